Context: an optimization exercise on an open-source flow, tuned for a short achievable clock period and few clock cycles per item. The choices shown serve that exercise and are no tape-out recipe.
Where RTL was checked, it was by simulation tests only, not by an equivalence proof against the original.
The runs stand in the order in which they began. Some may have run side by side, so a run need not build on the results above it, and the first need not be the original design.
The series may have gaps, and a smaller design here may also do less where the tests do not look.
For run 2, only the layout was checked, not whether the RTL still works.

File: design/flow/run.sh
#!/bin/bash
# synth_recipe.tcl (not shown) runs the flow's synth.tcl, then flattens the netlist and writes it again
# the make line also repeats each setting of config.mk as NAME=value (left out here)
make -C /OpenROAD-flow-scripts/flow DESIGN_CONFIG=/design/flow/config.mk WORK_HOME=/design/flow/orfs CLKGATE_MAP_FILE= SYNTH_SCRIPT=/design/flow/synth_recipe.tcl finish
File: design/flow/config.mk
export PLATFORM = sky130hd
export DESIGN_NAME = pd5
export DESIGN_NICKNAME = pd5
export VERILOG_FILES = /design/flow/design.v
export SDC_FILE = /design/flow/constraint.sdc
export NUM_CORES = 4
export LEC_CHECK = 0
export CAP_MARGIN = 20
export CORE_MARGIN = 2
export CORE_UTILIZATION = 40
export SLEW_MARGIN = 20
File: design/flow/constraint.sdc
create_clock -name core_clock -period 10.0 [get_ports {clk}]
set_input_delay 2.0000 -clock core_clock [delete_from_list [all_inputs] [get_ports {clk}]]
set_output_delay 2.0000 -clock core_clock [all_outputs]
set_load 0.01 [all_outputs]
File: design/flow/design.v
parameter logic [31:0] ZERO = 32'd0;
parameter logic [6:0] OPCODE_RTYPE  = 7'b0110011;
parameter logic [6:0] OPCODE_ITYPE  = 7'b0010011;
parameter logic [6:0] OPCODE_LOAD   = 7'b0000011;
parameter logic [6:0] OPCODE_STORE  = 7'b0100011;
parameter logic [6:0] OPCODE_BRANCH = 7'b1100011;
parameter logic [6:0] OPCODE_JALR   = 7'b1100111;
parameter logic [6:0] OPCODE_JAL    = 7'b1101111;
parameter logic [6:0] OPCODE_LUI    = 7'b0110111;
parameter logic [6:0] OPCODE_AUIPC  = 7'b0010111;
parameter logic [2:0] FUNCT3_ADD_SUB = 3'b000;
parameter logic [2:0] FUNCT3_SLL     = 3'b001;
parameter logic [2:0] FUNCT3_SLT     = 3'b010;
parameter logic [2:0] FUNCT3_SLTU    = 3'b011;
parameter logic [2:0] FUNCT3_XOR     = 3'b100;
parameter logic [2:0] FUNCT3_OR      = 3'b110;
parameter logic [2:0] FUNCT3_AND     = 3'b111;
parameter logic [2:0] FUNCT3_SRL_SRA = 3'b101;
parameter logic [2:0] FUNCT3_BEQ    = 3'b000;   
parameter logic [2:0] FUNCT3_BNE    = 3'b001;  
parameter logic [2:0] FUNCT3_BLT    = 3'b100;  
parameter logic [2:0] FUNCT3_BGE    = 3'b101;  
parameter logic [2:0] FUNCT3_BLTU   = 3'b110;  
parameter logic [2:0] FUNCT3_BGEU   = 3'b111;  
parameter logic [2:0] FUNCT3_LB    = 3'b000;
parameter logic [2:0] FUNCT3_LH    = 3'b001;
parameter logic [2:0] FUNCT3_LW    = 3'b010;
parameter logic [2:0] FUNCT3_LBU   = 3'b100;
parameter logic [2:0] FUNCT3_LHU   = 3'b101;
parameter logic [2:0] FUNCT3_SB    = 3'b000;
parameter logic [2:0] FUNCT3_SH    = 3'b001;
parameter logic [2:0] FUNCT3_SW    = 3'b010;
parameter logic [6:0] FUNCT7_ADD  = 7'b0000000;
parameter logic [6:0] FUNCT7_SUB  = 7'b0100000;
parameter logic [6:0] FUNCT7_SRL  = 7'b0000000;
parameter logic [6:0] FUNCT7_SRA  = 7'b0100000;
parameter logic [6:0] FUNCT7_SLL  = 7'b0000000;
parameter logic [6:0] FUNCT7_SLT  = 7'b0000000;
parameter logic [6:0] FUNCT7_SLTU = 7'b0000000;
parameter logic [6:0] FUNCT7_XOR  = 7'b0000000;
parameter logic [6:0] FUNCT7_OR   = 7'b0000000;
parameter logic [6:0] FUNCT7_AND  = 7'b0000000;
parameter logic [3:0] ALU_ADD  = 4'b0000;
parameter logic [3:0] ALU_SUB  = 4'b0001;
parameter logic [3:0] ALU_AND  = 4'b0010;
parameter logic [3:0] ALU_OR   = 4'b0011;
parameter logic [3:0] ALU_XOR  = 4'b0100;
parameter logic [3:0] ALU_SLL  = 4'b0101;
parameter logic [3:0] ALU_SRL  = 4'b0110;
parameter logic [3:0] ALU_SRA  = 4'b0111;
parameter logic [3:0] ALU_SLT  = 4'b1000;
parameter logic [3:0] ALU_SLTU = 4'b1001;
parameter logic [3:0] ALU_LUI  = 4'b1010;
parameter logic [3:0] ALU_AUIPC= 4'b1011;
 module branch_control #(
    parameter int DWIDTH=32
)(
    input logic [6:0] opcode_i,
    input logic [2:0] funct3_i,
    input logic [DWIDTH-1:0] rs1_i,
    input logic [DWIDTH-1:0] rs2_i,
    output logic breq_o,
    output logic brlt_o
);
    always_comb begin
        breq_o = 1'b0;
        brlt_o = 1'b0;
        if (opcode_i == OPCODE_BRANCH) begin
            breq_o = (rs1_i == rs2_i) ? 1'b1 : 1'b0;
            case (funct3_i)
                FUNCT3_BLT, FUNCT3_BGE: begin
                    brlt_o = ($signed(rs1_i) < $signed(rs2_i)) ? 1'b1 : 1'b0;
                end
                FUNCT3_BLTU, FUNCT3_BGEU: begin
                    brlt_o = (rs1_i < rs2_i) ? 1'b1 : 1'b0;
                end
                default: begin
                    brlt_o = 1'b0;
                end
            endcase
        end
    end
endmodule
module control #(
	parameter int DWIDTH=32
)(
    input logic [DWIDTH-1:0] insn_i,
    input logic [6:0] opcode_i,
    input logic [6:0] funct7_i,
    input logic [2:0] funct3_i,
    output logic pcsel_o,
    output logic immsel_o,
    output logic regwren_o,
    output logic rs1sel_o,
    output logic rs2sel_o,
    output logic memren_o,
    output logic memwren_o,
    output logic [1:0] wbsel_o,
    output logic [3:0] alusel_o
);
    always_comb begin
        pcsel_o = 1'b0;       
        immsel_o = 1'b0;      
        regwren_o = 1'b0;     
        rs1sel_o = 1'b0;      
        rs2sel_o = 1'b0;      
        memren_o = 1'b0;      
        memwren_o = 1'b0;     
        wbsel_o = 2'b00;      
        alusel_o = ALU_ADD;   
        case (opcode_i)
            OPCODE_RTYPE: begin
                regwren_o = 1'b1;     
                rs1sel_o = 1'b0;      
                rs2sel_o = 1'b0;      
                immsel_o = 1'b0;      
                wbsel_o = 2'b00;      
                case (funct3_i)
                    FUNCT3_ADD_SUB: begin
                        if (funct7_i == FUNCT7_SUB) begin
                            alusel_o = ALU_SUB;   
                        end else begin
                            alusel_o = ALU_ADD;   
                        end
                    end
                    FUNCT3_AND: alusel_o = ALU_AND;     
                    FUNCT3_OR: alusel_o = ALU_OR;       
                    FUNCT3_XOR: alusel_o = ALU_XOR;     
                    FUNCT3_SLL: alusel_o = ALU_SLL;     
                    FUNCT3_SRL_SRA: begin
                        if (funct7_i == FUNCT7_SRA) begin
                            alusel_o = ALU_SRA;   
                        end else begin
                            alusel_o = ALU_SRL;   
                        end
                    end
                    FUNCT3_SLT: alusel_o = ALU_SLT;     
                    FUNCT3_SLTU: alusel_o = ALU_SLTU;   
                    default: alusel_o = ALU_ADD;        
                endcase
            end
            OPCODE_ITYPE: begin
                regwren_o = 1'b1;     
                rs1sel_o = 1'b0;      
                rs2sel_o = 1'b1;      
                immsel_o = 1'b1;      
                wbsel_o = 2'b00;      
                case (funct3_i)
                    FUNCT3_ADD_SUB: alusel_o = ALU_ADD;   
                    FUNCT3_AND: alusel_o = ALU_AND;       
                    FUNCT3_OR: alusel_o = ALU_OR;         
                    FUNCT3_XOR: alusel_o = ALU_XOR;       
                    FUNCT3_SLL: alusel_o = ALU_SLL;       
                    FUNCT3_SRL_SRA: begin
                        if (funct7_i == FUNCT7_SRA) begin
                            alusel_o = ALU_SRA;   
                        end else begin
                            alusel_o = ALU_SRL;   
                        end
                    end
                    FUNCT3_SLT: alusel_o = ALU_SLT;       
                    FUNCT3_SLTU: alusel_o = ALU_SLTU;     
                    default: alusel_o = ALU_ADD;          
                endcase
            end
            OPCODE_LOAD: begin
                regwren_o = 1'b1;     
                rs1sel_o = 1'b0;      
                rs2sel_o = 1'b1;      
                immsel_o = 1'b1;      
                memren_o = 1'b1;      
                wbsel_o = 2'b01;      
                alusel_o = ALU_ADD;   
            end
            OPCODE_STORE: begin
                regwren_o = 1'b0;     
                rs1sel_o = 1'b0;      
                rs2sel_o = 1'b1;      
                immsel_o = 1'b1;      
                memwren_o = 1'b1;     
                wbsel_o = 2'b00;      
                alusel_o = ALU_ADD;   
            end
            OPCODE_BRANCH: begin
                regwren_o = 1'b0;     
                rs1sel_o = 1'b0;      
                rs2sel_o = 1'b0;      
                immsel_o = 1'b1;      
                pcsel_o = 1'b0;       
                wbsel_o = 2'b00;      
                alusel_o = ALU_SUB;   
            end
            OPCODE_JAL: begin
                regwren_o = 1'b1;     
                rs1sel_o = 1'b1;      
                rs2sel_o = 1'b1;      
                immsel_o = 1'b1;      
                pcsel_o = 1'b1;       
                wbsel_o = 2'b10;      
                alusel_o = ALU_ADD;   
            end
            OPCODE_JALR: begin
                regwren_o = 1'b1;     
                rs1sel_o = 1'b0;      
                rs2sel_o = 1'b1;      
                immsel_o = 1'b1;      
                pcsel_o = 1'b1;       
                wbsel_o = 2'b10;      
                alusel_o = ALU_ADD;   
            end
            OPCODE_LUI: begin
                regwren_o = 1'b1;     
                rs1sel_o = 1'b1;      
                rs2sel_o = 1'b1;      
                immsel_o = 1'b1;      
                wbsel_o = 2'b00;      
                alusel_o = ALU_LUI;   
            end
            OPCODE_AUIPC: begin
                regwren_o = 1'b1;     
                rs1sel_o = 1'b1;      
                rs2sel_o = 1'b1;      
                immsel_o = 1'b1;      
                wbsel_o = 2'b00;      
                alusel_o = ALU_AUIPC;  
            end
            default: begin
                pcsel_o = 1'b0;       
                immsel_o = 1'b0;      
                regwren_o = 1'b0;     
                rs1sel_o = 1'b0;      
                rs2sel_o = 1'b0;     
                memren_o = 1'b0;      
                memwren_o = 1'b0;    
                wbsel_o = 2'b00;      
                alusel_o = ALU_ADD;   
            end
        endcase
    end
endmodule
module decode #(
    parameter int DWIDTH=32,
    parameter int AWIDTH=32
)(
    input logic clk,
    input logic rst,
    input logic [DWIDTH - 1:0] insn_i,
    input logic [AWIDTH - 1:0] pc_i,
    output logic [AWIDTH-1:0] pc_o,
    output logic [DWIDTH-1:0] insn_o,
    output logic [6:0] opcode_o,
    output logic [4:0] rd_o,
    output logic [4:0] rs1_o,
    output logic [4:0] rs2_o,
    output logic [6:0] funct7_o,
    output logic [2:0] funct3_o,
    output logic [4:0] shamt_o,   
    output logic [DWIDTH-1:0] imm_o
);	
    logic [DWIDTH-1:0] imm_internal;
    logic [6:0] opcode_internal;
    igen #( .DWIDTH(DWIDTH) ) imm_gen (
        .opcode_i(insn_i[6:0]),
        .insn_i(insn_i),
        .imm_o(imm_internal)
    );
    assign opcode_internal = insn_i[6:0];
    always_comb begin
        pc_o = pc_i;
        insn_o = insn_i;
        opcode_o = opcode_internal;
        rd_o = insn_i[11:7];
        rs1_o = insn_i[19:15];
        rs2_o = insn_i[24:20];
        funct7_o = insn_i[31:25];
        funct3_o = insn_i[14:12];
        shamt_o = insn_i[24:20];  
        imm_o = imm_internal;
        case (opcode_internal)
            OPCODE_RTYPE: begin
                rd_o = insn_i[11:7];      
                funct3_o = insn_i[14:12];  
                rs1_o = insn_i[19:15];     
                rs2_o = insn_i[24:20];     
                funct7_o = insn_i[31:25];  
            end
            OPCODE_ITYPE, OPCODE_LOAD, OPCODE_JALR: begin
                rd_o = insn_i[11:7];      
                funct3_o = insn_i[14:12];  
                rs1_o = insn_i[19:15];     
                if (opcode_internal == OPCODE_ITYPE && 
                   (funct3_o == FUNCT3_SLL || funct3_o == FUNCT3_SRL_SRA)) begin
                    funct7_o = insn_i[31:25];  
                    shamt_o = insn_i[24:20];   
                end
            end
            OPCODE_STORE: begin
                funct3_o = insn_i[14:12];  
                rs1_o = insn_i[19:15];     
                rs2_o = insn_i[24:20];     
            end
            OPCODE_BRANCH: begin
                funct3_o = insn_i[14:12];  
                rs1_o = insn_i[19:15];     
                rs2_o = insn_i[24:20];     
            end
            OPCODE_LUI, OPCODE_AUIPC: begin
                rd_o = insn_i[11:7];       
            end
            OPCODE_JAL: begin
                rd_o = insn_i[11:7];       
            end
            default: begin
                rd_o = insn_i[11:7];       
                funct3_o = insn_i[14:12];  
                rs1_o = insn_i[19:15];     
                rs2_o = insn_i[24:20];     
                funct7_o = insn_i[31:25];  
                shamt_o = insn_i[24:20];   
            end
        endcase
    end
endmodule
module alu #(
    parameter int DWIDTH=32,
    parameter int AWIDTH=32
)(
    input logic [AWIDTH-1:0] pc_i,
    input logic [DWIDTH-1:0] rs1_i,
    input logic [DWIDTH-1:0] rs2_i,
    input logic [DWIDTH-1:0] imm_i,
    input logic [6:0] opcode_i,
    input logic [2:0] funct3_i,
    input logic [6:0] funct7_i,
    output logic [DWIDTH-1:0] res_o,
    output logic brtaken_o
);
    logic breq_o;
    logic brlt_o;
    branch_control br_ctrl (
        .opcode_i (opcode_i),
        .funct3_i (funct3_i),
        .rs1_i   (rs1_i),
        .rs2_i   (rs2_i),
        .breq_o   (breq_o),
        .brlt_o   (brlt_o)
    );
    always_comb begin
        res_o = ZERO;
        brtaken_o = 1'b0;
        case (opcode_i)
            OPCODE_RTYPE: begin  
                case (funct3_i)
                    FUNCT3_ADD_SUB: begin  
                        if (funct7_i == FUNCT7_SUB)
                            res_o = rs1_i - rs2_i;  
                        else
                            res_o = rs1_i + rs2_i;  
                    end
                    FUNCT3_SLL: res_o = rs1_i << rs2_i[4:0];  
                    FUNCT3_SLT: res_o = ($signed(rs1_i) < $signed(rs2_i)) ? 32'd1 : ZERO;  
                    FUNCT3_SLTU: res_o = (rs1_i < rs2_i) ? 32'd1 : ZERO;  
                    FUNCT3_XOR: res_o = rs1_i ^ rs2_i;  
                    FUNCT3_SRL_SRA: begin  
                        if (funct7_i == FUNCT7_SRA)
                            res_o = $signed(rs1_i) >>> rs2_i[4:0];  
                        else
                            res_o = rs1_i >> rs2_i[4:0];  
                    end
                    FUNCT3_OR: res_o = rs1_i | rs2_i;  
                    FUNCT3_AND: res_o = rs1_i & rs2_i;  
                    default: res_o = ZERO;
                endcase
            end
            OPCODE_ITYPE: begin  
                case (funct3_i)
                    FUNCT3_ADD_SUB: res_o = rs1_i + imm_i;  
                    FUNCT3_SLL: res_o = rs1_i << imm_i[4:0];  
                    FUNCT3_SLT: res_o = ($signed(rs1_i) < $signed(imm_i)) ? 32'd1 : ZERO;  
                    FUNCT3_SLTU: res_o = (rs1_i < imm_i) ? 32'd1 : ZERO;  
                    FUNCT3_XOR: res_o = rs1_i ^ imm_i;  
                    FUNCT3_SRL_SRA: begin  
                        if (imm_i[10] == 1'b1)  
                            res_o = $signed(rs1_i) >>> imm_i[4:0];  
                        else
                            res_o = rs1_i >> imm_i[4:0];  
                    end
                    FUNCT3_OR: res_o = rs1_i | imm_i;  
                    FUNCT3_AND: res_o = rs1_i & imm_i;  
                    default: res_o = ZERO;
                endcase
            end
            OPCODE_LOAD: begin  
                case (funct3_i)
                    FUNCT3_LB, FUNCT3_LBU, FUNCT3_LH, FUNCT3_LHU, FUNCT3_LW: begin
                        res_o = rs1_i + imm_i;  
                    end
                    default: res_o = ZERO;
                endcase
            end
            OPCODE_STORE: begin  
                case (funct3_i)
                    FUNCT3_SB, FUNCT3_SH, FUNCT3_SW: begin
                        res_o = rs1_i + imm_i;  
                    end
                    default: res_o = ZERO;
                endcase
            end
            OPCODE_BRANCH: begin  
                res_o = pc_i + imm_i;  
                case (funct3_i)
                    FUNCT3_BEQ: brtaken_o = breq_o;  
                    FUNCT3_BNE: brtaken_o = ~breq_o;  
                    FUNCT3_BLT: brtaken_o = brlt_o;  
                    FUNCT3_BGE: brtaken_o = ~brlt_o | breq_o;  
                    FUNCT3_BLTU: brtaken_o = brlt_o;  
                    FUNCT3_BGEU: brtaken_o = ~brlt_o | breq_o;  
                    default: brtaken_o = 1'b0;
                endcase
            end
            OPCODE_JAL: begin  
                res_o = pc_i + imm_i;  
            end
            OPCODE_JALR: begin  
                res_o = rs1_i + imm_i;  
            end
            OPCODE_LUI: begin  
                res_o = imm_i;  
            end
            OPCODE_AUIPC: begin  
                res_o = pc_i + imm_i;  
            end
            default: begin  
                res_o = ZERO;
                brtaken_o = 1'b0;
            end
        endcase
    end
endmodule
module fetch #(
    parameter int DWIDTH=32,
    parameter int AWIDTH=32,
    parameter int BASEADDR=32'h01000000
)(
    input logic clk,
    input logic rst,
    input logic pcsel_i,                     
    input logic [AWIDTH-1:0] pctarget_i,    
    output logic [AWIDTH-1:0] pc_o,
    output logic [DWIDTH-1:0] insn_o
);
    logic [AWIDTH - 1:0] pc;
    always_ff @(posedge clk) begin 
        if (rst) begin
            pc <= BASEADDR;
        end else begin
            if (pcsel_i)
                pc <= pctarget_i;   
            else
                pc <= pc + 32'd4;   
        end
    end
    assign pc_o = pc;
endmodule
module hazard_unit (
    input  logic [4:0] d_rs1,
    input  logic [4:0] d_rs2,
    input  logic [4:0] e_rs1,
    input  logic [4:0] e_rs2,
    input  logic [4:0] e_rd,
    input  logic       e_memren,
    input  logic [4:0] m_rd,
    input  logic       m_regwren,
    input  logic [4:0] w_rd,
    input  logic       w_regwren,
    input  logic       e_br_taken,
    input  logic [6:0] e_opcode,
    output logic       stall_if,
    output logic       ifid_wren,
    output logic       ifid_flush,
    output logic       idex_flush,
    output logic [1:0] rs1_sel,
    output logic [1:0] rs2_sel,
    output logic       wm_fwd_sel
);
    logic load_use_hazard;
    assign load_use_hazard =
        e_memren &&
        (e_rd != 5'd0) &&
        ((e_rd == d_rs1) || (e_rd == d_rs2));
    logic wd_hazard;
    assign wd_hazard =
        w_regwren &&
        (w_rd != 5'd0) &&
        ((w_rd == d_rs1) || (w_rd == d_rs2));
    logic stall_hazard;
    assign stall_hazard = load_use_hazard | wd_hazard;
    logic is_jump;
    assign is_jump =
        (e_opcode == 7'b1101111) ||    
        (e_opcode == 7'b1100111);      
    logic control_flow_change;
    assign control_flow_change = e_br_taken | is_jump;
    assign stall_if   = stall_hazard & ~control_flow_change;
    assign ifid_wren  = ~stall_if;
    assign ifid_flush = control_flow_change;
    assign idex_flush = control_flow_change | stall_hazard;
    always_comb begin
        rs1_sel = 2'b00;
        rs2_sel = 2'b00;
        if (m_regwren && (m_rd != 0) && (m_rd == e_rs1))
            rs1_sel = 2'b01;
        else if (w_regwren && (w_rd != 0) && (w_rd == e_rs1))
            rs1_sel = 2'b10;
        if (m_regwren && (m_rd != 0) && (m_rd == e_rs2))
            rs2_sel = 2'b01;
        else if (w_regwren && (w_rd != 0) && (w_rd == e_rs2))
            rs2_sel = 2'b10;
    end
    assign wm_fwd_sel = 1'b0;
endmodule
module igen #(
    parameter int DWIDTH=32
)(
    input logic [6:0] opcode_i,
    input logic [DWIDTH-1:0] insn_i,
    output logic [31:0] imm_o
);
    always_comb begin
        case (opcode_i)
            OPCODE_ITYPE, OPCODE_LOAD, OPCODE_JALR: begin
                imm_o = {{20{insn_i[31]}}, insn_i[31:20]};
            end
            OPCODE_STORE: begin
                imm_o = {{20{insn_i[31]}}, insn_i[31:25], insn_i[11:7]};
            end
            OPCODE_BRANCH: begin
                imm_o = {{19{insn_i[31]}}, insn_i[31], insn_i[7], insn_i[30:25], insn_i[11:8], 1'b0};
            end
            OPCODE_LUI, OPCODE_AUIPC: begin
                imm_o = {insn_i[31:12], 12'b0};
            end
            OPCODE_JAL: begin
                imm_o = {{11{insn_i[31]}}, insn_i[31], insn_i[19:12], insn_i[20], insn_i[30:21], 1'b0};
            end
            default: begin
                imm_o = 32'd0;  
            end
        endcase
    end
endmodule
module pipeline_registers #(
    parameter int AWIDTH = 32,
    parameter int DWIDTH = 32
)(
    input  logic clk,
    input  logic reset,
    input  logic               ifid_wren,           
    input  logic               ifid_flush,          
    input  logic [AWIDTH-1:0]  f_pc,                
    input  logic [DWIDTH-1:0]  f_insn,              
    output logic [AWIDTH-1:0]  d_pc,                
    output logic [DWIDTH-1:0]  d_insn,              
    input  logic               idex_wren,           
    input  logic               idex_flush,          
    input  logic [AWIDTH-1:0]  d_pc_i,              
    input  logic [DWIDTH-1:0]  d_rs1data,           
    input  logic [DWIDTH-1:0]  d_rs2data,           
    input  logic [DWIDTH-1:0]  d_imm,               
    input  logic [4:0]         d_rs1,               
    input  logic [4:0]         d_rs2,               
    input  logic [4:0]         d_rd,                
    input  logic [2:0]         d_funct3,            
    input  logic [6:0]         d_funct7,            
    input  logic [6:0]         d_opcode,            
    input  logic               d_regwren,           
    input  logic               d_memren,            
    input  logic               d_memwren,           
    input  logic [1:0]         d_wbsel,             
    input  logic [3:0]         d_alusel,            
    input  logic               d_pcsel,             
    output logic [AWIDTH-1:0]  e_pc,                
    output logic [DWIDTH-1:0]  e_rs1data,           
    output logic [DWIDTH-1:0]  e_rs2data,           
    output logic [DWIDTH-1:0]  e_imm,               
    output logic [4:0]         e_rs1,               
    output logic [4:0]         e_rs2,               
    output logic [4:0]         e_rd,                
    output logic [2:0]         e_funct3,            
    output logic [6:0]         e_funct7,            
    output logic [6:0]         e_opcode,            
    output logic               e_regwren,           
    output logic               e_memren,            
    output logic               e_memwren,           
    output logic [1:0]         e_wbsel,             
    output logic [3:0]         e_alusel,            
    output logic               e_pcsel,             
    input  logic               exmem_wren,          
    input  logic [AWIDTH-1:0]  e_pc_i,              
    input  logic [DWIDTH-1:0]  e_alu_res,           
    input  logic [DWIDTH-1:0]  e_rs2data_i,         
    input  logic [4:0]         e_rs2_i,             
    input  logic [4:0]         e_rd_i,              
    input  logic [2:0]         e_funct3_i,          
    input  logic               e_regwren_i,         
    input  logic               e_memren_i,          
    input  logic               e_memwren_i,         
    input  logic [1:0]         e_wbsel_i,           
    input  logic               e_br_taken,          
    output logic [AWIDTH-1:0]  m_pc,                
    output logic [DWIDTH-1:0]  m_alu_res,           
    output logic [DWIDTH-1:0]  m_rs2data,           
    output logic [4:0]         m_rs2,               
    output logic [4:0]         m_rd,                
    output logic [2:0]         m_funct3,            
    output logic               m_regwren,           
    output logic               m_memren,            
    output logic               m_memwren,           
    output logic [1:0]         m_wbsel,             
    output logic               m_br_taken,          
    input  logic               memwb_wren,          
    input  logic [AWIDTH-1:0]  m_pc_i,              
    input  logic [DWIDTH-1:0]  m_alu_res_i,         
    input  logic [DWIDTH-1:0]  m_mem_data,          
    input  logic [4:0]         m_rd_i,              
    input  logic               m_regwren_i,         
    input  logic [1:0]         m_wbsel_i,           
    input  logic               m_br_taken_i,        
    output logic [AWIDTH-1:0]  w_pc,                
    output logic [DWIDTH-1:0]  w_alu_res,           
    output logic [DWIDTH-1:0]  w_mem_data,          
    output logic [4:0]         w_rd,                
    output logic               w_regwren,           
    output logic [1:0]         w_wbsel,             
    output logic               w_br_taken           
);
    logic [AWIDTH-1:0] ifid_pc_reg;                 
    logic [DWIDTH-1:0] ifid_insn_reg;               
    always_ff @(posedge clk) begin
        if (reset) begin
            ifid_pc_reg   <= '0;
            ifid_insn_reg <= 32'h00000000;
        end else if (ifid_flush) begin
            ifid_pc_reg   <= d_pc_i;
            ifid_insn_reg <= 32'h00000013;   
        end else if (ifid_wren) begin
            ifid_pc_reg   <= f_pc;
            ifid_insn_reg <= f_insn;
        end
    end
    assign d_pc   = ifid_pc_reg;
    assign d_insn = ifid_insn_reg;
    logic [AWIDTH-1:0] idex_pc_reg;                 
    logic [DWIDTH-1:0] idex_rs1data_reg;            
    logic [DWIDTH-1:0] idex_rs2data_reg;            
    logic [DWIDTH-1:0] idex_imm_reg;                
    logic [4:0]        idex_rs1_reg;                
    logic [4:0]        idex_rs2_reg;                
    logic [4:0]        idex_rd_reg;                 
    logic [2:0]        idex_funct3_reg;             
    logic [6:0]        idex_funct7_reg;             
    logic [6:0]        idex_opcode_reg;             
    logic              idex_regwren_reg;            
    logic              idex_memren_reg;             
    logic              idex_memwren_reg;            
    logic [1:0]        idex_wbsel_reg;              
    logic [3:0]        idex_alusel_reg;             
    logic              idex_pcsel_reg;              
    always_ff @(posedge clk) begin
        if (reset) begin
            idex_pc_reg       <= '0;
            idex_rs1data_reg  <= '0;
            idex_rs2data_reg  <= '0;
            idex_imm_reg      <= '0;
            idex_rs1_reg      <= '0;
            idex_rs2_reg      <= '0;
            idex_rd_reg       <= '0;
            idex_funct3_reg   <= '0;
            idex_funct7_reg   <= '0;
            idex_opcode_reg   <= '0;
            idex_regwren_reg  <= 1'b0;
            idex_memren_reg   <= 1'b0;
            idex_memwren_reg  <= 1'b0;
            idex_wbsel_reg    <= 2'b00;
            idex_alusel_reg   <= 4'b0000;
            idex_pcsel_reg    <= 1'b0;
        end else if (idex_flush) begin
            idex_pc_reg       <= d_pc_i;
            idex_rs1data_reg  <= '0;
            idex_rs2data_reg  <= '0;
            idex_imm_reg      <= '0;
            idex_rs1_reg      <= '0;
            idex_rs2_reg      <= '0;
            idex_rd_reg       <= '0;
            idex_funct3_reg   <= '0;
            idex_funct7_reg   <= '0;
            idex_opcode_reg   <= '0;
            idex_regwren_reg  <= d_regwren;
            idex_memren_reg   <= 1'b0;
            idex_memwren_reg  <= 1'b0;
            idex_wbsel_reg    <= 2'b00;
            idex_alusel_reg   <= 4'b0000;
            idex_pcsel_reg    <= 1'b0;
        end else if (idex_wren) begin
            idex_pc_reg       <= d_pc_i;
            idex_rs1data_reg  <= d_rs1data;
            idex_rs2data_reg  <= d_rs2data;
            idex_imm_reg      <= d_imm;
            idex_rs1_reg      <= d_rs1;
            idex_rs2_reg      <= d_rs2;
            idex_rd_reg       <= d_rd;
            idex_funct3_reg   <= d_funct3;
            idex_funct7_reg   <= d_funct7;
            idex_opcode_reg   <= d_opcode;
            idex_regwren_reg  <= d_regwren;
            idex_memren_reg   <= d_memren;
            idex_memwren_reg  <= d_memwren;
            idex_wbsel_reg    <= d_wbsel;
            idex_alusel_reg   <= d_alusel;
            idex_pcsel_reg    <= d_pcsel;
        end
    end
    assign e_pc       = idex_pc_reg;
    assign e_rs1data  = idex_rs1data_reg;
    assign e_rs2data  = idex_rs2data_reg;
    assign e_imm      = idex_imm_reg;
    assign e_rs1      = idex_rs1_reg;
    assign e_rs2      = idex_rs2_reg;
    assign e_rd       = idex_rd_reg;
    assign e_funct3   = idex_funct3_reg;
    assign e_funct7   = idex_funct7_reg;
    assign e_opcode   = idex_opcode_reg;
    assign e_regwren  = idex_regwren_reg;
    assign e_memren   = idex_memren_reg;
    assign e_memwren  = idex_memwren_reg;
    assign e_wbsel    = idex_wbsel_reg;
    assign e_alusel   = idex_alusel_reg;
    assign e_pcsel    = idex_pcsel_reg;
    logic [AWIDTH-1:0] exmem_pc_reg;                
    logic [DWIDTH-1:0] exmem_alu_res_reg;           
    logic [DWIDTH-1:0] exmem_rs2data_reg;           
    logic [4:0]        exmem_rs2_reg;               
    logic [4:0]        exmem_rd_reg;                
    logic [2:0]        exmem_funct3_reg;            
    logic              exmem_regwren_reg;           
    logic              exmem_memren_reg;            
    logic              exmem_memwren_reg;           
    logic [1:0]        exmem_wbsel_reg;             
    logic              exmem_br_taken_reg;          
    always_ff @(posedge clk) begin
        if (reset) begin
            exmem_pc_reg       <= '0;
            exmem_alu_res_reg  <= '0;
            exmem_rs2data_reg  <= '0;
            exmem_rs2_reg      <= '0;
            exmem_rd_reg       <= '0;
            exmem_funct3_reg   <= '0;
            exmem_regwren_reg  <= 1'b0;
            exmem_memren_reg   <= 1'b0;
            exmem_memwren_reg  <= 1'b0;
            exmem_wbsel_reg    <= 2'b00;
            exmem_br_taken_reg <= 1'b0;
        end else if (exmem_wren) begin
            exmem_pc_reg       <= e_pc_i;
            exmem_alu_res_reg  <= e_alu_res;
            exmem_rs2data_reg  <= e_rs2data_i;
            exmem_rs2_reg      <= e_rs2_i;
            exmem_rd_reg       <= e_rd_i;
            exmem_funct3_reg   <= e_funct3_i;
            exmem_regwren_reg  <= e_regwren_i;
            exmem_memren_reg   <= e_memren_i;
            exmem_memwren_reg  <= e_memwren_i;
            exmem_wbsel_reg    <= e_wbsel_i;
            exmem_br_taken_reg <= e_br_taken;
        end
    end
    assign m_pc       = exmem_pc_reg;
    assign m_alu_res  = exmem_alu_res_reg;
    assign m_rs2data  = exmem_rs2data_reg;
    assign m_rs2      = exmem_rs2_reg;
    assign m_rd       = exmem_rd_reg;
    assign m_funct3   = exmem_funct3_reg;
    assign m_regwren  = exmem_regwren_reg;
    assign m_memren   = exmem_memren_reg;
    assign m_memwren  = exmem_memwren_reg;
    assign m_wbsel    = exmem_wbsel_reg;
    assign m_br_taken = exmem_br_taken_reg;
    logic [AWIDTH-1:0] memwb_pc_reg;                
    logic [DWIDTH-1:0] memwb_alu_res_reg;           
    logic [DWIDTH-1:0] memwb_mem_data_reg;          
    logic [4:0]        memwb_rd_reg;                
    logic              memwb_regwren_reg;           
    logic [1:0]        memwb_wbsel_reg;             
    logic              memwb_br_taken_reg;          
    always_ff @(posedge clk) begin
        if (reset) begin
            memwb_pc_reg       <= '0;
            memwb_alu_res_reg  <= '0;
            memwb_mem_data_reg <= '0;
            memwb_rd_reg       <= '0;
            memwb_regwren_reg  <= 1'b0;
            memwb_wbsel_reg    <= 2'b00;
            memwb_br_taken_reg <= 1'b0;
        end else if (memwb_wren) begin
            memwb_pc_reg       <= m_pc_i;
            memwb_alu_res_reg  <= m_alu_res_i;
            memwb_mem_data_reg <= m_mem_data;
            memwb_rd_reg       <= m_rd_i;
            memwb_regwren_reg  <= m_regwren_i;
            memwb_wbsel_reg    <= m_wbsel_i;
            memwb_br_taken_reg <= m_br_taken_i;
        end
    end
    assign w_pc       = memwb_pc_reg;
    assign w_alu_res  = memwb_alu_res_reg;
    assign w_mem_data = memwb_mem_data_reg;
    assign w_rd       = memwb_rd_reg;
    assign w_regwren  = memwb_regwren_reg;
    assign w_wbsel    = memwb_wbsel_reg;
    assign w_br_taken = memwb_br_taken_reg;
endmodule
 module register_file #(
     parameter int DWIDTH=32
 )(
     input logic clk,
     input logic rst,
     input logic [4:0] rs1_i,
     input logic [4:0] rs2_i,
     input logic [4:0] rd_i,
     input logic [DWIDTH-1:0] datawb_i,   
     input logic regwren_i,  
     output logic [DWIDTH-1:0] rs1data_o,
     output logic [DWIDTH-1:0] rs2data_o
 );
    localparam logic [DWIDTH-1:0] stack_pointer = 32'h0110_0000;
    logic [DWIDTH-1:0] registers [31:0];
    assign rs1data_o = (rs1_i != 0) ? registers[rs1_i] : '0;
    assign rs2data_o = (rs2_i != 0) ? registers[rs2_i] : '0;
    always_ff @(posedge clk) begin
        if (rst) begin
            for (int i = 0; i < 32; i++) begin
                registers[i] <= '0;
            end
            registers[2] <= stack_pointer;  
        end else begin
            if (regwren_i && rd_i != 5'd0) begin
                registers[rd_i] <= datawb_i;
            end
            registers[0] <= '0;
        end
    end
endmodule
 module writeback #(
     parameter int DWIDTH=32,
     parameter int AWIDTH=32
 )(
     input logic [AWIDTH-1:0] pc_i,
     input logic [DWIDTH-1:0] alu_res_i,
     input logic [DWIDTH-1:0] memory_data_i,
     input logic [1:0] wbsel_i,
     input logic brtaken_i,
     output logic [DWIDTH-1:0] writeback_data_o,
     output logic [AWIDTH-1:0] next_pc_o
 );
    always_comb begin
        case (wbsel_i)
            2'b00: begin
                writeback_data_o = alu_res_i;           
            end
            2'b01: begin
                writeback_data_o = memory_data_i;      
            end
            2'b10: begin
                writeback_data_o = pc_i + 4;           
            end
            default: begin
                writeback_data_o = '0;                
            end
        endcase
    end
    always_comb begin
        if (brtaken_i || wbsel_i == 2'b10) begin
            next_pc_o = alu_res_i;   
        end else begin
            next_pc_o = pc_i + 4;    
        end
    end
endmodule
module pd5 #(
    parameter int AWIDTH = 32,
    parameter int DWIDTH = 32)(
    input  logic              clk,
    input  logic              reset,
    output logic [AWIDTH-1:0] imem_addr,
    input  logic [DWIDTH-1:0] imem_rdata,
    output logic [AWIDTH-1:0] dmem_addr,
    output logic [DWIDTH-1:0] dmem_wdata,
    output logic [2:0]        dmem_funct3,
    output logic              dmem_re,
    output logic              dmem_we,
    input  logic [DWIDTH-1:0] dmem_rdata
);
  logic [AWIDTH-1:0] probe_f_pc;
  logic [DWIDTH-1:0] probe_f_insn;
  logic [AWIDTH-1:0] probe_d_pc;
  logic [6:0]        probe_d_opcode;
  logic [4:0]        probe_d_rd;
  logic [2:0]        probe_d_funct3;
  logic [4:0]        probe_d_rs1;
  logic [4:0]        probe_d_rs2;
  logic [6:0]        probe_d_funct7;
  logic [DWIDTH-1:0] probe_d_imm;
  logic [4:0]        probe_d_shamt;
  logic              probe_r_write_enable;
  logic [4:0]        probe_r_write_destination;
  logic [DWIDTH-1:0] probe_r_write_data;
  logic [4:0]        probe_r_read_rs1;
  logic [4:0]        probe_r_read_rs2;
  logic [DWIDTH-1:0] probe_r_read_rs1_data;
  logic [DWIDTH-1:0] probe_r_read_rs2_data;
  logic [AWIDTH-1:0] probe_e_pc;
  logic [DWIDTH-1:0] probe_e_alu_res;
  logic              probe_e_br_taken;
  logic [AWIDTH-1:0] probe_m_pc;
  logic [DWIDTH-1:0] probe_m_address;
  logic [1:0]        probe_m_size_encoded;
  logic [DWIDTH-1:0] probe_m_data;
  logic [AWIDTH-1:0] probe_w_pc;
  logic              probe_w_enable;
  logic [4:0]        probe_w_destination;
  logic [DWIDTH-1:0] probe_w_data;
  logic [DWIDTH-1:0] d_insn;
  logic [AWIDTH-1:0] next_pc;
  logic [DWIDTH-1:0] data_out;
  logic pcsel, immsel, regwren, rs1sel, rs2sel, memren, memwren;
  logic [1:0] wbsel;
  logic [3:0] alusel;
  logic [DWIDTH-1:0] dmem_data_o;
  logic [DWIDTH-1:0] rf_rs1data_raw;
  logic [DWIDTH-1:0] rf_rs2data_raw;
  logic [AWIDTH-1:0] ifid_pc;
  logic [DWIDTH-1:0] ifid_insn;
  logic [AWIDTH-1:0] e_pc;
  logic [DWIDTH-1:0] e_rs1data;
  logic [DWIDTH-1:0] e_rs2data;
  logic [DWIDTH-1:0] e_imm;
  logic [4:0]        e_rs1;
  logic [4:0]        e_rs2;
  logic [4:0]        e_rd;
  logic [2:0]        e_funct3;
  logic [6:0]        e_funct7;
  logic [6:0]        e_opcode;
  logic              e_regwren;
  logic              e_memren;
  logic              e_memwren;
  logic [1:0]        e_wbsel;
  logic [3:0]        e_alusel;
  logic              e_pcsel;
  logic [AWIDTH-1:0] m_pc;
  logic [DWIDTH-1:0] m_alu_res;
  logic [DWIDTH-1:0] m_rs2data;
  logic [4:0]        m_rd;
  logic [2:0]        m_funct3;
  logic              m_regwren;
  logic              m_memren;
  logic              m_memwren;
  logic [1:0]        m_wbsel;
  logic              m_br_taken;
  logic [4:0]        m_rs2;       
  logic [AWIDTH-1:0] w_pc;
  logic [DWIDTH-1:0] w_alu_res;
  logic [DWIDTH-1:0] w_mem_data;
  logic [4:0]        w_rd;
  logic              w_regwren;
  logic [1:0]        w_wbsel;
  logic              w_br_taken;
  logic       stall_if;     
  logic       ifid_wren;    
  logic       ifid_flush;   
  logic       idex_flush;   
  logic [1:0] rs1_sel;      
  logic [1:0] rs2_sel;      
  logic [DWIDTH-1:0] e_rs1_val;
  logic [DWIDTH-1:0] e_rs2_val;
  logic [DWIDTH-1:0] e_alu_res;
  logic              e_br_taken;
  logic              fetch_pcsel;
  logic [AWIDTH-1:0] fetch_pctarget;
  assign fetch_pcsel   = stall_if ? 1'b1 : (e_pcsel || e_br_taken);
  assign fetch_pctarget = stall_if ? probe_f_pc : next_pc;
  fetch #(
      .AWIDTH(AWIDTH),
      .DWIDTH(DWIDTH),
      .BASEADDR(32'h01000000)
  ) fetch_stage (
      .clk(clk),
      .rst(reset),
      .pcsel_i(fetch_pcsel),
      .pctarget_i(fetch_pctarget),
      .pc_o(probe_f_pc),
      .insn_o()   
  );
  assign imem_addr    = probe_f_pc;
  assign probe_f_insn = imem_rdata;
  pipeline_registers #(
      .AWIDTH(AWIDTH),
      .DWIDTH(DWIDTH)
  ) pipe_regs (
      .clk(clk),
      .reset(reset),
      .ifid_wren (ifid_wren),
      .ifid_flush(ifid_flush),
      .f_pc      (probe_f_pc),
      .f_insn    (probe_f_insn),
      .d_pc      (ifid_pc),
      .d_insn    (ifid_insn),
      .idex_wren (1'b1),         
      .idex_flush(idex_flush),
      .d_pc_i    (probe_d_pc),
      .d_rs1data (rf_rs1data_raw),
      .d_rs2data (rf_rs2data_raw),
      .d_imm     (probe_d_imm),
      .d_rs1     (probe_d_rs1),
      .d_rs2     (probe_d_rs2),
      .d_rd      (probe_d_rd),
      .d_funct3  (probe_d_funct3),
      .d_funct7  (probe_d_funct7),
      .d_opcode  (probe_d_opcode),
      .d_regwren (regwren),
      .d_memren  (memren),
      .d_memwren (memwren),
      .d_wbsel   (wbsel),
      .d_alusel  (alusel),
      .d_pcsel   (pcsel),
      .e_pc      (e_pc),
      .e_rs1data (e_rs1data),
      .e_rs2data (e_rs2data),
      .e_imm     (e_imm),
      .e_rs1     (e_rs1),
      .e_rs2     (e_rs2),
      .e_rd      (e_rd),
      .e_funct3  (e_funct3),
      .e_funct7  (e_funct7),
      .e_opcode  (e_opcode),
      .e_regwren (e_regwren),
      .e_memren  (e_memren),
      .e_memwren (e_memwren),
      .e_wbsel   (e_wbsel),
      .e_alusel  (e_alusel),
      .e_pcsel   (e_pcsel),
      .exmem_wren (1'b1),
      .e_pc_i     (e_pc),
      .e_alu_res  (e_alu_res),
      .e_rs2data_i(e_rs2_val),
      .e_rs2_i    (e_rs2),       
      .e_rd_i     (e_rd),
      .e_funct3_i (e_funct3),
      .e_regwren_i(e_regwren),
      .e_memren_i (e_memren),
      .e_memwren_i(e_memwren),
      .e_wbsel_i  (e_wbsel),
      .e_br_taken (e_br_taken),
      .m_pc       (m_pc),
      .m_alu_res  (m_alu_res),
      .m_rs2data  (m_rs2data),
      .m_rs2      (m_rs2),
      .m_rd       (m_rd),
      .m_funct3   (m_funct3),
      .m_regwren  (m_regwren),
      .m_memren   (m_memren),
      .m_memwren  (m_memwren),
      .m_wbsel    (m_wbsel),
      .m_br_taken (m_br_taken),
      .memwb_wren (1'b1),
      .m_pc_i      (m_pc),
      .m_alu_res_i (m_alu_res),
      .m_mem_data  (dmem_data_o),
      .m_rd_i      (m_rd),
      .m_regwren_i (m_regwren),
      .m_wbsel_i   (m_wbsel),
      .m_br_taken_i(m_br_taken),
      .w_pc       (w_pc),
      .w_alu_res  (w_alu_res),
      .w_mem_data (w_mem_data),
      .w_rd       (w_rd),
      .w_regwren  (w_regwren),
      .w_wbsel    (w_wbsel),
      .w_br_taken (w_br_taken)
  );
  decode #(
      .AWIDTH(AWIDTH),
      .DWIDTH(DWIDTH)
  ) decode_stage (
      .clk   (clk),
      .rst   (reset),
      .insn_i(ifid_insn),
      .pc_i  (ifid_pc),
      .pc_o     (probe_d_pc),
      .insn_o   (d_insn),
      .opcode_o (probe_d_opcode),
      .rd_o     (probe_d_rd),
      .rs1_o    (probe_d_rs1),
      .rs2_o    (probe_d_rs2),
      .funct7_o (probe_d_funct7),
      .funct3_o (probe_d_funct3),
      .shamt_o  (probe_d_shamt),
      .imm_o    (probe_d_imm)
  );
  control #(
      .DWIDTH(DWIDTH)
  ) control_unit (
      .insn_i   (d_insn),
      .opcode_i (probe_d_opcode),
      .funct7_i (probe_d_funct7),
      .funct3_i (probe_d_funct3),
      .pcsel_o  (pcsel),
      .immsel_o (immsel),
      .regwren_o(regwren),
      .rs1sel_o (rs1sel),
      .rs2sel_o (rs2sel),
      .memren_o (memren),
      .memwren_o(memwren),
      .wbsel_o  (wbsel),
      .alusel_o (alusel)
  );
  assign probe_r_read_rs1 = probe_d_rs1;
  assign probe_r_read_rs2 = probe_d_rs2;
  assign probe_r_write_enable      = w_regwren;
  assign probe_r_write_destination = w_rd;
  register_file #(
      .DWIDTH(DWIDTH)
  ) reg_file (
      .clk       (clk),
      .rst       (reset),
      .rs1_i     (probe_r_read_rs1),
      .rs2_i     (probe_r_read_rs2),
      .rd_i      (probe_r_write_destination),
      .datawb_i  (probe_w_data),
      .regwren_i (probe_r_write_enable),
      .rs1data_o (rf_rs1data_raw),
      .rs2data_o (rf_rs2data_raw)
  );
  assign probe_r_read_rs1_data = rf_rs1data_raw;
  assign probe_r_read_rs2_data = rf_rs2data_raw;
  hazard_unit hazards (
      .d_rs1     (probe_d_rs1),
      .d_rs2     (probe_d_rs2),
      .e_rs1     (e_rs1),
      .e_rs2     (e_rs2),
      .e_rd      (e_rd),
      .e_memren  (e_memren),
      .e_opcode  (e_opcode),
      .m_rd      (m_rd),
      .m_regwren (m_regwren),
      .w_rd      (w_rd),
      .w_regwren (w_regwren),
      .e_br_taken(e_br_taken),
      .stall_if  (stall_if),
      .ifid_wren (ifid_wren),
      .ifid_flush(ifid_flush),
      .idex_flush(idex_flush),
      .rs1_sel   (rs1_sel),
      .rs2_sel   (rs2_sel),
      .wm_fwd_sel()
  );
  assign probe_e_pc = e_pc;
  always_comb begin
      e_rs1_val = e_rs1data;
      e_rs2_val = e_rs2data;
      case (rs1_sel)
          2'b01: e_rs1_val = m_alu_res;     
          2'b10: e_rs1_val = probe_w_data;  
          default: e_rs1_val = e_rs1data;   
      endcase
      case (rs2_sel)
          2'b01: e_rs2_val = m_alu_res;     
          2'b10: e_rs2_val = probe_w_data;  
          default: e_rs2_val = e_rs2data;   
      endcase
  end
  alu #(
      .DWIDTH(DWIDTH),
      .AWIDTH(AWIDTH)
  ) alu_stage (
      .pc_i    (e_pc),
      .rs1_i   (e_rs1_val),
      .rs2_i   (e_rs2_val),
      .imm_i   (e_imm),
      .opcode_i(e_opcode),
      .funct3_i(e_funct3),
      .funct7_i(e_funct7),
      .res_o   (e_alu_res),
      .brtaken_o(e_br_taken)
  );
  assign probe_e_alu_res  = e_alu_res;
  assign probe_e_br_taken = e_br_taken;
  writeback #(
      .DWIDTH(DWIDTH),
      .AWIDTH(AWIDTH)
  ) writeback_pc (
      .pc_i          (probe_e_pc),
      .alu_res_i     (e_alu_res),
      .memory_data_i (dmem_data_o),   
      .wbsel_i       (e_wbsel),
      .brtaken_i     (e_br_taken),
      .writeback_data_o(),            
      .next_pc_o     (next_pc)
  );
  logic              wm_fwd_sel;
  logic [DWIDTH-1:0] m_store_data;
  assign wm_fwd_sel = m_memwren && w_regwren &&
                      (w_rd != 5'd0) &&
                      (w_rd == m_rs2);
  assign m_store_data = wm_fwd_sel ? probe_w_data : m_rs2data;
  assign dmem_addr   = m_alu_res;
  assign dmem_wdata  = m_store_data;   
  assign dmem_funct3 = m_funct3;
  assign dmem_re     = m_memren;
  assign dmem_we     = m_memwren;
  assign dmem_data_o = dmem_rdata;
  assign probe_m_pc           = m_pc;
  assign probe_m_address      = m_alu_res;
  assign probe_m_size_encoded = m_funct3[1:0];
  assign probe_m_data         = m_store_data;
  writeback #(
      .DWIDTH(DWIDTH),
      .AWIDTH(AWIDTH)
  ) writeback_stage (
      .pc_i          (w_pc),
      .alu_res_i     (w_alu_res),
      .memory_data_i (w_mem_data),
      .wbsel_i       (w_wbsel),
      .brtaken_i     (w_br_taken),
      .writeback_data_o(probe_w_data),
      .next_pc_o     ()   
  );
  assign probe_w_pc          = w_pc;
  assign probe_w_enable      = w_regwren;
  assign probe_w_destination = w_rd;
endmodule
==> flow_summary.ini, run 1 <==
[global_route]
grt-ovfl-total = 0
grt_max_degree = 119
grt_antenna_before_repair = 42
grt_usage = 0.399
grt_first_pass_wirelength_um = 629000
grt_pass1_vias = 73001

[flow_run]
drv_cap = 0

[setup_path]
r2r-end = pipe_regs.exmem_alu_res_reg[27]
critPathArrivalTime_ns = 9.26
end_kind = flip-flop
required_ns = 10.65
r2r_slack_ns = 1.39
reg2reg_depth = 19
path_class = reg -> reg
worstSetupStartpointType = flip-flop
rr_startpoint = pipe_regs.memwb_rd_reg[2]
path_max_fanout = 33

[clocking]
postCtsResizedCells = 0
clk_root_buffer_cell = clkbuf_16
cts_tree = built
clock_latency_ns = 0.85
cts-buffers-inserted = 167
cts_num_sinks = 1503
cts_hold_buf = 0
htree_num_levels = 4
clockBufferDepth = 3
cts_setup_buffers = 0
clk_pin_slew_ns = 0.06

[hold_path]
min_to = pipe_regs.exmem_regwren_reg
min_from = pipe_regs.idex_regwren_reg
hold_depth = 1
hold_path.class = reg -> reg

[floorplanning]
start_util = 0.401
io_pins = 167
die_y_um = 478
rows = 174
die_area_um2 = 229000
core-area_um2 = 224000
die_x_um = 478

[yosys]
avgSynthCellArea_um2 = 10.9
synth_cells = 8257
async_flop_share = 0
yosys.area.top_type = edfxtp_1
yosysSeqAreaShare = 0.445
synth_ff_type = edfxtp_1
ys_seq_elements = 1503
post_synth_main_area_contributors = edfxtp_1, mux4_2, dfxtp_1
netlist.area_leader.share = 0.331
synth-edff-count = 992
synthesis.area_um2 = 89900
synth_warnings = 11
ys_types = 124

[cells_and_area]
syn_to_final_growth_pct = 13.0
finalNetCount = 8516
final_cell_mix = nor2_1, edfxtp_1, mux4_2
postLayoutCoreUtil = 0.453
final_common_cell = nor2_1
fillers = 20862
drive_above_1_share = 0.184
regMostFlops = reg_file.registers
largest_register_ffs = 1024

[placement]
port_buffers = 166
place.gp.congestion = 1.10
dp_hpwl_um = 323000

[detailed_routing]
wl_per_cell_um = 41.0
drc_errors = 0
ant_nets = 0
drtPass1Iterations = 8
drtIter0Drc = 12383
vias_per_cell = 6.79
wirelength_um = 467000
vias = 77247

[sta]
period_share = 0.861
slew_headroom = 0.0969
hold_viol_final = 0
setup_violations = 0
worst_slew_pin_slew_ns = 1.34
period_minus_slack_ns = 8.61
max_freq_ghz = 0.116
rsz0062_at_grt = no
maxSlewViolCount = 0
skew_ns = 0.0612
fin_tns_setup_ns = 0

[outcome]
status = finished clean
## per-layer routing
metal | share of wire | GRT usage
met1 | 0.36 | 0.501
met5 | 0.00021 | 0
met4 | 0.096 | 0.309
met2 | 0.44 | 0.597
met3 | 0.11 | 0.0899
## worst max-delay path, cell delays in order (launching register included)
cell	delay, ns
dfxtp_1	0.76
nor3_2	0.27
a211oi_2	0.52
and2_2	0.82
buf_4	0.40
a211oi_1	0.12
a21oi_1	0.86
ha_1	0.44
nand3_1	0.22
a2111oi_0	0.46
buf_4	0.23
o21ai_0	0.31
a31oi_1	0.51
o221ai_1	0.41
o311ai_0	0.67
xnor2_1	0.36
a21oi_1	0.22
buf_4	0.26
nor2_1	0.40
nor2_1	0.10
## cell type report
cell class | count | area [µm²] | share of cell area
Clock buffer | 226 | 4640 | 0.0456
Inverter | 188 | 709 | 0.00698
Antenna cell | 32 | 80.1 | 0.000788
Clock inverter | 87 | 1070 | 0.0106
Timing Repair Buffer | 479 | 4120 | 0.0406
Sequential cell | 1503 | 40100 | 0.394
Multi-Input combinational cell | 5863 | 47200 | 0.464
Tap cell | 2992 | 3740 | 0.0368
## logic make-up (layout without fill, tap and decap cells)
group	Yosys count	count (layout)	share of synthesized area
xor+xnor	183	183	0.0178
fa+ha+maj	248	248	0.0348
buf+inv	922	980	0.0405
mux	874	874	0.191
compound gates	1737	1737	0.132
simple gates	2789	2789	0.139
flops	1503	1503	0.445
other cells	1	64	0.0000417
## worst max-delay path by stage
stage	start	to	depth (start not counted)	slack, ns
after detailed placement	pipe_regs.memwb_rd_reg[2]	fetch_stage.pc[22]	18	1.51
after global placement	pipe_regs.memwb_wbsel_reg[0]	pipe_regs.idex_imm_reg[13]	19	1.64
after floorplan	pipe_regs.memwb_wbsel_reg[0]	pipe_regs.idex_imm_reg[17]	25	3.94
after CTS	pipe_regs.memwb_rd_reg[2]	fetch_stage.pc[22]	18	1.52
final	pipe_regs.memwb_rd_reg[2]	pipe_regs.exmem_alu_res_reg[27]	19	1.39
after global routing	pipe_regs.memwb_rd_reg[2]	fetch_stage.pc[22]	19	1.08
## Yosys cell counts (all sizes together), types with 17 or more instances
master      n
o22a       38
a221o      17
a311oi     20
xor2       63
mux2i     176
a31oi      85
and3       54
xnor2     120
a221oi     47
nand2     377
and4       19
clkbuf    568
o211ai     61
nor3      130
mux2       25
o21a       26
a21oi     436
nor4       25
a2111oi    19
nor2b     198
mux4      673
o21bai     28
a32oi      19
dfxtp     511
ha        244
o22ai      48
a31o       17
nand3     120
o21ai     355
and2       58
nor2     1585
a22oi      39
or2        25
nand2b     68
a211oi    132
a21o       96
inv       181
o31ai      38
o311ai     18
buf       166
edfxtp    992
nand4      52
o221ai     36
## stage by stage
step                      std cells  instance area, µm²  hold slack, ns  setup slack [ns]
after floorplan                8288               90000           0.414              3.94
after global placement        11018               95700           0.433              1.64
after detailed placement      11021               95700           0.423              1.51
after CTS                     11334              101000           0.420              1.52
after global routing          11351              102000           0.436              1.08
final                         11370              102000           0.427              1.39
Testbench counts, summed over its fixed seeds: cycles 36,005, instrs 26,936.
Power of run 1 is not shown: the default activity estimate is doubtful for this run.
==> run 2, diff against run 1 <==
==> design/flow/design.v (replaced) <==
parameter logic [31:0] ZERO = 32'd0;
parameter logic [6:0] OPCODE_RTYPE  = 7'b0110011;
parameter logic [6:0] OPCODE_ITYPE  = 7'b0010011;
parameter logic [6:0] OPCODE_LOAD   = 7'b0000011;
parameter logic [6:0] OPCODE_STORE  = 7'b0100011;
parameter logic [6:0] OPCODE_BRANCH = 7'b1100011;
parameter logic [6:0] OPCODE_JALR   = 7'b1100111;
parameter logic [6:0] OPCODE_JAL    = 7'b1101111;
parameter logic [6:0] OPCODE_LUI    = 7'b0110111;
parameter logic [6:0] OPCODE_AUIPC  = 7'b0010111;
parameter logic [2:0] FUNCT3_ADD_SUB = 3'b000;
parameter logic [2:0] FUNCT3_SLL     = 3'b001;
parameter logic [2:0] FUNCT3_SLT     = 3'b010;
parameter logic [2:0] FUNCT3_SLTU    = 3'b011;
parameter logic [2:0] FUNCT3_XOR     = 3'b100;
parameter logic [2:0] FUNCT3_OR      = 3'b110;
parameter logic [2:0] FUNCT3_AND     = 3'b111;
parameter logic [2:0] FUNCT3_SRL_SRA = 3'b101;
parameter logic [2:0] FUNCT3_BEQ    = 3'b000;   
parameter logic [2:0] FUNCT3_BNE    = 3'b001;  
parameter logic [2:0] FUNCT3_BLT    = 3'b100;  
parameter logic [2:0] FUNCT3_BGE    = 3'b101;  
parameter logic [2:0] FUNCT3_BLTU   = 3'b110;  
parameter logic [2:0] FUNCT3_BGEU   = 3'b111;  
parameter logic [2:0] FUNCT3_LB    = 3'b000;
parameter logic [2:0] FUNCT3_LH    = 3'b001;
parameter logic [2:0] FUNCT3_LW    = 3'b010;
parameter logic [2:0] FUNCT3_LBU   = 3'b100;
parameter logic [2:0] FUNCT3_LHU   = 3'b101;
parameter logic [2:0] FUNCT3_SB    = 3'b000;
parameter logic [2:0] FUNCT3_SH    = 3'b001;
parameter logic [2:0] FUNCT3_SW    = 3'b010;
parameter logic [6:0] FUNCT7_ADD  = 7'b0000000;
parameter logic [6:0] FUNCT7_SUB  = 7'b0100000;
parameter logic [6:0] FUNCT7_SRL  = 7'b0000000;
parameter logic [6:0] FUNCT7_SRA  = 7'b0100000;
parameter logic [6:0] FUNCT7_SLL  = 7'b0000000;
parameter logic [6:0] FUNCT7_SLT  = 7'b0000000;
parameter logic [6:0] FUNCT7_SLTU = 7'b0000000;
parameter logic [6:0] FUNCT7_XOR  = 7'b0000000;
parameter logic [6:0] FUNCT7_OR   = 7'b0000000;
parameter logic [6:0] FUNCT7_AND  = 7'b0000000;
parameter logic [3:0] ALU_ADD  = 4'b0000;
parameter logic [3:0] ALU_SUB  = 4'b0001;
parameter logic [3:0] ALU_AND  = 4'b0010;
parameter logic [3:0] ALU_OR   = 4'b0011;
parameter logic [3:0] ALU_XOR  = 4'b0100;
parameter logic [3:0] ALU_SLL  = 4'b0101;
parameter logic [3:0] ALU_SRL  = 4'b0110;
parameter logic [3:0] ALU_SRA  = 4'b0111;
parameter logic [3:0] ALU_SLT  = 4'b1000;
parameter logic [3:0] ALU_SLTU = 4'b1001;
parameter logic [3:0] ALU_LUI  = 4'b1010;
parameter logic [3:0] ALU_AUIPC= 4'b1011;
module pd5 #(
    parameter int AWIDTH = 32,
    parameter int DWIDTH = 32)(
    input  logic              clk,
    input  logic              reset,
    output logic [AWIDTH-1:0] imem_addr,
    input  logic [DWIDTH-1:0] imem_rdata,
    output logic [AWIDTH-1:0] dmem_addr,
    output logic [DWIDTH-1:0] dmem_wdata,
    output logic [2:0]        dmem_funct3,
    output logic              dmem_re,
    output logic              dmem_we,
    input  logic [DWIDTH-1:0] dmem_rdata
);
  localparam logic [31:0] BASEADDR = 32'h0100_0000;
  localparam logic [31:0] SP_RESET = 32'h0110_0000;
  localparam logic [6:0] OP_R      = 7'b0110011;
  localparam logic [6:0] OP_I      = 7'b0010011;
  localparam logic [6:0] OP_LOAD   = 7'b0000011;
  localparam logic [6:0] OP_STORE  = 7'b0100011;
  localparam logic [6:0] OP_BRANCH = 7'b1100011;
  localparam logic [6:0] OP_JAL    = 7'b1101111;
  localparam logic [6:0] OP_JALR   = 7'b1100111;
  localparam logic [6:0] OP_LUI    = 7'b0110111;
  localparam logic [6:0] OP_AUIPC  = 7'b0010111;
  logic [31:0] pc;
  logic        d_valid;
  logic [31:0] d_pc;
  logic [31:0] d_insn;
  logic        e_we, e_load, e_store, e_branch, e_jalr, e_pred, e_sfwd;
  logic [4:0]  e_rd;
  logic [2:0]  e_f3;
  logic [31:0] e_a, e_b, e_s, e_alt, e_pc4;
  logic        e_sub, e_sra;
  logic        e_r_add, e_r_sll, e_r_sr, e_r_slt, e_r_sltu;
  logic        e_r_xor, e_r_or, e_r_and, e_r_link;
  logic        m_we, m_load, m_store, m_sfwd;
  logic [4:0]  m_rd;
  logic [2:0]  m_f3;
  logic [31:0] m_res, m_sdata;
  logic        w_we;
  logic [4:0]  w_rd;
  logic [31:0] w_res;
  logic [31:0] rf [1:31];
  logic [31:0] e_bx, e_sum, e_res, e_sll, e_sr;
  logic        e_eq, e_ltu, e_lt, e_taken, e_redirect;
  logic [31:0] e_target;
  assign e_bx  = e_sub ? ~e_b : e_b;
  assign e_sum = e_a + e_bx + {31'b0, e_sub};
  assign e_eq  = (e_a == e_b);
  assign e_ltu = (e_a < e_b);
  assign e_lt  = (e_a[31] ^ e_b[31]) ? e_a[31] : e_ltu;
  assign e_sll = e_a << e_b[4:0];
  assign e_sr  = $signed({e_sra & e_a[31], e_a}) >>> e_b[4:0];
  assign e_res = ({32{e_r_add}}  & e_sum)
               | ({32{e_r_sll}}  & e_sll)
               | ({32{e_r_sr}}   & e_sr)
               | ({32{e_r_slt}}  & {31'b0, e_lt})
               | ({32{e_r_sltu}} & {31'b0, e_ltu})
               | ({32{e_r_xor}}  & (e_a ^ e_b))
               | ({32{e_r_or}}   & (e_a | e_b))
               | ({32{e_r_and}}  & (e_a & e_b))
               | ({32{e_r_link}} & e_pc4);
  always_comb begin
    case (e_f3[2:1])
      2'b00:   e_taken = e_eq;
      2'b10:   e_taken = e_lt;
      2'b11:   e_taken = e_ltu;
      default: e_taken = 1'b0;
    endcase
    e_taken = e_taken ^ e_f3[0];
  end
  assign e_redirect = e_jalr | (e_branch & (e_taken ^ e_pred));
  assign e_target   = e_jalr ? {e_sum[31:1], 1'b0} : e_alt;
  logic [31:0] m_fwd;
  assign m_fwd = m_load ? dmem_rdata : m_res;
  assign dmem_addr   = m_res;
  assign dmem_wdata  = m_sfwd ? w_res : m_sdata;
  assign dmem_funct3 = m_f3;
  assign dmem_re     = m_load;
  assign dmem_we     = m_store;
  logic [6:0]  op;
  logic [4:0]  rs1, rs2, rd;
  logic [2:0]  f3;
  logic        is_r, is_i, is_load, is_store, is_branch, is_jal, is_jalr;
  logic        is_lui, is_auipc;
  logic        uses_rs1, uses_rs2, use_imm, writes;
  logic [31:0] imm_i, imm_s, imm_b, imm_u, imm_j, imm;
  assign op  = d_insn[6:0];
  assign rd  = d_insn[11:7];
  assign f3  = d_insn[14:12];
  assign rs1 = d_insn[19:15];
  assign rs2 = d_insn[24:20];
  assign is_r      = (op == OP_R);
  assign is_i      = (op == OP_I);
  assign is_load   = (op == OP_LOAD);
  assign is_store  = (op == OP_STORE);
  assign is_branch = (op == OP_BRANCH);
  assign is_jal    = (op == OP_JAL);
  assign is_jalr   = (op == OP_JALR);
  assign is_lui    = (op == OP_LUI);
  assign is_auipc  = (op == OP_AUIPC);
  assign uses_rs1 = is_r | is_i | is_load | is_store | is_branch | is_jalr;
  assign uses_rs2 = is_r | is_store | is_branch;
  assign use_imm  = is_i | is_load | is_store | is_jalr | is_lui | is_auipc;
  assign writes   = (is_r | is_i | is_load | is_jal | is_jalr | is_lui | is_auipc)
                    && (rd != 5'd0);
  assign imm_i = {{20{d_insn[31]}}, d_insn[31:20]};
  assign imm_s = {{20{d_insn[31]}}, d_insn[31:25], d_insn[11:7]};
  assign imm_b = {{20{d_insn[31]}}, d_insn[7], d_insn[30:25], d_insn[11:8], 1'b0};
  assign imm_u = {d_insn[31:12], 12'b0};
  assign imm_j = {{12{d_insn[31]}}, d_insn[19:12], d_insn[20], d_insn[30:21], 1'b0};
  always_comb begin
    if (is_store)               imm = imm_s;
    else if (is_lui | is_auipc) imm = imm_u;
    else                        imm = imm_i;
  end
  logic [31:0] d_pc4, d_target;
  logic        d_pred, d_redirect;
  assign d_pc4      = d_pc + 32'd4;
  assign d_target   = d_pc + (is_jal ? imm_j : imm_b);
  assign d_pred     = is_branch & d_insn[31];           
  assign d_redirect = d_valid & (is_jal | d_pred);
  logic e_ld_wr, stall, issue, sfwd;
  assign e_ld_wr = e_load & e_we;
  assign stall   = d_valid & e_ld_wr &
                   ((uses_rs1 & (e_rd == rs1)) |
                    (uses_rs2 & ~is_store & (e_rd == rs2)));
  assign sfwd    = is_store & e_ld_wr & (e_rd == rs2);
  assign issue   = d_valid & ~stall & ~e_redirect;
  logic [31:0] rf1, rf2;
  assign rf1 = (rs1 == 5'd0) ? 32'b0 : rf[rs1];
  assign rf2 = (rs2 == 5'd0) ? 32'b0 : rf[rs2];
  logic hit_e1, hit_m1, hit_w1, hit_e2, hit_m2, hit_w2;
  assign hit_e1 = e_we & (e_rd == rs1);
  assign hit_m1 = m_we & (m_rd == rs1);
  assign hit_w1 = w_we & (w_rd == rs1);
  assign hit_e2 = e_we & (e_rd == rs2);
  assign hit_m2 = m_we & (m_rd == rs2);
  assign hit_w2 = w_we & (w_rd == rs2);
  logic [31:0] rs1_val, rs2_val, a_val, b_val;
  always_comb begin
    if (hit_e1)      rs1_val = e_res;
    else if (hit_m1) rs1_val = m_fwd;
    else if (hit_w1) rs1_val = w_res;
    else             rs1_val = rf1;
    if (hit_e2)      rs2_val = e_res;
    else if (hit_m2) rs2_val = m_fwd;
    else if (hit_w2) rs2_val = w_res;
    else             rs2_val = rf2;
    if (is_auipc)    a_val = d_pc;
    else if (is_lui) a_val = 32'b0;
    else             a_val = rs1_val;
    b_val = use_imm ? imm : rs2_val;
  end
  always_ff @(posedge clk) begin
    if (reset)           pc <= BASEADDR;
    else if (e_redirect) pc <= e_target;
    else if (stall)      pc <= pc;
    else if (d_redirect) pc <= d_target;
    else                 pc <= pc + 32'd4;
    if (reset)
      d_valid <= 1'b0;
    else if (e_redirect | d_redirect)
      d_valid <= stall & ~e_redirect;
    else if (!stall)
      d_valid <= 1'b1;
    if (!stall) begin
      d_pc   <= pc;
      d_insn <= imem_rdata;
    end
    if (reset) begin
      e_we     <= 1'b0;
      e_load   <= 1'b0;
      e_store  <= 1'b0;
      e_branch <= 1'b0;
      e_jalr   <= 1'b0;
    end else begin
      e_we     <= issue & writes;
      e_load   <= issue & is_load;
      e_store  <= issue & is_store;
      e_branch <= issue & is_branch;
      e_jalr   <= issue & is_jalr;
    end
    e_pred   <= d_pred;
    e_sfwd   <= sfwd;
    e_rd     <= rd;
    e_f3     <= f3;
    e_a      <= a_val;
    e_b      <= b_val;
    e_s      <= rs2_val;
    e_alt    <= d_pred ? d_pc4 : d_target;
    e_pc4    <= d_pc4;
    e_sub    <= is_r & (f3 == 3'b000) & d_insn[30];
    e_sra    <= d_insn[30];
    e_r_add  <= ((is_r | is_i) & (f3 == 3'b000)) | is_load | is_store | is_lui | is_auipc;
    e_r_sll  <= (is_r | is_i) & (f3 == 3'b001);
    e_r_slt  <= (is_r | is_i) & (f3 == 3'b010);
    e_r_sltu <= (is_r | is_i) & (f3 == 3'b011);
    e_r_xor  <= (is_r | is_i) & (f3 == 3'b100);
    e_r_sr   <= (is_r | is_i) & (f3 == 3'b101);
    e_r_or   <= (is_r | is_i) & (f3 == 3'b110);
    e_r_and  <= (is_r | is_i) & (f3 == 3'b111);
    e_r_link <= is_jal | is_jalr;
    if (reset) begin
      m_we    <= 1'b0;
      m_load  <= 1'b0;
      m_store <= 1'b0;
    end else begin
      m_we    <= e_we;
      m_load  <= e_load;
      m_store <= e_store;
    end
    m_sfwd  <= e_sfwd;
    m_rd    <= e_rd;
    m_f3    <= e_f3;
    m_res   <= e_res;
    m_sdata <= e_s;
    if (reset) w_we <= 1'b0;
    else       w_we <= m_we;
    w_rd  <= m_rd;
    w_res <= m_fwd;
  end
  always_ff @(posedge clk) begin
    for (int i = 1; i < 32; i++) begin
      if (reset)
        rf[i] <= (i == 2) ? SP_RESET : 32'b0;
      else if (w_we && w_rd == 5'(i))
        rf[i] <= w_res;
    end
  end
  assign imem_addr = pc;
endmodule
--- a/design/flow/config.mk
+++ b/design/flow/config.mk
@@ -6,6 +6,8 @@
 export NUM_CORES = 4
 export LEC_CHECK = 0
+export ABC_CLOCK_PERIOD_IN_PS = 2500
 export CAP_MARGIN = 20
 export CORE_MARGIN = 2
 export CORE_UTILIZATION = 40
+export SETUP_SLACK_MARGIN = 5
 export SLEW_MARGIN = 20
==> run 2 against run 1 <==
Against the previous run:
- still clean on timing, DRC and antenna
- first-iteration DRC count up 51%
- synthesized cell count is 11% higher
- clock skew is 0.016 ns higher
==> flow_summary.ini, run 2 <==
[clocking]
cts_num_sinks = 1388
clk_pin_slew_ns = 0.06
clockBufferDepth = 3
cts-buffers-inserted = 155
clk_root_buffer_cell = clkbuf_16
cts_tree = built
clock_latency_ns = 0.89
htree_num_levels = 4

[global_route]
grt_max_degree = 219
grt_first_pass_wirelength_um = 596000
grt_usage = 0.469
grt_pass1_vias = 73054
grt_antenna_before_repair = 26
grt-ovfl-total = 0

[yosys]
ys_top_cells_by_count = nand2_1, dfxtp_1, a21oi_1
yosysSeqAreaShare = 0.400
post_synth_main_area_contributors = dfxtp_1, nand2_1, a21oi_1
yosys.area.top_type = dfxtp_1
synth_warnings = 34
yosysMostFrequentCell = nand2_1
avgSynthCellArea_um2 = 7.74
async_flop_share = 0
synthesis.area_um2 = 71100
synth-edff-count = 64
netlist.area_leader.share = 0.373
ys_seq_elements = 1388
synth_ff_type = dfxtp_1
ys_types = 92
synth_cells = 9185

[floorplanning]
rows = 154
die_area_um2 = 181000
die_x_um = 426
start_util = 0.403
die_y_um = 426
core-area_um2 = 176000
io_pins = 167

[detailed_routing]
drc_errors = 0
wl_per_cell_um = 38.9
ant_nets = 0
drtIter0Drc = 18658
vias_per_cell = 7.13
drtPass1Iterations = 12
vias = 81349
wirelength_um = 444000

[placement]
dp_hpwl_um = 266000
place.gp.congestion = 1.05
port_buffers = 166

[cells_and_area]
seqCellArea_um2 = 28400
syn_to_final_growth_pct = 13.2
final_cell_mix = nand2_1, dfxtp_1, a21oi_1
multi_input_area_um2 = 39700
largest_register_ffs = 992
finalNetCount = 9130
drive_above_1_share = 0.0916
final_common_cell = nand2_1
regMostFlops = rf
fillers = 17508

[sta]
period_minus_slack_ns = 5.34
period_share = 0.534
max_freq_ghz = 0.187
fin_tns_setup_ns = 0
setup_violations = 0
skew_ns = 0.0776
slew_headroom = 0.0460
maxSlewViolCount = 0
rsz0062_at_grt = no
whs_ns = 0.279
worst_slew_pin_slew_ns = 1.43
hold_viol_final = 0

[setup_path]
rr_startpoint = d_insn[20]
startpoint = d_insn[20]
end_kind = flip-flop
required_ns = 10.70
path_max_fanout = 22
slowest_stage = a2111oi_0
cpPeakStageDelay_ns = 0.98
critPathBufInv = 1
crit_chain = buf_4, and3b_1, and2_2, a2111oi_0, nand3_1, nor4_1, nor3_1, a21oi_1, nand2_1, a22o_1, a221o_1
worstSetupStartpointType = flip-flop
critPathTopFamily = simple AND/OR/NAND/NOR gates
critPathArrivalTime_ns = 6.05
path_class = reg -> reg

[hold_path]
hold_path.class = reg -> reg
min_from = e_s[19]

[flow_run]
drv_cap = 0

[outcome]
status = finished clean
[run 2: kinds of logic (layout without fill, tap and decap cells)]
family	Yosys count	in the layout	synth area share
flops	1388	1388	0.400
compound gates	2836	2836	0.253
simple gates	3464	3464	0.205
other cells	0	38	0
fa+ha+maj	165	165	0.0292
mux	182	182	0.0388
xor+xnor	175	175	0.0215
buf+inv	975	818	0.0528
[run 2: worst paths after layout]
check,to,slack (ns),depth (start not counted)
worst min-delay path,m_sdata[19],0.28,0
worst max register to register,e_b[25],4.66,11
worst max-delay path,e_b[25],4.66,11
worst min register to register,m_sdata[19],0.28,0
[run 2: layout make-up]
class	count	area share
Clock inverter	64	0.00929
Multi-Input combinational cell	6822	0.493
Clock buffer	222	0.0567
Antenna cell	38	0.00118
Tap cell	2340	0.0364
Inverter	122	0.00569
Sequential cell	1388	0.353
Timing Repair Buffer	410	0.0441
[run 2: per-stage QoR]
stage / utilization / std cells / setup slack (ns) / area [µm²]
4_1_cts: 0.455 / 11358 / 5.01 / 80300
2_1_floorplan: - / 9185 / 5.63 / 71100
3_5_place_dp: 0.425 / 11072 / 4.65 / 74900
3_3_place_gp: 0.425 / 11072 / 4.61 / 74900
5_1_grt: 0.456 / 11368 / 5.01 / 80400
6_report: 0.456 / 11406 / 4.66 / 80500
[run 2: layer usage]
layer	vias up	wire (µm)	track usage
met5	-	377	0.0108
met4	26	50400	0.422
met3	2822	68400	0.211
met2	8236	176000	0.651
met1	38205	148000	0.536
li1	32060	-	-
[run 2: timing repair]
| item | in CTS | in global routing |
|---|---|---|
| hold buffers | 0 | 0 |
| gates resized for setup | 2 | 6 |
| endpoints found under the setup margin | 4 | 18 |
| buffers inserted | 0 | 7 |
Power of run 2 is not shown: the default activity estimate is doubtful for this run.
==> run 3, diff against run 2 <==
--- a/design/flow/design.v
+++ b/design/flow/design.v
@@ -80,33 +80,77 @@
   logic [31:0] pc;
   logic        d_valid;
+  logic        d_btb;        
+  logic        d_pj;         
+  logic [31:0] d_timm;       
   logic [31:0] d_pc;
   logic [31:0] d_insn;
-  logic        e_we, e_load, e_store, e_branch, e_jalr, e_pred, e_sfwd;
+  logic        e_we, e_load, e_store, e_jalr, e_auipc, e_sfwd;
+  logic        e_kill;       
+  logic        e_wv;         
+  logic        e_c_eq, e_c_ne, e_c_lt, e_c_ge, e_c_ltu, e_c_geu;
   logic [4:0]  e_rd;
   logic [2:0]  e_f3;
   logic [31:0] e_a, e_b, e_s, e_alt, e_pc4;
-  logic        e_sub, e_sra;
-  logic        e_r_add, e_r_sll, e_r_sr, e_r_slt, e_r_sltu;
+  logic        e_sra;
+  logic        e_r_add, e_r_sub, e_r_sll, e_r_sr, e_r_slt, e_r_sltu;
   logic        e_r_xor, e_r_or, e_r_and, e_r_link;
-  logic        m_we, m_load, m_store, m_sfwd;
+  logic        m_we, m_load, m_store;
   logic [4:0]  m_rd;
   logic [2:0]  m_f3;
-  logic [31:0] m_res, m_sdata;
+  logic [31:0] m_res;        
+  logic [31:0] m_alu;        
+  logic [31:0] m_sdata;
   logic        w_we;
   logic [4:0]  w_rd;
   logic [31:0] w_res;
   logic [31:0] rf [1:31];
-  logic [31:0] e_bx, e_sum, e_res, e_sll, e_sr;
-  logic        e_eq, e_ltu, e_lt, e_taken, e_redirect;
+  localparam int BTB_N  = 4;
+  localparam int BTB_IW = 2;               
+  localparam int BTB_TW = 32 - BTB_IW;
+  logic                  btb_v   [BTB_N];
+  logic [BTB_TW-1:0]     btb_tag [BTB_N];
+  logic [31:0]           btb_tgt [BTB_N];
+  logic [31:0]           pc4;
+  logic [BTB_IW-1:0]     n_idx;
+  logic                  n_hit;
+  logic                  f_hit;
+  logic [31:0]           f_tgt;
+  logic                  btb_hit;
+  logic [31:0]           btb_target;
+  assign pc4        = pc + 32'd4;
+  assign n_idx      = pc4[BTB_IW+1:2];
+  assign n_hit      = btb_v[n_idx] && (btb_tag[n_idx] == {pc4[31:BTB_IW+2], pc4[1:0]});
+  assign btb_hit    = f_hit;
+  assign btb_target = f_tgt;
+  logic [6:0]  f_op;
+  logic [31:0] f_timm;
+  logic        f_pj;
+  assign f_op = imem_rdata[6:0];
+  always_comb begin
+    case (f_op[3:2])
+      2'b11:   f_timm = {{12{imem_rdata[31]}}, imem_rdata[19:12], imem_rdata[20],
+                         imem_rdata[30:21], 1'b0};                        
+      2'b01:   f_timm = {imem_rdata[31:12], 12'b0};                       
+      default: f_timm = {{20{imem_rdata[31]}}, imem_rdata[7], imem_rdata[30:25],
+                         imem_rdata[11:8], 1'b0};                         
+    endcase
+  end
+  assign f_pj = (f_op == OP_JAL) | ((f_op == OP_BRANCH) & imem_rdata[31]);
+  logic [31:0] e_sum, e_diff, e_res, e_sll, e_sr;
+  logic        e_eq, e_ltu, e_lt, e_redirect;
   logic [31:0] e_target;
-  assign e_bx  = e_sub ? ~e_b : e_b;
-  assign e_sum = e_a + e_bx + {31'b0, e_sub};
+  logic e_cout_d;
+  ks_add32 add_u (.a(e_a), .b(e_b),  .cin(1'b0), .s(e_sum),  .cout());
+  ks_add32 sub_u (.a(e_a), .b(~e_b), .cin(1'b1), .s(e_diff), .cout(e_cout_d));
   assign e_eq  = (e_a == e_b);
-  assign e_ltu = (e_a < e_b);
+  assign e_ltu = ~e_cout_d;
   assign e_lt  = (e_a[31] ^ e_b[31]) ? e_a[31] : e_ltu;
   assign e_sll = e_a << e_b[4:0];
   assign e_sr  = $signed({e_sra & e_a[31], e_a}) >>> e_b[4:0];
+  logic [31:0] e_res_f;
   assign e_res = ({32{e_r_add}}  & e_sum)
-               | ({32{e_r_sll}}  & e_sll)
+               | ({32{e_r_sub}}  & e_diff)
+               | e_res_f;
+  assign e_res_f = ({32{e_r_sll}}  & e_sll)
                | ({32{e_r_sr}}   & e_sr)
                | ({32{e_r_slt}}  & {31'b0, e_lt})
@@ -116,19 +160,14 @@
                | ({32{e_r_and}}  & (e_a & e_b))
                | ({32{e_r_link}} & e_pc4);
-  always_comb begin
-    case (e_f3[2:1])
-      2'b00:   e_taken = e_eq;
-      2'b10:   e_taken = e_lt;
-      2'b11:   e_taken = e_ltu;
-      default: e_taken = 1'b0;
-    endcase
-    e_taken = e_taken ^ e_f3[0];
-  end
-  assign e_redirect = e_jalr | (e_branch & (e_taken ^ e_pred));
+  assign e_wv       = e_we & ~e_kill;
+  assign e_redirect = ~e_kill & (e_jalr |
+                                 (e_c_eq  &  e_eq)  | (e_c_ne  & ~e_eq) |
+                                 (e_c_lt  &  e_lt)  | (e_c_ge  & ~e_lt) |
+                                 (e_c_ltu &  e_ltu) | (e_c_geu & ~e_ltu));
   assign e_target   = e_jalr ? {e_sum[31:1], 1'b0} : e_alt;
   logic [31:0] m_fwd;
-  assign m_fwd = m_load ? dmem_rdata : m_res;
+  assign m_fwd = dmem_rdata | m_alu;
   assign dmem_addr   = m_res;
-  assign dmem_wdata  = m_sfwd ? w_res : m_sdata;
+  assign dmem_wdata  = m_sdata;
   assign dmem_funct3 = m_f3;
   assign dmem_re     = m_load;
@@ -170,41 +209,50 @@
     else                        imm = imm_i;
   end
-  logic [31:0] d_pc4, d_target;
-  logic        d_pred, d_redirect;
-  assign d_pc4      = d_pc + 32'd4;
-  assign d_target   = d_pc + (is_jal ? imm_j : imm_b);
-  assign d_pred     = is_branch & d_insn[31];           
-  assign d_redirect = d_valid & (is_jal | d_pred);
+  logic [31:0] d_pc4, d_target, d_jtarget, d_rtarget;
+  logic        d_pred, d_fuse, d_jump, d_redirect;
+  assign d_pc4     = d_pc + 32'd4;
+  ks_add32 tgt_u  (.a(d_pc),  .b(d_timm), .cin(1'b0), .s(d_target),  .cout());
+  assign d_pred    = is_branch & d_insn[31];           
+  assign d_fuse    = is_jalr & e_auipc & e_wv & (e_rd == rs1);
+  ks_add32 jtgt_u (.a(e_alt), .b(imm_i),  .cin(1'b0), .s(d_jtarget), .cout());
+  assign d_rtarget = d_fuse ? {d_jtarget[31:1], 1'b0} : d_target;
+  assign d_jump    = (d_pj & ~d_btb) | d_fuse;
+  assign d_redirect = d_valid & d_jump;
   logic e_ld_wr, stall, issue, sfwd;
-  assign e_ld_wr = e_load & e_we;
+  assign e_ld_wr = e_load & e_wv;
   assign stall   = d_valid & e_ld_wr &
                    ((uses_rs1 & (e_rd == rs1)) |
                     (uses_rs2 & ~is_store & (e_rd == rs2)));
-  assign sfwd    = is_store & e_ld_wr & (e_rd == rs2);
-  assign issue   = d_valid & ~stall & ~e_redirect;
+  assign sfwd    = hit_e2;
+  assign issue   = d_valid & ~stall;    
   logic [31:0] rf1, rf2;
   assign rf1 = (rs1 == 5'd0) ? 32'b0 : rf[rs1];
   assign rf2 = (rs2 == 5'd0) ? 32'b0 : rf[rs2];
   logic hit_e1, hit_m1, hit_w1, hit_e2, hit_m2, hit_w2;
-  assign hit_e1 = e_we & (e_rd == rs1);
+  assign hit_e1 = e_wv & (e_rd == rs1);
   assign hit_m1 = m_we & (m_rd == rs1);
   assign hit_w1 = w_we & (w_rd == rs1);
-  assign hit_e2 = e_we & (e_rd == rs2);
+  assign hit_e2 = e_wv & (e_rd == rs2);
   assign hit_m2 = m_we & (m_rd == rs2);
   assign hit_w2 = w_we & (w_rd == rs2);
-  logic [31:0] rs1_val, rs2_val, a_val, b_val;
+  logic [31:0] r1_old, r2_old, a_o, b_o, a_val, b_val;
+  logic        sa_e, sb_e;
+  assign sa_e = hit_e1 & ~is_auipc & ~is_lui;
+  assign sb_e = hit_e2 & ~use_imm;
   always_comb begin
-    if (hit_e1)      rs1_val = e_res;
-    else if (hit_m1) rs1_val = m_fwd;
-    else if (hit_w1) rs1_val = w_res;
-    else             rs1_val = rf1;
-    if (hit_e2)      rs2_val = e_res;
-    else if (hit_m2) rs2_val = m_fwd;
-    else if (hit_w2) rs2_val = w_res;
-    else             rs2_val = rf2;
-    if (is_auipc)    a_val = d_pc;
-    else if (is_lui) a_val = 32'b0;
-    else             a_val = rs1_val;
-    b_val = use_imm ? imm : rs2_val;
+    if (hit_m1)      r1_old = m_fwd;
+    else if (hit_w1) r1_old = w_res;
+    else             r1_old = rf1;
+    if (hit_m2)      r2_old = m_fwd;
+    else if (hit_w2) r2_old = w_res;
+    else             r2_old = rf2;
+    if (is_auipc)    a_o = d_pc;
+    else if (is_lui) a_o = 32'b0;
+    else             a_o = r1_old;
+    b_o = use_imm ? imm : r2_old;
+    a_val = ({32{sa_e & e_r_add}} & e_sum) | ({32{sa_e & e_r_sub}} & e_diff)
+          | (sa_e ? e_res_f : a_o);
+    b_val = ({32{sb_e & e_r_add}} & e_sum) | ({32{sb_e & e_r_sub}} & e_diff)
+          | (sb_e ? e_res_f : b_o);
   end
   always_ff @(posedge clk) begin
@@ -212,6 +260,20 @@
     else if (e_redirect) pc <= e_target;
     else if (stall)      pc <= pc;
-    else if (d_redirect) pc <= d_target;
-    else                 pc <= pc + 32'd4;
+    else if (d_redirect) pc <= d_rtarget;
+    else if (btb_hit)    pc <= btb_target;
+    else                 pc <= pc4;
+    if (reset | e_redirect)
+      f_hit <= 1'b0;
+    else if (!stall)
+      f_hit <= n_hit & ~d_redirect & ~btb_hit;
+    if (!stall)
+      f_tgt <= btb_tgt[n_idx];
+    if (reset) begin
+      for (int i = 0; i < BTB_N; i++) btb_v[i] <= 1'b0;
+    end else if (d_valid & d_pj & ~d_btb) begin
+      btb_v[d_pc[BTB_IW+1:2]]   <= 1'b1;
+      btb_tag[d_pc[BTB_IW+1:2]] <= {d_pc[31:BTB_IW+2], d_pc[1:0]};
+      btb_tgt[d_pc[BTB_IW+1:2]] <= d_target;
+    end
     if (reset)
       d_valid <= 1'b0;
@@ -223,4 +285,7 @@
       d_pc   <= pc;
       d_insn <= imem_rdata;
+      d_btb  <= btb_hit;
+      d_pj   <= f_pj;
+      d_timm <= f_timm;
     end
     if (reset) begin
@@ -228,14 +293,27 @@
       e_load   <= 1'b0;
       e_store  <= 1'b0;
-      e_branch <= 1'b0;
       e_jalr   <= 1'b0;
+      e_kill   <= 1'b0;
+      e_c_eq   <= 1'b0;
+      e_c_ne   <= 1'b0;
+      e_c_lt   <= 1'b0;
+      e_c_ge   <= 1'b0;
+      e_c_ltu  <= 1'b0;
+      e_c_geu  <= 1'b0;
+      e_auipc  <= 1'b0;
     end else begin
       e_we     <= issue & writes;
       e_load   <= issue & is_load;
       e_store  <= issue & is_store;
-      e_branch <= issue & is_branch;
-      e_jalr   <= issue & is_jalr;
+      e_kill   <= e_redirect;
+      e_c_eq   <= issue & is_branch & (f3[2:1] == 2'b00) & ~(f3[0] ^ d_pred);
+      e_c_ne   <= issue & is_branch & (f3[2:1] == 2'b00) &  (f3[0] ^ d_pred);
+      e_c_lt   <= issue & is_branch & (f3[2:1] == 2'b10) & ~(f3[0] ^ d_pred);
+      e_c_ge   <= issue & is_branch & (f3[2:1] == 2'b10) &  (f3[0] ^ d_pred);
+      e_c_ltu  <= issue & is_branch & (f3[2:1] == 2'b11) & ~(f3[0] ^ d_pred);
+      e_c_geu  <= issue & is_branch & (f3[2:1] == 2'b11) &  (f3[0] ^ d_pred);
+      e_jalr   <= issue & is_jalr & ~d_fuse;
+      e_auipc  <= issue & is_auipc;
     end
-    e_pred   <= d_pred;
     e_sfwd   <= sfwd;
     e_rd     <= rd;
@@ -243,10 +321,11 @@
     e_a      <= a_val;
     e_b      <= b_val;
-    e_s      <= rs2_val;
+    e_s      <= r2_old;    
     e_alt    <= d_pred ? d_pc4 : d_target;
     e_pc4    <= d_pc4;
-    e_sub    <= is_r & (f3 == 3'b000) & d_insn[30];
     e_sra    <= d_insn[30];
-    e_r_add  <= ((is_r | is_i) & (f3 == 3'b000)) | is_load | is_store | is_lui | is_auipc;
+    e_r_add  <= (is_i & (f3 == 3'b000)) | (is_r & (f3 == 3'b000) & ~d_insn[30]) |
+                is_load | is_store | is_lui | is_auipc;
+    e_r_sub  <= is_r & (f3 == 3'b000) & d_insn[30];
     e_r_sll  <= (is_r | is_i) & (f3 == 3'b001);
     e_r_slt  <= (is_r | is_i) & (f3 == 3'b010);
@@ -262,13 +341,13 @@
       m_store <= 1'b0;
     end else begin
-      m_we    <= e_we;
-      m_load  <= e_load;
-      m_store <= e_store;
+      m_we    <= e_wv;
+      m_load  <= e_load & ~e_kill;
+      m_store <= e_store & ~e_kill;
     end
-    m_sfwd  <= e_sfwd;
     m_rd    <= e_rd;
     m_f3    <= e_f3;
     m_res   <= e_res;
-    m_sdata <= e_s;
+    m_alu   <= e_load ? 32'b0 : e_res;
+    m_sdata <= e_sfwd ? m_fwd : e_s;    
     if (reset) w_we <= 1'b0;
     else       w_we <= m_we;
@@ -286,2 +365,29 @@
   assign imem_addr = pc;
 endmodule
+module ks_add32 (
+    input  logic [31:0] a,
+    input  logic [31:0] b,
+    input  logic        cin,
+    output logic [31:0] s,
+    output logic        cout
+);
+  logic [31:0] p;
+  logic [31:0] g [0:5];
+  logic [31:0] t [0:5];    
+  assign p    = a ^ b;
+  assign g[0] = (a & b) | {31'b0, p[0] & cin};
+  assign t[0] = p;
+  for (genvar k = 0; k < 5; k++) begin : lvl
+    for (genvar i = 0; i < 32; i++) begin : bit_
+      if (i >= (1 << k)) begin : comb
+        assign g[k+1][i] = g[k][i] | (t[k][i] & g[k][i - (1 << k)]);
+        assign t[k+1][i] = t[k][i] & t[k][i - (1 << k)];
+      end else begin : pass
+        assign g[k+1][i] = g[k][i];
+        assign t[k+1][i] = t[k][i];
+      end
+    end
+  end
+  assign s    = p ^ {g[5][30:0], cin};
+  assign cout = g[5][31];
+endmodule
==> design/flow/flow/run.sh (new file) <==
#!/bin/bash
set -euo pipefail
MARGIN=$(cat flow/margin.txt)
bash standard.sh SETUP_SLACK_MARGIN=$MARGIN ADDER_MAP_FILE= finish > flow_make.log 2>&1
==> design/flow/flow/margin.txt (new file) <==
7
==> design/flow/standard.sh (new file) <==
#!/bin/bash
# synth_recipe.tcl (not shown) runs the flow's synth.tcl, then flattens the netlist and writes it again
# the make line also repeats each setting of config.mk as NAME=value (left out here)
make -C /OpenROAD-flow-scripts/flow DESIGN_CONFIG=/design/flow/config.mk WORK_HOME=/design/flow/orfs CLKGATE_MAP_FILE= SYNTH_SCRIPT=/design/flow/synth_recipe.tcl "${@:-finish}"
--- a/design/flow/config.mk
+++ b/design/flow/config.mk
@@ -8,6 +8,7 @@
 export ABC_CLOCK_PERIOD_IN_PS = 2500
 export CAP_MARGIN = 20
+export CELL_PAD_IN_SITES_DETAIL_PLACEMENT = 1
+export CELL_PAD_IN_SITES_GLOBAL_PLACEMENT = 1
 export CORE_MARGIN = 2
-export CORE_UTILIZATION = 40
-export SETUP_SLACK_MARGIN = 5
+export CORE_UTILIZATION = 35
 export SLEW_MARGIN = 20
removed: design/flow/run.sh
==> run 3 against run 2 <==
Against the previous run:
- still clean
- non-clock buffer count up 1072
- global-route usage fell by 1.7 points
- sequential share of layout area is 2.1 points lower
- register-to-register slack better by 1.5 ns
- via count rose by 23%
- synthesized cell count is 11% higher
- worst setup slack improved by 1.5 ns
- count of clock-buffer cells in the layout rose by 57
- maximum frequency is 39% higher
- design area grew 45%
- area after synthesis grew 19%
- critical endpoint is now pc[15]
- largest cell class unchanged
==> flow_summary.ini, run 3 <==
[outcome]
status = finished clean

[floorplanning]
io_pins = 167
die_area_um2 = 247000
core-area_um2 = 241000
die_y_um = 497
die_x_um = 497
start_util = 0.352
rows = 180

[yosys]
yosysMostFrequentCell = nand2_1
post_synth_main_area_contributors = dfxtp_1, edfxtp_1, nand2_1
synth-edff-count = 376
synth_ff_type = dfxtp_1
ys_top_cells_by_count = nand2_1, a21oi_1, dfxtp_1
yosysSeqAreaShare = 0.454
synth_warnings = 37
ys_seq_elements = 1738
synth_cells = 10187
avgSynthCellArea_um2 = 8.34
synthesis.area_um2 = 84900
yosys.area.top_type = dfxtp_1
ys_types = 103
netlist.area_leader.share = 0.321
async_flop_share = 0

[cells_and_area]
largest_register_ffs = 992
fillers = 26745
syn_to_final_growth_pct = 37.7
regMostFlops = rf
stdcell_area_um2 = 117000
final_cell_mix = nand2_1, a21oi_1, dfxtp_1
final_common_cell = nand2_1
drive_above_1_share = 0.284
finalNetCount = 10972

[setup_path]
worstSetupStartpointType = flip-flop
end_kind = flip-flop
required_ns = 10.78
path_class = reg -> reg
path_max_fanout = 3
critPathArrivalTime_ns = 4.63
reg2reg_depth = 17

[detailed_routing]
wirelength_um = 599000
ant_nets = 0
vias = 99803
drtPass1Iterations = 14
wl_per_cell_um = 41.9
drc_errors = 0
drtIter0Drc = 16584
vias_per_cell = 6.98

[sta]
worst_slew_pin_slew_ns = 1.30
maxSlewViolCount = 0
period_share = 0.385
skew_ns = 0.0909
setup_violations = 0
fin_tns_setup_ns = 0
period_minus_slack_ns = 3.85
slew_headroom = 0.136
rsz0062_at_grt = yes
hold_viol_final = 0
max_freq_ghz = 0.260

[global_route]
met2_usage = 0.658
grt-ovfl-total = 0
grt.busiest_layer = met2
grt_max_degree = 100
use_met1 = 0.520
grt_antenna_before_repair = 55
grt_pass1_vias = 93193
grt_usage = 0.452
grt_first_pass_wirelength_um = 776000
met3_usage = 0.177

[clocking]
clk_pin_slew_ns = 0.06
cts_hold_buf = 0
clk_root_buffer_cell = clkbuf_16
cts_tree = built
htree_num_levels = 4
cts-buffers-inserted = 195
cts_num_sinks = 1738
clock_latency_ns = 0.95
clockBufferDepth = 3

[placement]
port_buffers = 166
place.gp.congestion = 0.994
place_area_um2 = 89900
dp_hpwl_um = 321000

[flow_run]
drv_cap = 0

[hold_path]
hold_depth = 0
hold_path.class = reg -> reg
run 3: changes by cell type in the layout (fill, tap and decap cells not counted), moves of 89 or more:
cell | previous run | this run
o21ai_0 | 244 | 155
a211oi_2 | 2 | 91
buf_12 | 4 | 185
ha_1 | 163 | 0
nor2_1 | 262 | 384
dfxtp_1 | 1314 | 1218
a22oi_1 | 792 | 361
edfxtp_1 | 64 | 376
a22o_1 | 42 | 238
a221oi_2 | 3 | 142
clkdlybuf4s50_1 | 165 | 62
nand2_1 | 2421 | 2288
buf_4 | 237 | 761
buf_6 | 1 | 299
run 3: worst paths after layout:
path | start | to | slack [ns]
setup reg to reg | e_b[3] | pc[15] | 6.15
hold reg to reg | e_f3[0] | m_f3[0] | 0.33
setup / recovery | e_b[3] | pc[15] | 6.15
hold / removal | e_f3[0] | m_f3[0] | 0.33
run 3: per-layer routing:
layer  up-vias  share of wire
met5         -         0.0011
met4        48           0.11
met3      3511           0.14
met2      8891           0.40
met1     49222           0.34
li1      38131              -
run 3: worst max-delay path, cell delays in order (launching register included):
cell and delay (ns):
dfxtp_4 0.36, buf_12 0.13, xnor2_4 0.12, or4_4 0.58
a21boi_4 0.26, buf_6 0.14, buf_12 0.10, a21oi_4 0.07
o32ai_4 0.18, buf_4 0.18, buf_6 0.10, a31oi_4 0.09
xnor2_2 0.31, buf_12 0.18, nor2_2 0.07, nor3_1 0.53
a31oi_1 0.14, o32ai_1 0.19
run 3: repair_timing:
action / 4_1_cts / 5_1_grt
gates cloned: 64 / 24
pin swaps: 445 / 468
setup buffers: 675 / 291
endpoints found under the setup margin: 1556 / 646
resized for setup: 2012 / 661
hold endpoints to repair: 0 / 0
run 3: per-stage QoR:
step | hold slack, ns | cells | utilization | setup slack, ns
final | 0.329 | 14303 | 0.485 | 6.15
after CTS | 0.331 | 13943 | 0.460 | 6.48
after detailed placement | 0.319 | 12839 | 0.373 | 4.43
after global placement | 0.311 | 12836 | 0.373 | 4.15
after global routing | 0.337 | 14269 | 0.485 | 6.21
after floorplan | 0.310 | 10187 | - | 5.63
run 3: final cells by class:
type	count	area (µm²)	area share
clock inverter	86	986	0.00843
multi-input combinational	7366	49700	0.425
inverter	119	473	0.00404
antenna	44	110	0.000942
sequential	1738	38900	0.333
timing repair buffer	1482	17000	0.145
timing repair inverter	4	67.6	0.000578
clock buffer	279	5690	0.0486
tap	3185	3990	0.0341
run 3: logic make-up (layout without fill, tap and decap cells):
logic type	count (synthesis)	after routing	share of synthesized area
compound gates	3081	3082	0.235
xor+xnor	307	307	0.0318
fa+ha+maj	50	50	0.00592
buf+inv	1095	1970	0.0499
flops	1738	1738	0.454
mux	222	222	0.0398
other cells	0	44	0
simple gates	3694	3705	0.183
Testbench counts for the RTL of run 3, summed over its fixed seeds: cycles 31,148, instrs 26,936.
Power of run 3 is not shown: the default activity estimate is doubtful for this run.
==> run 4, diff against run 3 <==
==> design/flow/run.sh (new file) <==
#!/bin/bash
# synth_recipe.tcl (not shown) runs the flow's synth.tcl, then flattens the netlist and writes it again
# the make line also repeats each setting of config.mk as NAME=value (left out here)
make -C /OpenROAD-flow-scripts/flow DESIGN_CONFIG=/design/flow/config.mk WORK_HOME=/design/flow/orfs CLKGATE_MAP_FILE= SYNTH_SCRIPT=/design/flow/synth_recipe.tcl finish
--- a/design/flow/config.mk
+++ b/design/flow/config.mk
@@ -11,4 +11,5 @@
 export CELL_PAD_IN_SITES_GLOBAL_PLACEMENT = 1
 export CORE_MARGIN = 2
-export CORE_UTILIZATION = 35
+export CORE_UTILIZATION = 30
+export SETUP_SLACK_MARGIN = 5
 export SLEW_MARGIN = 20
removed: design/flow/flow/run.sh
removed: design/flow/flow/margin.txt
removed: design/flow/standard.sh
==> run 4 against run 3 <==
Against the previous run:
- critical path depth is 5 lower
- hold slack barely moved
- register-to-register slack lost 1.3 ns
- count of clock-buffer cells in the layout shrank 6
- sequential share of layout area grew 5.8 points
- largest cell class unchanged
==> flow_summary.ini, run 4 <==
[outcome]
status = finished clean

[floorplanning]
core-area_um2 = 285000
io_pins = 167
rows = 196
die_y_um = 539
start_util = 0.302
die_x_um = 539
die_area_um2 = 291000

[clocking]
htree_num_levels = 4
cts-buffers-inserted = 200
clk_root_buffer_cell = clkbuf_16
clock_latency_ns = 0.96
cts_tree = built
clk_pin_slew_ns = 0.06
clockBufferDepth = 4
cts_num_sinks = 1738

[cells_and_area]
syn_to_final_growth_pct = 14.9
final_common_cell = nand2_1
layout.cells.non_filler = 13910
fillers = 33142
finalNetCount = 10214
largest_register_ffs = 992
drive_above_1_share = 0.103
regMostFlops = rf
final_cell_mix = nand2_1, a21oi_1, dfxtp_1
stdcell_area_um2 = 98800

[sta]
skew_ns = 0.115
slew_headroom = 0.115
fin_tns_setup_ns = 0
whs_ns = 0.329
max_freq_ghz = 0.194
rsz0062_at_grt = yes
period_minus_slack_ns = 5.17
worst_slew_pin_slew_ns = 1.32
maxSlewViolCount = 0
setup_violations = 0
hold_viol_final = 0
period_share = 0.517

[yosys]
ys_seq_elements = 1738
synth_warnings = 37
netlist.area_leader.share = 0.317
post_synth_main_area_contributors = dfxtp_1, edfxtp_1, nand2_1
ys_types = 100
ys_top_cells_by_count = nand2_1, a21oi_1, dfxtp_1
yosys.area.top_type = dfxtp_1
avgSynthCellArea_um2 = 8.44
synth-edff-count = 376
synth_cells = 10184
yosysMostFrequentCell = nand2_1
synthesis.area_um2 = 86000
synth_ff_type = dfxtp_1
yosysSeqAreaShare = 0.448
async_flop_share = 0

[setup_path]
required_ns = 10.77
critPathTopFamily = compound AO/OA/AOI/OAI gates
critPathArrivalTime_ns = 5.93
r2r-end = e_a[15]
path_class = reg -> reg
worstSetupStartpointType = flip-flop
cpPeakStageDelay_ns = 0.96
rr_startpoint = d_insn[15]
critPathBufInv = 2
path_max_fanout = 18
reg2reg_depth = 12
startpoint = d_insn[15]
crit_chain = nand2_1, nor2_4, buf_4, buf_4, a22oi_1, nand2_1, nor4_1, a21oi_1, a211oi_1, a211oi_1, a41oi_1, a31oi_1
r2r_slack_ns = 4.83
end_kind = flip-flop
slowest_stage = nor4_1

[global_route]
grt_max_degree = 188
grt-ovfl-total = 0
grt_pass1_vias = 87360
grt_usage = 0.356
grt_antenna_before_repair = 42
grt_first_pass_wirelength_um = 732000

[hold_path]
min_from = e_f3[1]
hold_path.class = reg -> reg
hold_depth = 0
min_to = m_f3[1]

[detailed_routing]
vias = 90601
wl_per_cell_um = 38.9
ant_nets = 0
drtPass1Iterations = 10
vias_per_cell = 6.51
drc_errors = 0
drtIter0Drc = 14327
wirelength_um = 540000

[placement]
place.gp.congestion = 0.992
port_buffers = 166
placed_cells = 13536
place_area_um2 = 92200
dp_hpwl_um = 354000

[flow_run]
drv_cap = 0
[run 4: cells by family after synthesis]
group                    after synthesis  synth area share
flip-flops                          1738             0.448
adder cells (fa/ha/maj)              166            0.0245
XOR/XNOR                             198            0.0202
AO/OA/AOI/OAI                       3099             0.233
AND/OR/NAND/NOR                     3675             0.179
buffers and inverters               1077            0.0491
multiplexers                         231            0.0463
[run 4: worst max path at each step]
stage,to,slack (ns),cells past startpoint
floorplan,btb_tag[0][0],5.58,4
global placement,e_b[18],4.49,13
detailed placement,e_b[18],4.91,13
CTS,e_b[23],5.00,13
global route,e_b[18],4.99,13
finish,e_a[15],4.83,12
[run 4: metrics by stage]
step                 util  setup slack [ns]
floorplan               -              5.58
detailed placement  0.323              4.91
CTS                 0.346              5.00
global placement    0.323              4.49
global route        0.346              4.99
finish              0.346              4.83
[run 4: worst register-to-register path, stage by stage, from the launching register on]
cell      delay (ns)
edfxtp_1        0.66
nand2_1         0.66
nor2_4          0.11
buf_4           0.32
buf_4           0.39
a22oi_1         0.29
nand2_1         0.07
nor4_1          0.96
a21oi_1         0.46
a211oi_1        0.58
a211oi_1        0.22
a41oi_1         0.27
a31oi_1         0.11
[run 4: repair_timing]
| action | CTS | global route |
|---|---|---|
| resized for setup | 1 | 15 |
| pin swaps | 0 | 0 |
| hold buffers | 0 | 0 |
| gates cloned | 0 | 1 |
| setup endpoints to repair | 1 | 43 |
| hold endpoints to repair | 0 | 0 |
| buffers inserted | 0 | 5 |
[run 4: layer usage]
metal,GRT usage,share of wire
met5,0.00181,0.00053
met4,0.254,0.086
met2,0.532,0.42
met3,0.104,0.12
met1,0.438,0.37
[run 4: layout make-up]
cell class | count | area, µm² | share of cell area
Clock inverter | 75 | 722 | 0.00731
Clock buffer | 273 | 5620 | 0.0569
Inverter | 181 | 688 | 0.00697
Multi-Input combinational cell | 7369 | 44200 | 0.448
Sequential cell | 1738 | 38600 | 0.391
Tap cell | 3762 | 4710 | 0.0476
Antenna cell | 20 | 50.0 | 0.000507
Timing Repair Buffer | 491 | 4160 | 0.0421
Timing Repair inverter | 1 | 5.00 | 0.0000507
Power of run 4 is not shown: the default activity estimate is doubtful for this run.

-- port drivers added, routing unchanged --
How much do the figures lean on ideal ports? The routed layouts below were timed once more, with nothing changed but the port constraints.
Step 1, drivers: a clkbuf_16 drives clk and a buf_2 each remaining input, both assumed.
Step 2 also shifts input and output timing later by t, the mid clock arrival at the registers, as if the neighbouring blocks saw the same clock.
a / b / c = ideal ports / drivers / drivers and shift; a / b = the first two.
run	shift t [ns]	setup WS [ns]	worst setup path at the end	worst register clock-pin slew, ns	pins driven straight from the clock port
run 1	0.914	1.391 / 1.391 / 1.391	register to register	0.07 / 0.07	1
run 2	0.954	4.657 / 4.657 / 4.657	register to register	0.07 / 0.07	1
run 3	1.008	6.155 / 6.155 / 5.804	input to register	0.07 / 0.07	1
run 4	1.001	4.835 / 4.835 / 4.835	register to register	0.07 / 0.07	1
After both steps every run listed still meets setup and hold. For run 3, which loses most, drivers alone change the setup slack by 0.000 ns; drivers and shift together by -0.351 ns.
